This design comes from an exercise in tuning for small area on the open sky130 flow, not from production work.
Only simulation tests tie the RTL to the original design; equivalence was not proved.
Order is by start time. A run may have started before the one above it ended, and the first run may already hold edits.
Some runs may be left out. An edit can pass the tests and still lose a function that they never use.
In runs 8 and 9 the design's own scripts or RTL, not TritonCTS, make the clock network.
The flow treats the clock pin as an ideal source. Dropping or thinning the clock tree relies on that and would not hold on a real chip.
Power figures rest on the tool's default switching activity, not on a simulated workload.

## flow/design.v

```verilog
`timescale 1ns / 1ps
module metro(
input clk,
input rst,
input sw1,
input sw2,
input sw3,
input sw4,
input sw5,
input sw6,
input swyon1,
input swyon2,
output AB1,
output AB2,
output AB3,
output AB4,
output AB5,
output AB6,
output reg CD1,
output reg CD2,
output reg CD3,
output reg CD4,
output reg CD5,
output reg CD6,
output reg CD7,
output reg CD8,
output reg CD9,
output reg CD10,
output [6:0] seg,
output reg [3:0] an 
    );
reg yonel;
wire yon;
reg [20:0]sayac1;
reg [31:0]sayac2;
reg [30:0]sayac3;
reg [31:0]sayac4;
reg clk1; 
reg clk2;
reg activate1;
reg activate2;
reg activate3;
reg activate4;
reg activate5;
reg activate6;
reg [6:0] one,two,three,four;
reg [1:0] count;
reg [2:0]scroll;
reg [10:0] D;
assign AB1 = (activate1 || sw1) & ~CD1 & ~CD2 & ~CD3 & ~CD4 & ~CD5 & ~CD6 & ~CD7 & ~CD8 & ~CD9 & ~CD10 & ~activate2 & ~activate3 & ~activate4 & ~activate5 & ~activate6;
assign AB2 = (activate2 || (sw2 & (swyon1 || swyon2))) & ~CD1 & ~CD2 & ~CD3 & ~CD4 & ~CD5 & ~CD6 & ~CD7 & ~CD8 & ~CD9 & ~CD10 & ~activate1 & ~activate3 & ~activate4 & ~activate5 & ~activate6;
assign AB3 = (activate3 || (sw3 & (swyon1 || swyon2))) & ~CD1 & ~CD2 & ~CD3 & ~CD4 & ~CD5 & ~CD6 & ~CD7 & ~CD8 & ~CD9 & ~CD10 & ~activate2 & ~activate1 & ~activate4 & ~activate5 & ~activate6;
assign AB4 = (activate4 || (sw4 & (swyon1 || swyon2))) & ~CD1 & ~CD2 & ~CD3 & ~CD4 & ~CD5 & ~CD6 & ~CD7 & ~CD8 & ~CD9 & ~CD10 & ~activate2 & ~activate3 & ~activate1 & ~activate5 & ~activate6;
assign AB5 = (activate5 || (sw5 & (swyon1 || swyon2))) & ~CD1 & ~CD2 & ~CD3 & ~CD4 & ~CD5 & ~CD6 & ~CD7 & ~CD8 & ~CD9 & ~CD10 & ~activate2 & ~activate3 & ~activate1 & ~activate4 & ~activate6;
assign AB6 = (activate6 || sw6) & ~CD1 & ~CD2 & ~CD3 & ~CD4 & ~CD5 & ~CD6 & ~CD7 & ~CD8 & ~CD9 & ~CD10 & ~activate2 & ~activate3 & ~activate4 & ~activate5 & ~activate1;
assign yon = yonel & (sw6 || (~swyon1 & ~sw1));
localparam [31:0] HALF1 = 500;
localparam [31:0] HALF2 = 5;
wire tick1 = (sayac2 == HALF1) & ~clk1;
wire tick2 = (sayac4 == HALF2) & ~clk2;
wire [1:0] count_n = count + 1;
always@(posedge clk)begin
    if (rst) begin
    sayac2 <= 0;
    clk1 <= 0;
    sayac4 <= 0;
    clk2 <= 0;
    end
    else begin
    if (sayac2 == HALF1)begin
    sayac2 <= 1;
    clk1 <= ~clk1;
    end
    else sayac2 <= sayac2 + 1;
    if (sayac4 == HALF2)begin
    sayac4 <= 1;
    clk2 <= ~clk2;
    end
    else sayac4 <= sayac4 + 1;
    end
end
segmento HH(D,seg);
always@(posedge clk)begin
    if (rst) scroll <= 0;
    else if (tick1) begin
    if (scroll == 4)begin
        scroll <= 1;
    end
    else begin
        scroll <= scroll + 1;
    end
    end
end
always@(posedge clk)begin
    if (rst) begin
    one <= 0;
    two <= 0;
    three <= 0;
    four <= 0;
    end
    else if (tick1)
    case(scroll)
        1:begin
        if (AB6)begin
        four <= 0;
        three <= 1;
        two <= 2;
        one <= 0;
        end
        if (AB5)begin
        four <= 3;
        three <= 4;
        two <= 5;
        one <= 6;
        end
        if (AB4)begin
        four <= 0;
        three <= 7;
        two <= 8;
        one <= 0;
        end
        if (AB3)begin
        four <= 0;
        three <= 9;
        two <= 10;
        one <= 11;
        end
        if (AB2)begin
        four <= 0;
        three <= 12;
        two <= 13;
        one <= 14;
        end
        if (AB1)begin
        four <= 15;
        three <= 16;
        two <= 17;
        one <= 18;
        end
        end
        2:begin
        if (AB6)begin
        four <= 1;
        three <= 2;
        two <= 0;
        one <= 0;
        end
        if (AB5)begin
        four <= 4;
        three <= 5;
        two <= 6;
        one <= 3;
        end
        if (AB4)begin
        four <= 7;
        three <= 8;
        two <= 0;
        one <= 0;
        end
        if (AB3)begin
        four <= 9;
        three <= 10;
        two <= 11;
        one <= 0;
        end
        if (AB2)begin
        four <= 12;
        three <= 13;
        two <= 14;
        one <= 0;
        end
        if (AB1)begin
        four <= 16;
        three <= 17;
        two <= 18;
        one <= 15;
        end
        end
        3:begin
        if (AB6)begin
        four <= 2;
        three <= 0;
        two <= 0;
        one <= 1;
        end
        if (AB5)begin
        four <= 5;
        three <= 6;
        two <= 3;
        one <= 4;
        end
        if (AB4)begin
        four <= 8;
        three <= 0;
        two <= 0;
        one <= 7;
        end
        if (AB3)begin
        four <= 10;
        three <= 11;
        two <= 0;
        one <= 9;
        end
        if (AB2)begin
        four <= 13;
        three <= 14;
        two <= 0;
        one <= 12;
        end
        if (AB1)begin
        four <= 17;
        three <= 18;
        two <= 15;
        one <= 16;
        end
        end
        4:begin
        if (AB6)begin
        four <= 0;
        three <= 0;
        two <= 1;
        one <= 2;
        end
        if (AB5)begin
        four <= 6;
        three <= 3;
        two <= 4;
        one <= 5;
        end
        if (AB4)begin
        four <= 0;
        three <= 0;
        two <= 7;
        one <= 8;
        end
        if (AB3)begin
        four <= 11;
        three <= 0;
        two <= 9;
        one <= 10;
        end
        if (AB2)begin
        four <= 14;
        three <= 0;
        two <= 12;
        one <= 13;
        end
        if (AB1)begin
        four <= 18;
        three <= 15;
        two <= 16;
        one <= 17;
        end
        end
    endcase
end
always@(posedge clk)begin
    if (rst) begin
    count <= 0;
    D <= 0;
    an <= 4'b1111;
    end
    else if (tick2) begin
    count <= count_n;
    case(count_n)
    2'b00: begin
    D <= one;
    if(AB1 || AB2 || AB3 || AB4 || AB5 || AB6)begin an <= 4'b1110;
    end
    else begin
    an <= 4'b1111;
    end
    end
    2'b01: begin
    D <= two;
    if(AB1 || AB2 || AB3 || AB4 || AB5 || AB6)begin an <= 4'b1101;
    end
    else begin
    an <= 4'b1111;
    end  
    end
    2'b10: begin
    D <= three;
    if(AB1 || AB2 || AB3 || AB4 || AB5 || AB6)begin an <= 4'b1011;
    end
    else begin
    an <= 4'b1111;
    end
    end
    2'b11: begin
    D <= four;
   if(AB1 || AB2 || AB3 || AB4 || AB5 || AB6)begin an <= 4'b0111;
    end
    else begin
    an <= 4'b1111;
    end
    end
    endcase
end
    end
always@(posedge clk)begin
if (rst) begin
    sayac1 <= 0;
    sayac3 <= 0;
    CD1 <= 0;
    CD2 <= 0;
    CD3 <= 0;
    CD4 <= 0;
    CD5 <= 0;
    CD6 <= 0;
    CD7 <= 0;
    CD8 <= 0;
    CD9 <= 0;
    CD10 <= 0;
    activate1 <= 0;
    activate2 <= 0;
    activate3 <= 0;
    activate4 <= 0;
    activate5 <= 0;
    activate6 <= 0;
    yonel <= 1;
end
else if (tick1) begin
if (sayac3 == 4 )begin
    sayac3 <= 0;
    if (AB1)begin
    if (sayac1 == 5)
    begin CD1 <= 1;
    activate1 <= 0;  
    yonel <= 0;
    sayac1 <= 0;
    end
    else begin 
    sayac1 <= sayac1 + 1;   
    end   
    end    
    else if (CD1 & yon)begin
    CD1 <= 0;
    activate1 <= 1;
    end
    else if (CD1 & ~yon)begin
    CD2 <= 1;
    CD1 <= 0;           
    end
    else if (CD2 & yon)begin
    CD2 <= 0;
    CD1 <= 1;       
    end
    else if (CD2 & ~yon)begin
    CD2 <= 0;
    activate2 <= 1;
    end
    else if (AB2 & yon)begin
    if (sayac1 == 5) begin
    CD2 <= 1;
    activate2 <= 0; 
    sayac1 <= 0;      
    end
    else begin 
        sayac1 <= sayac1 + 1;
    end
    end
    else if (AB2 & ~yon)begin
    if (sayac1 == 5) begin
    CD3 <= 1;
    activate2 <= 0;
    sayac1 <= 0;           
    end
    else begin 
        sayac1 <= sayac1 + 1;
    end
    end
    else if (CD3 & yon)begin
    CD3 <= 0;
    activate2 <= 1; 
    end
    else if (CD3 & ~yon)begin
    CD3 <= 0;
    CD4 <= 1;       
    end
    else if (CD4 & yon)begin
    CD4 <= 0;
    CD3 <= 1;       
    end
    else if (CD4 & ~yon)begin
    CD4 <= 0;
    activate3 <= 1; 
    end
    else if (AB3 & yon)begin
    if (sayac1 == 5)begin
    CD4 <= 1;
    activate3 <= 0;
    sayac1 <= 0;           
    end
    else begin
    sayac1 <= sayac1 + 1;
    end
    end
    else if (AB3 & ~yon)begin
    if (sayac1 == 5)begin
    CD5 <= 1;
    activate3 <= 0;
    sayac1 <= 0;           
    end
    else begin
        sayac1 <= sayac1 + 1;
    end
    end
    else if (CD5 & yon)begin
    CD5 <= 0;
    activate3 <= 1; 
    end
    else if (CD5 & ~yon)begin
    CD5 <= 0;
    CD6 <= 1;       
    end
    else if (CD6 & yon)begin
    CD6 <= 0;
    CD5 <= 1;       
    end
    else if (CD6 & ~yon)begin
    CD6 <= 0;
    activate4 <= 1;  
    end
    else if (AB4 & yon)begin
    if (sayac1 == 5)begin
    CD6 <= 1;
    activate4 <= 0;
    sayac1 <= 0;           
    end
    else begin
        sayac1 <= sayac1 + 1;
    end
    end
    else if (AB4 & ~yon)begin
    if (sayac1 == 5)begin
    CD7 <= 1;
    activate4 <= 0;
    sayac1 <= 0;           
    end
    else begin
        sayac1 <= sayac1 + 1;
    end
    end
    else if (CD7 & yon)begin
    CD7 <= 0;
    activate4 <= 1;  
    end
    else if (CD7 & ~yon)begin
    CD7 <= 0;
    CD8 <= 1;       
    end
    else if (CD8 & yon)begin
    CD8 <= 0;
    CD7 <= 1;       
    end
    else if (CD8 & ~yon)begin
    CD8 <= 0;
    activate5 <= 1;
    end
    else if (AB5 & yon)begin
    if (sayac1 == 5)begin
    CD8 <= 1;
    activate5 <= 0;
    sayac1 <= 0;      
    end
    else begin
        sayac1 <= sayac1 + 1;
    end
    end
    else if (AB5 & ~yon)begin
    if (sayac1 == 5)begin
    CD9 <= 1;
    activate5 <= 0;
    sayac1 <= 0;     
    end
    else begin
        sayac1 <= sayac1 + 1;
    end
    end
    else if (CD9 & yon)begin
    CD9 <= 0;
    activate5 <= 1; 
    end
    else if (CD9 & ~yon)begin
    CD9 <= 0;
    CD10 <= 1;       
    end
    else if (CD10 & yon)begin
    CD10 <= 0;
    CD9 <= 1;       
    end
    else if (CD10 & ~yon)begin
    CD10 <= 0;
    activate6 <= 1;  
    end
    else if (AB6)begin
    if (sayac1 == 5)begin
    CD10 <= 1;
    activate6 <= 0;
    sayac1 <= 0;     
    yonel <= 1;      
    end
    else begin 
        sayac1 <= sayac1 + 1;
    end
    end
    end
    else begin
        sayac3 <= sayac3 + 1 ;
    end
    end
end
endmodule
`timescale 1ns / 1ps
module segmento(
input [10:0] Y,
output reg [6:0] disp
    );
always@(Y)begin
case(Y)
0: disp = 7'b0111111;
1: disp = 7'b0001000;
2: disp = 7'b0000011; 
3: disp = 7'b0000011;
4: disp = 7'b0001011;
5: disp = 7'b1000110; 
6: disp = 7'b0000110;
7: disp = 7'b0010010;
8: disp = 7'b0010010;
9: disp = 7'b0010000;
10: disp = 7'b0001100;
11: disp = 7'b1100001;
12: disp = 7'b0001101;
13: disp = 7'b0100001;
14: disp = 7'b0000011;
15: disp = 7'b0111111;
16: disp = 7'b0000111;
17: disp = 7'b0101011;
18: disp = 7'b0101011;
default: disp = 7'b0000000;
endcase
end
endmodule
```

## flow/run.sh

```bash
#!/bin/bash
# synth_recipe.tcl (not shown) runs the flow's synth.tcl, then flattens the netlist and writes it again
# the make line also repeats each setting of config.mk as NAME=value (left out here)
make -C /OpenROAD-flow-scripts/flow DESIGN_CONFIG=/design/flow/config.mk WORK_HOME=/design/flow/orfs CLKGATE_MAP_FILE= SYNTH_SCRIPT=/design/flow/synth_recipe.tcl finish
```

## flow/config.mk

```make
export PLATFORM = sky130hd
export DESIGN_NAME = metro
export DESIGN_NICKNAME = metro
export VERILOG_FILES = /design/flow/design.v
export SDC_FILE = /design/flow/constraint.sdc
export NUM_CORES = 4
export LEC_CHECK = 0
export CAP_MARGIN = 20
export CORE_MARGIN = 2
export CORE_UTILIZATION = 40
export SLEW_MARGIN = 20
```

## flow/constraint.sdc

```tcl
create_clock -name core_clock -period 10.0 [get_ports {clk}]
set_input_delay 2.0000 -clock core_clock [delete_from_list [all_inputs] [get_ports {clk}]]
set_output_delay 2.0000 -clock core_clock [all_outputs]
set_load 0.01 [all_outputs]
```

==> flow_metrics.py, run 1 <==
metrics = {
    "status": {
        "status": "no timing/DRC/antenna violations",
    },
    "yosys": {
        "ys_types": 79,
        "synth_nets": 1286,
        "synth-edff-count": 0,
        "syn_inst": 1255,
        "async_reset_ff_share_pct": 0,
        "syn_area_per_cell_um2": 7.93,
        "synth_top_flop_cell": "dfxtp_1",
        "synth-seq-cells": 186,
        "synth_warnings": 2,
        "yosysSeqAreaShare_pct": 37.4,
        "syn_area_mm2": 0.00996,
    },
    "route": {
        "routed_wl_mm": 24.8,
        "viasPerCell": 5.68,
        "vias": 9024,
        "ant_nets": 0,
        "wl_per_cell_um": 15.6,
        "first_iter_violations": 819,
        "drtPass1Iterations": 6,
        "drc": 0,
    },
    "clock_tree": {
        "ctsHoldBuffers": 0,
        "ctsResizeCount": 0,
        "post_cts_buffers": 0,
        "clk_pin_slew_ns": 0.07,
        "cts.path.max_buffers": 2,
        "cts_tree": "built",
        "root_buffer": "clkbuf_16",
        "htreeDepth": 4,
        "clock_latency_ns": 0.44,
        "clock_sinks": 186,
        "numCtsBuffers": 17,
    },
    "worst_setup_path": {
        "crit_top_cell": "clkdlybuf4s50_1",
        "worst-path-buf-inv": 3,
        "critPathTopFamily": "buffers and inverters",
        "crit_type": "in2out",
        "cp-start-kind": "input port",
        "critical-path-max-stage-delay_ns": 0.61,
        "crit_chain": "clkdlybuf4s50_1 -> or2_1 -> a21oi_1 -> nand4bb_1 -> inv_2 -> clkdlybuf4s50_1",
        "cp_max_fo": 19,
        "worst_ep_arrival_time_ns": 4.48,
        "end_kind": "output pin",
        "slowest_stage": "clkdlybuf4s50_1",
        "worstPathRequired_ns": 8.00,
    },
    "run": {
        "cap_violations": 0,
    },
    "timing": {
        "hold_viol_final": 0,
        "tns_ns": 0,
        "slew_violations": 0,
        "maxClockFrequency_mhz": 154,
        "worst_clock_skew_ns": 0.0136,
        "setup_violations": 0,
        "layout_min_cycle_time_ns": 6.48,
        "fin_crit_sh_pct": 64.8,
        "slew_headroom_pct": 30.1,
        "setup_ws_ns": 3.52,
        "worst_pin_slew_ns": 1.05,
        "rsz0062_at_grt": "false",
    },
    "hold_path": {
        "hold_path_class": "reg2reg",
    },
    "global_routing": {
        "grt_pass1_vias": 8203,
        "grt_max_degree": 57,
        "overflow": 0,
        "grtUsageMet2_pct": 29.8,
        "grt_usage_pct": 19.1,
        "antenna_found_initial": 0,
        "grt_first_pass_wirelength_mm": 41.3,
        "use_met1_pct": 26.1,
        "met3_usage_pct": 3.22,
        "top_usage_layer": "met2",
    },
    "floorplanning": {
        "die-area_mm2": 0.0262,
        "core_area_mm2": 0.0244,
        "start_util_pct": 40.8,
        "io_pins": 37,
        "die_x_um": 162,
        "die_h_um": 162,
        "rows": 57,
    },
    "finish": {
        "layout.nets": 1284,
        "drive_above_1_share_pct": 5.53,
        "antenna_cells": 0,
        "area_growth_pct": 11.3,
    },
    "power": {
        "powerDensity_mw_per_mm2": 133,
        "vdd_drop_max_v": 0.0000975,
        "p_leak_nw": 3.69,
    },
    "placed_design": {
        "numPortBuffers": 36,
        "routabilityCongestion": 0.934,
        "hpwl_mm": 17.1,
        "dp_slack_ns": 3.57,
    },
}
[per-layer routing]
metal	vias up	share of wire, %
met4	0	2.7
met5	-	0
met2	314	44
li1	4484	-
met3	68	5.9
met1	4158	47
[power breakdown]
group | internal (mW) | total [mW] | switching (mW) | leakage (nW)
Combinational | 0.0256 | 0.0860 | 0.0605 | 1.93
Sequential | 0.743 | 0.746 | 0.00300 | 1.50
Clock | 0.325 | 0.641 | 0.316 | 0.257
[through the flow]
stage	power [mW]	cells	util [%]	hold slack, ns	instance area [um2]
floorplan	0.820	1255	-	0.429	9960
CTS	1.48	1589	45.3	0.466	11100
finish	1.47	1590	45.4	0.464	11100
global placement	0.846	1557	43.1	0.443	10500
detailed placement	0.846	1557	43.1	0.444	10500
global route	1.53	1590	45.4	0.480	11100
[sequential cells by signal (all words and copies together), names as in the netlist, 2 cells and up, named ones only]
name,cells
four,7
count,2
sayac4,32
an,4
one,7
sayac2,32
sayac1,21
two,7
three,7
sayac3,31
scroll,3
D,7
[synthesized netlist by cell type, drive strengths merged (28+ instances only)]
cell type	count	area (um2)
nand4	32	200
nor2	175	657
dfxtp	186	3720
a21oi	79	399
nor3	43	236
xnor2	53	464
nand2	97	364
nor4	39	289
o21ai	72	364
inv	40	150
nand3	60	300
xor2	42	368
clkbuf	50	188
or3	28	175
[worst register-to-register path, stage by stage (launching register included)]
cell and delay [ns]:
dfxtp_1 0.42, ha_1 0.17, nor4b_1 0.22, nand4_1 0.29
nor3_4 0.86, mux2i_1 0.44, nor2_1 0.13, ha_1 0.28
or2_2 0.32, and3_1 0.18, o21a_1 0.19
[cell type report]
| type | count | area [um2] |
|---|---|---|
| multi-input cells | 960 | 5790 |
| clock buffers | 19 | 433 |
| fillers | 2499 | 13300 |
| repair buffers | 45 | 443 |
| inverters | 43 | 174 |
| well taps | 324 | 405 |
| flip-flops and latches | 186 | 3720 |
| clock inverters | 13 | 114 |
[layout by cell type (no fill, tap or decap), types with 11 or more instances in the layout]
master           synthesis  layout
dfxtp_1                186     186
nor2_1                 175     175
nand2_1                 97      97
a21oi_1                 78      78
o21ai_0                 70      70
nand3_1                 60      60
xnor2_1                 53      53
xor2_1                  42      42
nor3_1                  40      40
inv_1                   38      38
nor4_1                  36      35
clkdlybuf4s50_1          0      35
nand4_1                 32      32
or3_1                   28      28
and3_1                  23      23
and2_1                  22      22
ha_1                    21      21
clkbuf_16                0      17
mux2i_1                 14      14
a31oi_1                 11      11
[kinds of logic after synthesis]
| group | share of synthesized area, % |
|---|---|
| xor gates and xnor gates | 8.36 |
| and+or+nand+nor | 29.2 |
| buffers and inverters | 4.54 |
| DFF | 37.4 |
| AOI/OAI and AO/OA | 16.2 |
| muxes | 1.63 |
| adders and majority gates | 2.64 |
[final timing paths]
path                            startpoint         to  slack, ns  depth (start not counted)
worst max register to register   sayac4[0]  flip-flop       6.41                         10
worst min register to register      one[6]     one[6]       0.46                          1
worst max-delay path                swyon1        AB4       3.52                          6
worst min-delay path                one[6]     one[6]       0.46                          1
==> run 2: changes to the inputs <==
==> flow/design.v (replaced) <==
`timescale 1ns / 1ps
module metro(
input clk,
input rst,
input sw1,
input sw2,
input sw3,
input sw4,
input sw5,
input sw6,
input swyon1,
input swyon2,
output AB1,
output AB2,
output AB3,
output AB4,
output AB5,
output AB6,
output CD1,
output CD2,
output CD3,
output CD4,
output CD5,
output CD6,
output CD7,
output CD8,
output CD9,
output CD10,
output [6:0] seg,
output [3:0] an
    );
reg [4:0] q;
reg [6:0] h;
wire tick2 = q[4] & ~q[3];                         
wire tick1 = ~q[4] & q[3] & (h == 7'd50);          
always @(posedge clk) begin
    if (rst) begin
        q <= 5'b01111;
        h <= 7'd0;
    end else begin
        q <= {q[3:0], ~q[4]};
        if (tick2) h <= (h[6] & h[5] & h[1] & h[0]) ? 7'd0 : h + 7'd1;
    end
end
wire [1:0] count = h[1:0];
reg init;           
reg [1:0] sc;       
reg [2:0] s3;       
always @(posedge clk) begin
    if (rst) begin
        init <= 1'b1;
        sc <= 2'd0;
        s3 <= 3'd0;
    end else if (tick1) begin
        init <= 1'b0;
        sc <= sc + 2'd1;
        s3 <= s3[2] ? 3'd0 : s3 + 3'd1;
    end
end
wire step = tick1 & s3[2];
reg [1:0] ph;
reg [2:0] sg;
reg [2:0] wt;       
reg yonel;
wire none = ph[1] & ph[0];
wire at = ~ph[1] & ~ph[0];
wire anysw = swyon1 | swyon2;
wire r1 = sw1;
wire r2 = sw2 & anysw;
wire r3 = sw3 & anysw;
wire r4 = sw4 & anysw;
wire r5 = sw5 & anysw;
wire r6 = sw6;
wire [5:0] sgd = {sg == 3'd5, sg == 3'd4, sg == 3'd3, sg == 3'd2, sg == 3'd1, sg == 3'd0};
wire [5:0] ab = ({6{at}} & sgd) | ({6{none}} & {r6, r5, r4, r3, r2, r1});
assign {AB6, AB5, AB4, AB3, AB2, AB1} = ab;
wire [4:0] cdo = {5{ph == 2'd1}} & sgd[4:0];
wire [4:0] cde = {5{ph == 2'd2}} & sgd[4:0];
assign {CD9, CD7, CD5, CD3, CD1} = cdo;
assign {CD10, CD8, CD6, CD4, CD2} = cde;
wire anyab = |ab;
reg [2:0] sel;
always @(*) begin
    if (ab[0]) sel = 3'd0;
    else if (ab[1]) sel = 3'd1;
    else if (ab[2]) sel = 3'd2;
    else if (ab[3]) sel = 3'd3;
    else if (ab[4]) sel = 3'd4;
    else sel = 3'd5;
end
wire yon = yonel & (sw6 | (~swyon1 & ~sw1));
wire wdone = wt[2] & wt[0];     
always @(posedge clk) begin
    if (rst) begin
        ph <= 2'd3;
        sg <= 3'd0;
        wt <= 3'd0;
        yonel <= 1'b1;
    end else if (step) begin
        if (ph[1] == ph[0]) begin
            if (anyab) begin
                if (wdone) begin
                    wt <= 3'd0;
                    if (sel == 3'd0) begin
                        ph <= 2'd1; sg <= 3'd0; yonel <= 1'b0;
                    end else if (sel == 3'd5) begin
                        ph <= 2'd2; sg <= 3'd4; yonel <= 1'b1;
                    end else if (yon) begin
                        ph <= 2'd2; sg <= sel - 3'd1;
                    end else begin
                        ph <= 2'd1; sg <= sel;
                    end
                end else
                    wt <= wt + 3'd1;
            end
        end else if (ph == 2'd1) begin
            ph <= yon ? 2'd0 : 2'd2;
        end else begin
            if (yon) ph <= 2'd1;
            else begin ph <= 2'd0; sg <= sg + 3'd1; end
        end
    end
end
reg [2:0] pend;
reg [2:0] st;
reg [1:0] rr;
always @(posedge clk) begin
    if (rst) begin
        pend <= 3'd0;
        st <= 3'd0;
        rr <= 2'd0;
    end else begin
        if (tick1) pend <= (~init & anyab) ? sel + 3'd1 : 3'd0;
        if (tick2 & (pend != 3'd0)) begin
            st <= pend;
            rr <= sc + 2'd1;
        end
    end
end
wire [1:0] j = rr - count;
reg [4:0] code;
always @(*) begin
    case ({st, j})
        {3'd1, 2'd0}: code = 5'd15;
        {3'd1, 2'd1}: code = 5'd16;
        {3'd1, 2'd2}: code = 5'd17;
        {3'd1, 2'd3}: code = 5'd18;
        {3'd2, 2'd1}: code = 5'd12;
        {3'd2, 2'd2}: code = 5'd13;
        {3'd2, 2'd3}: code = 5'd14;
        {3'd3, 2'd1}: code = 5'd9;
        {3'd3, 2'd2}: code = 5'd10;
        {3'd3, 2'd3}: code = 5'd11;
        {3'd4, 2'd1}: code = 5'd7;
        {3'd4, 2'd2}: code = 5'd8;
        {3'd5, 2'd0}: code = 5'd3;
        {3'd5, 2'd1}: code = 5'd4;
        {3'd5, 2'd2}: code = 5'd5;
        {3'd5, 2'd3}: code = 5'd6;
        {3'd6, 2'd1}: code = 5'd1;
        {3'd6, 2'd2}: code = 5'd2;
        default: code = 5'd0;
    endcase
end
segmento HH(.Y({6'd0, code}), .disp(seg));
reg anf;
always @(posedge clk) begin
    if (rst) anf <= 1'b0;
    else if (tick2) anf <= anyab;
end
assign an = anf ? ~(4'b0001 << count) : 4'b1111;
endmodule
`timescale 1ns / 1ps
module segmento(
input [10:0] Y,
output reg [6:0] disp
    );
always@(Y)begin
case(Y)
0: disp = 7'b0111111;
1: disp = 7'b0001000;
2: disp = 7'b0000011; 
3: disp = 7'b0000011;
4: disp = 7'b0001011;
5: disp = 7'b1000110; 
6: disp = 7'b0000110;
7: disp = 7'b0010010;
8: disp = 7'b0010010;
9: disp = 7'b0010000;
10: disp = 7'b0001100;
11: disp = 7'b1100001;
12: disp = 7'b0001101;
13: disp = 7'b0100001;
14: disp = 7'b0000011;
15: disp = 7'b0111111;
16: disp = 7'b0000111;
17: disp = 7'b0101011;
18: disp = 7'b0101011;
default: disp = 7'b0000000;
endcase
end
endmodule
--- a/flow/config.mk
+++ b/flow/config.mk
@@ -6,6 +6,7 @@
 export NUM_CORES = 4
 export LEC_CHECK = 0
+export ABC_AREA = 1
 export CAP_MARGIN = 20
 export CORE_MARGIN = 2
-export CORE_UTILIZATION = 40
+export CORE_UTILIZATION = 60
 export SLEW_MARGIN = 20
==> run 2 against run 1 <==
Sequential power decreased by 81%. Combinational power decreased by 66%. Still clean. Via count is 72% lower.
==> flow_metrics.py, run 2 <==
metrics = {
    "status": {
        "status": "no timing/DRC/antenna violations",
    },
    "route": {
        "viasPerCell": 5.06,
        "routed_wl_mm": 5.53,
        "first_iter_violations": 107,
        "wl_per_cell_um": 11.2,
        "vias": 2496,
        "ant_nets": 0,
        "drtPass1Iterations": 4,
        "drc": 0,
    },
    "worst_setup_path": {
        "end_kind": "output pin",
        "reg2reg_setup_slack_ns": 7.80,
        "worstPathRequired_ns": 8.00,
        "cp-start-kind": "input port",
        "crit_type": "in2out",
        "worst_ep_arrival_time_ns": 3.40,
        "cp_max_fo": 4,
    },
    "finish": {
        "final_common_cell": "nand2_1",
        "antenna_cells": 0,
        "drive_above_1_share_pct": 8.58,
        "largest_register_ffs": 7,
        "final_cell_mix": "114 x nand2_1, 62 x inv_1, 36 x dfxtp_1, 36 x clkdlybuf4s50_1, 32 x nor2_1",
        "layout.nets": 479,
        "seqCellArea_um2": 721,
        "multiInputGateArea_mm2": 0.00163,
        "area_growth_pct": 19.1,
        "reg_top3": "h (7), q (5)",
        "top_register": "h",
        "fillers": 347,
        "stdcell_count": 493,
    },
    "placed_design": {
        "hpwl_mm": 4.33,
        "dp_slack_ns": 4.61,
        "routabilityCongestion": 0.892,
        "placed_cells": 485,
        "numPortBuffers": 36,
    },
    "global_routing": {
        "grt_pass1_vias": 2356,
        "grt_usage_pct": 23.8,
        "grt_first_pass_wirelength_mm": 9.69,
        "antenna_found_initial": 0,
        "overflow": 0,
        "grt_max_degree": 21,
    },
    "yosys": {
        "ys_types": 31,
        "synthAdderAreaFrac_pct": 12.9,
        "synth_xor_area_share_pct": 1.01,
        "yosys.area_share.simple_pct": 35.9,
        "synth-edff-count": 0,
        "synth_nets": 439,
        "syn_inst": 402,
        "synth_top_area_share_pct": 27.6,
        "synth-seq-cells": 36,
        "synth.most_common_cell": "nand2_1",
        "syn_area_mm2": 0.00261,
        "synth_warnings": 2,
        "syn_area_per_cell_um2": 6.49,
        "yosysSeqAreaShare_pct": 27.6,
        "synth_top_area_cell": "dfxtp_1",
        "synthTopCellsByArea": "dfxtp_1 28%, nand2_1 16%, ha_1 13%",
        "async_reset_ff_share_pct": 0,
        "synth_top_flop_cell": "dfxtp_1",
        "synth_top_family_by_area": "simple AND/OR/NAND/NOR gates",
        "synth_common_cells": "114 x nand2_1, 62 x inv_1, 36 x dfxtp_1, 32 x nor2_1, 29 x nand3_1",
        "synth_compound_area_share_pct": 12.6,
        "synth.area.mux_share_pct": 0,
    },
    "floorplanning": {
        "core_area_mm2": 0.00409,
        "die-area_mm2": 0.00489,
        "rows": 23,
        "io_pins": 37,
        "die_x_um": 69.9,
        "die_h_um": 69.9,
        "start_util_pct": 63.8,
    },
    "run": {
        "cap_violations": 0,
    },
    "clock_tree": {
        "post_cts_buffers": 0,
        "cts.path.max_buffers": 2,
        "cts_tree": "built",
        "ctsHoldBuffers": 0,
        "root_buffer": "clkbuf_8",
        "htreeDepth": 2,
        "ctsResizeCount": 0,
        "clock_latency_ns": 0.30,
        "clock_sinks": 36,
        "numCtsBuffers": 5,
        "clk_pin_slew_ns": 0.07,
    },
    "timing": {
        "setup_ws_ns": 4.60,
        "slew_violations": 0,
        "hold_slack_ns": 0.413,
        "fin_crit_sh_pct": 54.0,
        "worst_clock_skew_ns": 0.00300,
        "worst_pin_slew_ns": 0.684,
        "maxClockFrequency_mhz": 185,
        "layout_min_cycle_time_ns": 5.40,
        "tns_ns": 0,
        "hold_viol_final": 0,
        "slew_headroom_pct": 54.3,
        "setup_violations": 0,
        "rsz0062_at_grt": "false",
    },
    "power": {
        "p_leak_nw": 1.45,
        "powerDensity_mw_per_mm2": 89.5,
        "vdd_drop_max_v": 0.0000642,
    },
    "hold_path": {
        "hold_path_class": "reg2reg",
    },
}
run 2: cell types whose count changed in the layout (fill, tap and decap cells not counted), moves of 39 or more:
cell / change
xnor2_1: -53
nor2_1: -143
xor2_1: -39
dfxtp_1: -150
o21ai_0: -50
a21oi_1: -54
run 2: power by group:
group | total, mW | switching, mW | internal (mW)
registers | 0.145 | 0.000559 | 0.144
clock network | 0.104 | 0.0559 | 0.0485
logic | 0.0291 | 0.0165 | 0.0126
total | 0.278 | 0.0730 | 0.205
run 2: worst paths after layout:
check,startpoint,end,cells past startpoint
max reg2reg,ph[1],sg[1],15
min reg2reg,q[2],q[3],1
max,swyon1,AB3,4
min,q[2],q[3],1
run 2: per-layer routing:
metal | share of wire (%) | vias up | track usage [%]
li1 | - | 1355 | -
met1 | 44 | 1074 | 27.5
met2 | 50 | 59 | 43.3
met3 | 4.7 | 8 | 4.76
met4 | 1.2 | 0 | 8.33
met5 | 0 | - | 0
run 2: kinds of logic (layout without fill, tap and decap cells):
group,count (synthesis),after routing
simple gates,208,208
buf+inv,69,110
compound gates,59,59
flops,36,36
fa+ha+maj,27,27
xor+xnor,3,3
run 2: layout make-up:
class | count | share of cell area (%)
clock inverters | 3 | 0.604
repair buffers | 36 | 11.6
inverters | 66 | 7.97
multi-input cells | 297 | 52.4
well taps | 50 | 2.01
flip-flops and latches | 36 | 23.2
clock buffers | 5 | 2.21
run 2: worst max-delay path, cell delays in order:
cell and delay [ns]:
clkdlybuf4s50_1 0.54, nor2_4 0.07, o21ai_2 0.21, clkdlybuf4s50_1 0.58
run 2: metrics by stage:
| step | utilization (%) | power [mW] | area, um2 |
|---|---|---|---|
| floorplan | - | 0.167 | 2610 |
| global placement | 73.9 | 0.177 | 3020 |
| detailed placement | 73.9 | 0.177 | 3020 |
| CTS | 76.1 | 0.280 | 3110 |
| global route | 76.1 | 0.290 | 3110 |
| finish | 76.1 | 0.278 | 3110 |
==> run 3: changes to the inputs <==
==> flow/flow/run.sh (new file) <==
#!/bin/bash
# Layout flow: the standard ORFS flow, with
#  - synthesis: ORFS's own script (same register names), but without the
#    half/full-adder extraction and with an area-oriented ABC script
#  - port buffers of the smallest buffer cell
#  - a clock tree without dummy loads
# Each tool's full output goes to a log file in the work folder.
set -euo pipefail
W=$(pwd)
F=$W/flow
# synthesis script: the reference script, with abc calls redirected to flow/area.abc
{
  echo 'proc synth {args} { yosys synth -nofsm -noshare {*}$args }'
  cat "$F/abc_wrap.tcl"
  sed -n '2,$p' "$W/synth_recipe.tcl"
} > "$W/own_synth.tcl"
export OWN_ABC_SCRIPT="$F/area.abc"
bash "$W/standard.sh" SYNTH_SCRIPT="$W/own_synth.tcl" ADDER_MAP_FILE= \
  "BUFFER_PORTS_ARGS=-buffer_cell sky130_fd_sc_hd__buf_1" \
  "CTS_ARGS=-sink_clustering_enable -repair_clock_nets -dont_use_dummy_load -buf_list {sky130_fd_sc_hd__clkbuf_4 sky130_fd_sc_hd__clkbuf_8}" \
  finish > "$W/own_flow_make.log" 2>&1
==> flow/flow/abc_wrap.tcl (new file) <==
# Route ORFS's abc call through an area-oriented script: keep the liberty and
# dont_use arguments, drop the speed constraints.
proc abc {args} {
  set keep {}
  for {set i 0} {$i < [llength $args]} {incr i} {
    set a [lindex $args $i]
    if {$a eq "-liberty" || $a eq "-dont_use"} {
      lappend keep $a [lindex $args [expr {$i + 1}]]
      incr i
    } elseif {$a eq "-script" || $a eq "-constr" || $a eq "-D"} {
      incr i
    } else {
      lappend keep $a
    }
  }
  yosys abc -script $::env(OWN_ABC_SCRIPT) {*}$keep
}
==> flow/flow/area.abc (new file) <==
strash
&get -n
&deepsyn -T 60
&put
dch -f
map -a
==> flow/standard.sh (new file) <==
#!/bin/bash
# synth_recipe.tcl (not shown) runs the flow's synth.tcl, then flattens the netlist and writes it again
# the make line also repeats each setting of config.mk as NAME=value (left out here)
make -C /OpenROAD-flow-scripts/flow DESIGN_CONFIG=/design/flow/config.mk WORK_HOME=/design/flow/orfs CLKGATE_MAP_FILE= SYNTH_SCRIPT=/design/flow/synth_recipe.tcl "${@:-finish}"
removed: flow/run.sh
==> run 3 against run 2 <==
Still clean. Via count fell by 24%. Clock skew rose by 0.013 ns. Register-to-register slack got worse by 1.4 ns. Routed wire length fell by 30%. Fmax rose by 8.4%. Largest cell class unchanged.
==> flow_metrics.py, run 3 <==
metrics = {
    "yosys": {
        "synth_common_cells": "64 x nor2_1, 61 x clkinv_1, 36 x dfxtp_1, 34 x nand2_1, 19 x a21oi_1",
        "syn_area_per_cell_um2": 6.50,
        "synth_top_area_cell": "dfxtp_1",
        "ys_types": 24,
        "synth.most_common_cell": "nor2_1",
        "yosysSeqAreaShare_pct": 39.0,
        "synth_nets": 294,
        "syn_inst": 284,
        "syn_area_mm2": 0.00185,
        "synth-edff-count": 0,
        "synth_top_area_share_pct": 39.0,
        "synthTopCellsByArea": "dfxtp_1 39%, nor2_1 13%, clkinv_1 12%",
        "synth_warnings": 2,
        "async_reset_ff_share_pct": 0,
        "synth-seq-cells": 36,
        "synth_top_flop_cell": "dfxtp_1",
    },
    "clock_tree": {
        "htreeDepth": 2,
        "cts.path.max_buffers": 2,
        "root_buffer": "clkbuf_4",
        "cts_tree": "built",
        "clk_pin_slew_ns": 0.10,
        "post_cts_buffers": 0,
        "clock_sinks": 36,
        "ctsResizeCount": 0,
        "ctsHoldBuffers": 0,
        "clock_latency_ns": 0.33,
        "numCtsBuffers": 5,
    },
    "timing": {
        "fin_crit_sh_pct": 49.8,
        "tns_ns": 0,
        "worst_pin_slew_ns": 0.604,
        "slew_headroom_pct": 59.4,
        "hold_viol_final": 0,
        "worst_clock_skew_ns": 0.0157,
        "setup_violations": 0,
        "layout_min_cycle_time_ns": 4.98,
        "rsz0062_at_grt": "false",
        "maxClockFrequency_mhz": 201,
        "slew_violations": 0,
    },
    "global_routing": {
        "antenna_found_initial": 0,
        "grt_first_pass_wirelength_mm": 6.47,
        "grt_max_degree": 16,
        "grt_usage_pct": 24.2,
        "overflow": 0,
        "grt_pass1_vias": 1606,
    },
    "worst_setup_path": {
        "worst_ep_arrival_time_ns": 5.21,
        "worstPathRequired_ns": 10.23,
        "end_kind": "flip-flop",
        "crit_type": "in2reg",
        "cp_max_fo": 4,
        "r2r_cells": 25,
        "cp-start-kind": "input port",
    },
    "finish": {
        "multiInputGateArea_um2": 897,
        "reg_top3": "h (7), q (5)",
        "final_common_cell": "nor2_1",
        "area_growth_pct": 11.6,
        "top_register": "h",
        "drive_above_1_share_pct": 2.77,
        "layout.nets": 337,
        "antenna_cells": 0,
        "fillers": 306,
        "seqCellArea_um2": 721,
        "final_cell_mix": "64 x nor2_1, 61 x clkinv_1, 36 x dfxtp_1, 36 x buf_1, 34 x nand2_1",
        "largest_register_ffs": 7,
    },
    "floorplanning": {
        "die_x_um": 59.5,
        "rows": 20,
        "die-area_mm2": 0.00354,
        "die_h_um": 59.5,
        "io_pins": 37,
        "start_util_pct": 62.0,
        "core_area_mm2": 0.00298,
    },
    "hold_path": {
        "whs_path_depth": 1,
        "hold_path_class": "reg2reg",
    },
    "route": {
        "highest_layer": "met4",
        "wl_per_cell_um": 10.8,
        "wl_met1_mm": 1.90,
        "vias": 1894,
        "ant_nets": 0,
        "viasPerCell": 5.29,
        "met2_wirelength_mm": 1.73,
        "drtPass1Iterations": 4,
        "route.met3.wl_um": 161,
        "drc": 0,
        "routed_wl_mm": 3.86,
        "first_iter_violations": 128,
    },
    "placed_design": {
        "numPortBuffers": 36,
        "hpwl_mm": 3.08,
        "routabilityCongestion": 0.872,
    },
    "power": {
        "p_leak_nw": 0.718,
        "p_total_uw": 226,
        "vdd_drop_max_v": 0.0000805,
        "powerDensity_mw_per_mm2": 110,
    },
    "run": {
        "cap_violations": 0,
    },
    "status": {
        "status": "no timing/DRC/antenna violations",
    },
}
==> run 3: cell types whose count changed after synthesis, moves of 21 or more <==
| cell | before | now |
|---|---|---|
| ha_1 | 27 | 0 |
| clkinv_1 | 0 | 61 |
| nand3_1 | 29 | 8 |
| inv_1 | 62 | 0 |
| nor2_1 | 32 | 64 |
| nand2_1 | 114 | 34 |
==> run 3: kinds of logic after synthesis <==
| family | after synthesis | synth area share [%] |
|---|---|---|
| AO/OA/AOI/OAI | 60 | 19.6 |
| XOR/XNOR | 2 | 0.949 |
| buffers and inverters | 61 | 12.4 |
| flip-flops | 36 | 39.0 |
| multiplexers | 1 | 0.542 |
| AND/OR/NAND/NOR | 124 | 27.4 |
==> run 3: stage by stage <==
stage / cell area (um2) / instances / utilization, % / setup WS (ns) / hold WS [ns]
6_report: 2060 / 358 / 69.2 / 5.02 / 0.419
5_1_grt: 2060 / 358 / 69.2 / 4.64 / 0.425
4_1_cts: 2060 / 358 / 69.2 / 5.06 / 0.418
3_5_place_dp: 2020 / 353 / 67.9 / 4.77 / 0.399
3_3_place_gp: 2020 / 353 / 67.9 / 4.96 / 0.395
2_1_floorplan: 1850 / 284 / - / 5.25 / 0.380
==> run 3: worst paths after layout <==
check / start / to / slack [ns]
max reg2reg: ph[1] / sg[1] / 6.38
min reg2reg: q[2] / q[3] / 0.42
min: q[2] / q[3] / 0.42
max: swyon1 / sg[1] / 5.02
==> run 3: layer usage <==
layer  global-route usage, %  up-vias
met5                       0        -
met4                    8.12        0
met3                    7.86        7
met2                    38.5       50
met1                    30.9      820
li1                        -     1017
==> run 3: critical path, cell delays in order <==
cell,delay (ns)
buf_1,0.08
o21ai_0,0.17
clkinv_1,0.16
a22oi_1,0.25
clkinv_1,0.13
nor2_1,0.13
nand2_1,0.11
nor2_1,0.14
clkinv_1,0.12
nor2_1,0.24
clkinv_1,0.13
nor2_1,0.25
clkinv_1,0.14
nand3_1,0.11
nor2_1,0.07
a21oi_1,0.23
a21oi_1,0.08
clkinv_1,0.07
nor2_1,0.04
nand2_1,0.13
a21oi_1,0.07
clkinv_1,0.08
a31oi_1,0.04
a221oi_1,0.24
==> run 3: power by group <==
part | internal (mW) | total, mW | switching, mW
logic | 0.00531 | 0.0164 | 0.0111
clock network | 0.0235 | 0.0639 | 0.0404
registers | 0.145 | 0.145 | 0.000928
==> run 3: layout make-up <==
class                           count  area share, %
Clock buffer                        5           1.82
Inverter                           61           11.1
Multi-Input combinational cell    187           43.5
Sequential cell                    36           35.0
Tap cell                           33           2.00
Timing Repair Buffer               36           6.56
==> run 4: changes to the inputs <==
==> flow/design.v (replaced) <==
`timescale 1ns / 1ps
module metro(
input clk,
input rst,
input sw1,
input sw2,
input sw3,
input sw4,
input sw5,
input sw6,
input swyon1,
input swyon2,
output AB1,
output AB2,
output AB3,
output AB4,
output AB5,
output AB6,
output CD1,
output CD2,
output CD3,
output CD4,
output CD5,
output CD6,
output CD7,
output CD8,
output CD9,
output CD10,
output [6:0] seg,
output [3:0] an
    );
reg [4:0] q;
reg [6:0] h;
wire tick2 = q[4] & ~q[3];
wire tick1 = ~q[4] & q[3] & (h == 7'd50);
always @(posedge clk) begin
    if (rst) begin
        q <= 5'b01111;
        h <= 7'd0;
    end else begin
        q <= {q[3:0], ~q[4]};
        if (tick2) h <= (h[6] & h[5] & h[1] & h[0]) ? 7'd0 : h + 7'd1;
    end
end
wire [1:0] count = h[1:0];
reg [1:0] sc;
reg [2:0] s3;
wire init = s3[2] & s3[0];
always @(posedge clk) begin
    if (rst) begin
        sc <= 2'd0;
        s3 <= 3'd5;
    end else if (tick1) begin
        sc <= sc + 2'd1;
        s3 <= s3[2] ? {2'b00, s3[0]} : s3 + 3'd1;
    end
end
wire step = tick1 & s3[2] & ~s3[0];
reg [1:0] ph;
reg [2:0] sg;
reg [2:0] wt;       
reg yonel;
wire none = ph[1] & ph[0];
wire at = ~ph[1] & ~ph[0];
wire anysw = swyon1 | swyon2;
wire [5:0] r = {sw6, sw5 & anysw, sw4 & anysw, sw3 & anysw, sw2 & anysw, sw1};
wire [5:0] sgd = {sg == 3'd5, sg == 3'd4, sg == 3'd3, sg == 3'd2, sg == 3'd1, sg == 3'd0};
wire [5:0] ab = ({6{at}} & sgd) | ({6{none}} & r);
assign {AB6, AB5, AB4, AB3, AB2, AB1} = ab;
assign {CD9, CD7, CD5, CD3, CD1} = {5{ph == 2'd1}} & sgd[4:0];
assign {CD10, CD8, CD6, CD4, CD2} = {5{ph == 2'd2}} & sgd[4:0];
wire anyab = at | (none & (|r));
reg [2:0] sel;
always @(*) begin
    if (at) sel = sg;
    else if (r[0]) sel = 3'd0;
    else if (r[1]) sel = 3'd1;
    else if (r[2]) sel = 3'd2;
    else if (r[3]) sel = 3'd3;
    else if (r[4]) sel = 3'd4;
    else sel = 3'd5;
end
wire yon = yonel & (sw6 | (~swyon1 & ~sw1));
wire wdone = wt[2] & wt[0];     
always @(posedge clk) begin
    if (rst) begin
        ph <= 2'd3;
        sg <= 3'd0;
        wt <= 3'd0;
        yonel <= 1'b1;
    end else if (step) begin
        if (ph[1] == ph[0]) begin
            if (anyab) begin
                if (wdone) begin
                    wt <= 3'd0;
                    if (sel == 3'd0) begin
                        ph <= 2'd1; sg <= 3'd0; yonel <= 1'b0;
                    end else if (sel == 3'd5) begin
                        ph <= 2'd2; sg <= 3'd4; yonel <= 1'b1;
                    end else if (yon) begin
                        ph <= 2'd2; sg <= sel - 3'd1;
                    end else begin
                        ph <= 2'd1; sg <= sel;
                    end
                end else
                    wt <= wt + 3'd1;
            end
        end else if (ph == 2'd1) begin
            ph <= yon ? 2'd0 : 2'd2;
        end else begin
            if (yon) ph <= 2'd1;
            else begin ph <= 2'd0; sg <= sg + 3'd1; end
        end
    end
end
reg [2:0] pend;
reg [2:0] st;
reg [1:0] rr;
always @(posedge clk) begin
    if (rst) begin
        pend <= 3'd7;
        st <= 3'd7;
        rr <= 2'd0;
    end else begin
        if (tick1) pend <= (init | ~anyab) ? 3'd7 : sel;
        if (tick2 & ~(&pend)) begin
            st <= pend;
            rr <= sc;
        end
    end
end
segmento HH(.st(st), .rr(rr), .c(count), .disp(seg));
reg anf;
always @(posedge clk) begin
    if (rst) anf <= 1'b0;
    else if (tick2) anf <= anyab;
end
assign an = anf ? ~(4'b0001 << count) : 4'b1111;
endmodule
`timescale 1ns / 1ps
module segmento(
input [2:0] st,
input [1:0] rr,
input [1:0] c,
output reg [6:0] disp
    );
always @(*) begin
case ({st, rr, c})
7'd0: disp = 7'b0000111;
7'd1: disp = 7'b0111111;
7'd2: disp = 7'b0101011;
7'd3: disp = 7'b0101011;
7'd4: disp = 7'b0101011;
7'd5: disp = 7'b0000111;
7'd6: disp = 7'b0111111;
7'd7: disp = 7'b0101011;
7'd8: disp = 7'b0101011;
7'd9: disp = 7'b0101011;
7'd10: disp = 7'b0000111;
7'd11: disp = 7'b0111111;
7'd12: disp = 7'b0111111;
7'd13: disp = 7'b0101011;
7'd14: disp = 7'b0101011;
7'd15: disp = 7'b0000111;
7'd16: disp = 7'b0001101;
7'd17: disp = 7'b0111111;
7'd18: disp = 7'b0000011;
7'd19: disp = 7'b0100001;
7'd20: disp = 7'b0100001;
7'd21: disp = 7'b0001101;
7'd22: disp = 7'b0111111;
7'd23: disp = 7'b0000011;
7'd24: disp = 7'b0000011;
7'd25: disp = 7'b0100001;
7'd26: disp = 7'b0001101;
7'd27: disp = 7'b0111111;
7'd28: disp = 7'b0111111;
7'd29: disp = 7'b0000011;
7'd30: disp = 7'b0100001;
7'd31: disp = 7'b0001101;
7'd32: disp = 7'b0010000;
7'd33: disp = 7'b0111111;
7'd34: disp = 7'b1100001;
7'd35: disp = 7'b0001100;
7'd36: disp = 7'b0001100;
7'd37: disp = 7'b0010000;
7'd38: disp = 7'b0111111;
7'd39: disp = 7'b1100001;
7'd40: disp = 7'b1100001;
7'd41: disp = 7'b0001100;
7'd42: disp = 7'b0010000;
7'd43: disp = 7'b0111111;
7'd44: disp = 7'b0111111;
7'd45: disp = 7'b1100001;
7'd46: disp = 7'b0001100;
7'd47: disp = 7'b0010000;
7'd48: disp = 7'b0010010;
7'd49: disp = 7'b0111111;
7'd50: disp = 7'b0111111;
7'd51: disp = 7'b0010010;
7'd52: disp = 7'b0010010;
7'd53: disp = 7'b0010010;
7'd54: disp = 7'b0111111;
7'd55: disp = 7'b0111111;
7'd56: disp = 7'b0111111;
7'd57: disp = 7'b0010010;
7'd58: disp = 7'b0010010;
7'd59: disp = 7'b0111111;
7'd60: disp = 7'b0111111;
7'd61: disp = 7'b0111111;
7'd62: disp = 7'b0010010;
7'd63: disp = 7'b0010010;
7'd64: disp = 7'b0001011;
7'd65: disp = 7'b0000011;
7'd66: disp = 7'b0000110;
7'd67: disp = 7'b1000110;
7'd68: disp = 7'b1000110;
7'd69: disp = 7'b0001011;
7'd70: disp = 7'b0000011;
7'd71: disp = 7'b0000110;
7'd72: disp = 7'b0000110;
7'd73: disp = 7'b1000110;
7'd74: disp = 7'b0001011;
7'd75: disp = 7'b0000011;
7'd76: disp = 7'b0000011;
7'd77: disp = 7'b0000110;
7'd78: disp = 7'b1000110;
7'd79: disp = 7'b0001011;
7'd80: disp = 7'b0001000;
7'd81: disp = 7'b0111111;
7'd82: disp = 7'b0111111;
7'd83: disp = 7'b0000011;
7'd84: disp = 7'b0000011;
7'd85: disp = 7'b0001000;
7'd86: disp = 7'b0111111;
7'd87: disp = 7'b0111111;
7'd88: disp = 7'b0111111;
7'd89: disp = 7'b0000011;
7'd90: disp = 7'b0001000;
7'd91: disp = 7'b0111111;
7'd92: disp = 7'b0111111;
7'd93: disp = 7'b0111111;
7'd94: disp = 7'b0000011;
7'd95: disp = 7'b0001000;
7'd96: disp = 7'b0111111;
7'd97: disp = 7'b0111111;
7'd98: disp = 7'b0111111;
7'd99: disp = 7'b0111111;
7'd100: disp = 7'b0111111;
7'd101: disp = 7'b0111111;
7'd102: disp = 7'b0111111;
7'd103: disp = 7'b0111111;
7'd104: disp = 7'b0111111;
7'd105: disp = 7'b0111111;
7'd106: disp = 7'b0111111;
7'd107: disp = 7'b0111111;
7'd108: disp = 7'b0111111;
7'd109: disp = 7'b0111111;
7'd110: disp = 7'b0111111;
7'd111: disp = 7'b0111111;
7'd112: disp = 7'b0111111;
7'd113: disp = 7'b0111111;
7'd114: disp = 7'b0111111;
7'd115: disp = 7'b0111111;
7'd116: disp = 7'b0111111;
7'd117: disp = 7'b0111111;
7'd118: disp = 7'b0111111;
7'd119: disp = 7'b0111111;
7'd120: disp = 7'b0111111;
7'd121: disp = 7'b0111111;
7'd122: disp = 7'b0111111;
7'd123: disp = 7'b0111111;
7'd124: disp = 7'b0111111;
7'd125: disp = 7'b0111111;
7'd126: disp = 7'b0111111;
7'd127: disp = 7'b0111111;
default: disp = 7'b0000000;
endcase
end
endmodule
==> run 4 against run 3 <==
Still clean on timing, DRC and antenna. Synthesized cell count is 1.8% higher. Sequential share of layout area is 1.2 points lower. Final area is 0.67% higher. Clock power is 3% higher. Hold slack worse by 0.0014 ns. Register-to-register slack better by 0.58 ns. Critical path depth is 20 lower. Core utilization is 0.12 points lower. Die area is 0.69% higher. Combinational power is 2% higher. Final cell count is 1.4% higher. Critical path type is now in2out. Critical endpoint is now AB5. Largest cell class unchanged. Highest routed layer unchanged.
==> flow_metrics.py, run 4 <==
metrics = {
    "status": {
        "status": "no timing/DRC/antenna violations",
    },
    "finish": {
        "drive_above_1_share_pct": 3.03,
        "fillers": 295,
        "reg_top3": "h (7), q (5)",
        "seqCellArea_um2": 701,
        "top_register": "h",
        "multiInputGateArea_um2": 942,
        "area_growth_pct": 11.5,
        "layout.nets": 342,
        "largest_register_ffs": 7,
        "final_cell_mix": "59 x nor2_1, 58 x clkinv_1, 36 x buf_1, 35 x dfxtp_1, 31 x nand2_1",
        "final_common_cell": "nor2_1",
        "antenna_cells": 0,
    },
    "clock_tree": {
        "clk_pin_slew_ns": 0.11,
        "ctsHoldBuffers": 0,
        "ctsResizeCount": 0,
        "root_buffer": "clkbuf_4",
        "clock_sinks": 35,
        "htreeDepth": 2,
        "numCtsBuffers": 5,
        "clock_latency_ns": 0.35,
        "post_cts_buffers": 0,
        "cts.path.max_buffers": 2,
        "cts_tree": "built",
    },
    "timing": {
        "worst_pin_slew_ns": 0.632,
        "slew_headroom_pct": 57.5,
        "tns_ns": 0,
        "setup_ws_ns": 5.26,
        "worst_clock_skew_ns": 0.0218,
        "rsz0062_at_grt": "false",
        "setup_violations": 0,
        "layout_min_cycle_time_ns": 4.74,
        "maxClockFrequency_mhz": 211,
        "slew_violations": 0,
        "hold_viol_final": 0,
        "fin_crit_sh_pct": 47.4,
    },
    "yosys": {
        "syn_area_per_cell_um2": 6.44,
        "ys_types": 21,
        "synth_top_area_cell": "dfxtp_1",
        "synth_top_area_share_pct": 37.7,
        "yosysSeqAreaShare_pct": 37.7,
        "synth_common_cells": "59 x nor2_1, 58 x clkinv_1, 35 x dfxtp_1, 31 x nand2_1, 25 x a21oi_1",
        "async_reset_ff_share_pct": 0,
        "synthTopCellsByArea": "dfxtp_1 38%, nor2_1 12%, clkinv_1 12%",
        "synth-seq-cells": 35,
        "synth_nets": 299,
        "synth_top_flop_cell": "dfxtp_1",
        "synth-edff-count": 0,
        "syn_area_mm2": 0.00186,
        "synth_warnings": 2,
        "synth.most_common_cell": "nor2_1",
        "syn_inst": 289,
    },
    "floorplanning": {
        "rows": 20,
        "start_util_pct": 62.0,
        "io_pins": 37,
        "die_x_um": 59.7,
        "core_area_mm2": 0.00300,
        "die_h_um": 59.7,
        "die-area_mm2": 0.00356,
    },
    "placed_design": {
        "dp_slack_ns": 5.26,
        "routabilityCongestion": 0.861,
        "numPortBuffers": 36,
        "hpwl_mm": 3.09,
    },
    "route": {
        "wl_per_cell_um": 10.9,
        "viasPerCell": 5.39,
        "routed_wl_mm": 3.97,
        "vias": 1958,
        "first_iter_violations": 103,
        "drc": 0,
        "drtPass1Iterations": 4,
        "ant_nets": 0,
    },
    "worst_setup_path": {
        "worst_ep_arrival_time_ns": 2.74,
        "worstReg2RegStart": "h[4]",
        "end_kind": "output pin",
        "crit_start": "swyon1",
        "cp_max_fo": 4,
        "crit_type": "in2out",
        "worstPathRequired_ns": 8.00,
        "crit_chain": "buf_1 -> o21ai_0 -> o22ai_1 -> buf_1",
        "cp-start-kind": "input port",
        "slowest_stage": "o21ai_0",
        "crit_top_cell": "buf_1",
        "critical-path-max-stage-delay_ns": 0.37,
    },
    "hold_path": {
        "hold_path_class": "reg2reg",
        "holdCritStartpoint": "q[2]",
    },
    "global_routing": {
        "grt_first_pass_wirelength_mm": 6.70,
        "antenna_found_initial": 0,
        "grt_max_degree": 16,
        "grt_usage_pct": 24.9,
        "overflow": 0,
        "grt_pass1_vias": 1602,
    },
    "power": {
        "vdd_drop_max_v": 0.000112,
        "powerDensity_mw_per_mm2": 108,
        "switching_share_pct": 24.1,
        "clock_power_share_pct": 29.5,
        "p_leak_nw": 0.719,
        "power_frac_comb_pct": 7.5,
        "pwr-share-seq_pct": 63.0,
        "power.internal_uw": 169,
        "p_sw_uw": 53.7,
    },
    "run": {
        "cap_violations": 0,
    },
}
-- run 4: changes by cell type after synthesis, sizes merged, moves of 3 or more --
cell and change:
nor3 -3, clkinv -3, nand3 +5, a21oi +6
nand2 -3, o21ai +8, nor2 -5
-- run 4: path summary, 6_finish.rpt --
path | to | slack (ns) | cells past startpoint
max | AB5 | 5.26 | 4
min | q[3] | 0.42 | 1
max reg2reg | sg[0] | 6.96 | 14
min reg2reg | q[3] | 0.42 | 1
-- run 4: cell type report --
type | count | area share, %
tap | 33 | 1.99
sequential | 35 | 33.8
timing repair buffer | 36 | 6.51
clock buffer | 5 | 1.81
multi-input combinational | 196 | 45.4
inverter | 58 | 10.5
-- run 4: critical path, delay by kind of cell --
family | cells | cell delay, ns
buffers and inverters | 2 | 0.24
AOI/OAI and AO/OA | 2 | 0.50
-- run 4: cells by family after synthesis --
logic type / after synthesis / share of synthesized area [%]
DFF: 35 / 37.7
and+or+nand+nor: 120 / 26.8
AOI/OAI and AO/OA: 74 / 22.9
xor gates and xnor gates: 2 / 0.942
buffers and inverters: 58 / 11.7
-- run 4: metrics by stage --
step / hold slack (ns) / area [um2] / cells / power, mW / util (%)
CTS: 0.423 / 2070 / 363 / 0.226 / 69.1
finish: 0.418 / 2070 / 363 / 0.223 / 69.1
detailed placement: 0.396 / 2040 / 358 / 0.160 / 67.8
global placement: 0.393 / 2040 / 358 / 0.160 / 67.8
global route: 0.447 / 2070 / 363 / 0.233 / 69.1
floorplan: 0.380 / 1860 / 289 / 0.155 / -
-- run 4: power groups by stage --
stage               clock (mW)  combinational, mW  sequential (mW)
finish                  0.0657             0.0168            0.141
global route            0.0735             0.0190            0.141
CTS                     0.0686             0.0167            0.141
detailed placement           0             0.0166            0.144
global placement             0             0.0164            0.144
floorplan                    0             0.0112            0.144
-- run 4: metal layers --
metal  GRT usage [%]  up-vias  share of wire, %
met5               0        -                 0
met4            8.57        0               1.6
met2            38.8       44                44
met3            7.14        8               4.3
met1            32.8      859                50
li1                -     1047                 -
==> run 5: changes to the inputs <==
--- a/flow/flow/run.sh
+++ b/flow/flow/run.sh
@@ -18,4 +18,4 @@
 bash "$W/standard.sh" SYNTH_SCRIPT="$W/own_synth.tcl" ADDER_MAP_FILE= \
   "BUFFER_PORTS_ARGS=-buffer_cell sky130_fd_sc_hd__buf_1" \
-  "CTS_ARGS=-sink_clustering_enable -repair_clock_nets -dont_use_dummy_load -buf_list {sky130_fd_sc_hd__clkbuf_4 sky130_fd_sc_hd__clkbuf_8}" \
+  "CTS_ARGS=-sink_clustering_enable -sink_clustering_size 50 -sink_clustering_max_diameter 300 -repair_clock_nets -dont_use_dummy_load -buf_list {sky130_fd_sc_hd__clkbuf_8 sky130_fd_sc_hd__clkbuf_16} -root_buf sky130_fd_sc_hd__clkbuf_8" \
   finish > "$W/own_flow_make.log" 2>&1
==> flow/flow/area.abc (replaced) <==
strash
&get -n
&deepsyn -T 60
&put
dch -f
amap
==> run 5 against run 4 <==
Largest cell class unchanged. Highest routed layer unchanged. Synthesized cell count fell by 9.0%. Sequential cell count did not move. Via count fell by 0.31%. Fmax fell by 2.7%. Synthesized area fell by 3.0%. Worst setup slack got worse by 0.13 ns. Clock-buffer cell count did not move. Global-route usage fell by 0.19 points. Combinational power fell by 9.5%. Routed wire length fell by 1.4%.
==> flow_metrics.py, run 5 <==
metrics = {
    "status": {
        "status": "no timing/DRC/antenna violations",
    },
    "clock_tree": {
        "clock_latency_ns": 0.28,
        "post_cts_buffers": 0,
        "htreeDepth": 2,
        "numCtsBuffers": 5,
        "cts_tree": "built",
        "cts.path.max_buffers": 2,
        "clock_sinks": 35,
        "clk_pin_slew_ns": 0.07,
        "ctsHoldBuffers": 0,
        "ctsResizeCount": 0,
        "root_buffer": "clkbuf_8",
    },
    "yosys": {
        "synth_top_area_cell": "dfxtp_1",
        "synthTopCellsByArea": "dfxtp_1 39%, nor2_1 11%, clkinv_1 7.9%",
        "synthAdderAreaFrac_pct": 0,
        "synth_warnings": 2,
        "synth.area.mux_share_pct": 0,
        "synth-seq-cells": 35,
        "synth-edff-count": 0,
        "synth_nets": 273,
        "yosys.area_share.simple_pct": 27.5,
        "synth_top_area_share_pct": 38.8,
        "synth_xor_area_share_pct": 0,
        "ys_types": 28,
        "async_reset_ff_share_pct": 0,
        "synth_common_cells": "54 x nor2_1, 38 x clkinv_1, 35 x dfxtp_1, 26 x nand2_1, 26 x o21ai_0",
        "syn_inst": 263,
        "synth_top_family_by_area": "simple AND/OR/NAND/NOR gates",
        "syn_area_per_cell_um2": 6.86,
        "synth.most_common_cell": "nor2_1",
        "synth_compound_area_share_pct": 25.8,
        "syn_area_mm2": 0.00181,
        "synth_top_flop_cell": "dfxtp_1",
        "yosysSeqAreaShare_pct": 38.8,
    },
    "route": {
        "ant_nets": 0,
        "route.met3.wl_um": 257,
        "vias": 1952,
        "wl_per_cell_um": 11.7,
        "wl_met1_mm": 1.82,
        "drc": 0,
        "routed_wl_mm": 3.91,
        "highest_layer": "met4",
        "viasPerCell": 5.83,
        "first_iter_violations": 156,
        "drtPass1Iterations": 16,
        "met2_wirelength_mm": 1.80,
    },
    "timing": {
        "fin_crit_sh_pct": 48.7,
        "hold_viol_final": 0,
        "setup_violations": 0,
        "layout_min_cycle_time_ns": 4.87,
        "maxClockFrequency_mhz": 205,
        "slew_headroom_pct": 53.8,
        "rsz0062_at_grt": "false",
        "tns_ns": 0,
        "hold_slack_ns": 0.387,
        "worst_clock_skew_ns": 0.00764,
        "worst_pin_slew_ns": 0.693,
        "slew_violations": 0,
    },
    "power": {
        "p_sw_uw": 54.2,
        "vdd_drop_max_v": 0.000103,
        "power.internal_uw": 190,
        "p_leak_nw": 0.679,
        "powerDensity_mw_per_mm2": 119,
        "p_total_uw": 244,
        "switching_share_pct": 22.2,
        "pwr-share-seq_pct": 57.6,
        "clock_power_share_pct": 36.2,
        "power_frac_comb_pct": 6.2,
    },
    "floorplanning": {
        "die_x_um": 58.9,
        "io_pins": 37,
        "start_util_pct": 64.4,
        "die-area_mm2": 0.00346,
        "die_h_um": 58.9,
        "rows": 19,
        "core_area_mm2": 0.00281,
    },
    "finish": {
        "area_growth_pct": 13.4,
        "antenna_cells": 0,
        "drive_above_1_share_pct": 1.64,
        "top_register": "h",
        "layout.nets": 316,
        "reg_top3": "h (7), q (5)",
        "final_common_cell": "nor2_1",
        "largest_register_ffs": 7,
        "stdcell_count": 335,
        "fin_util_pct": 73.0,
        "fillers": 243,
        "final_cell_mix": "54 x nor2_1, 38 x clkinv_1, 36 x buf_1, 35 x dfxtp_1",
    },
    "worst_setup_path": {
        "worst_ep_arrival_time_ns": 2.87,
        "cp-start-kind": "input port",
        "end_kind": "output pin",
        "slowest_stage": "or3_1",
        "crit_chain": "buf_1 -> nor2_1 -> or3_1 -> o22ai_1 -> buf_1",
        "crit_type": "in2out",
        "critical-path-max-stage-delay_ns": 0.37,
        "worstPathRequired_ns": 8.00,
        "crit_top_cell": "buf_1",
        "cp_max_fo": 4,
    },
    "placed_design": {
        "hpwl_mm": 3.07,
        "placed_cells": 330,
        "numPortBuffers": 36,
        "routabilityCongestion": 0.902,
    },
    "global_routing": {
        "grt_max_degree": 17,
        "overflow": 0,
        "grt_pass1_vias": 1599,
        "antenna_found_initial": 0,
        "grt_first_pass_wirelength_mm": 6.68,
        "grt_usage_pct": 24.7,
    },
    "run": {
        "cap_violations": 0,
    },
    "hold_path": {
        "hold_path_class": "reg2reg",
    },
}
[run 5: cell types whose count changed after synthesis, sizes merged, moves of 3 or more]
cell / delta
a211oi: +7
a21oi: -13
a22oi: -4
a31oi: -4
clkinv: -20
nand2: -5
nor2: -5
o21ai: +4
o22a: +6
o22ai: +3
or3: +3
[run 5: through the flow]
step	worst slack, ns	area [um2]
2_1_floorplan	5.40	1810
3_3_place_gp	5.19	1980
3_5_place_dp	5.14	1980
4_1_cts	5.14	2050
5_1_grt	5.06	2050
6_report	5.13	2050
[run 5: logic make-up after synthesis]
group | after synthesis
simple gates | 115
compound gates | 75
buf+inv | 38
flops | 35
[run 5: per-layer routing]
layer	global-route usage [%]	vias up
met2	39.5	69
li1	-	1001
met4	7.14	0
met3	5.27	6
met5	0	-
met1	33.5	876
[run 5: path summary, 6_finish.rpt]
check	from	to	slack, ns	cells past startpoint
max reg2reg	h[4]	sg[0]	6.42	11
min	q[4]	q[0]	0.39	1
min reg2reg	q[4]	q[0]	0.39	1
max	swyon1	AB5	5.13	5
[run 5: critical path, delay by kind of cell]
family | cells | cell delay (ns)
compound gates | 1 | 0.16
simple gates | 2 | 0.43
buf+inv | 2 | 0.28
[run 5: area by class of cell]
class	instances	area, um2	area share [%]
clock buffers	5	68.8	3.36
inverters	38	143	6.96
multi-input cells	190	962	47.0
flip-flops and latches	35	701	34.2
well taps	31	38.8	1.89
repair buffers	36	135	6.60
[run 5: power groups by stage]
stage          logic, mW  clock network, mW  registers [mW]
5_1_grt           0.0172             0.0952           0.141
3_3_place_gp      0.0148                  0           0.144
3_5_place_dp      0.0151                  0           0.144
2_1_floorplan    0.00962                  0           0.144
6_report          0.0152             0.0885           0.141
4_1_cts           0.0152             0.0907           0.141
==> run 6: changes to the inputs <==
==> flow/design.v (replaced) <==
`timescale 1ns / 1ps
module metro(
input clk,
input rst,
input sw1,
input sw2,
input sw3,
input sw4,
input sw5,
input sw6,
input swyon1,
input swyon2,
output AB1,
output AB2,
output AB3,
output AB4,
output AB5,
output AB6,
output CD1,
output CD2,
output CD3,
output CD4,
output CD5,
output CD6,
output CD7,
output CD8,
output CD9,
output CD10,
output [6:0] seg,
output [3:0] an
    );
reg [4:0] q;
reg [6:0] h;
wire tick2 = q[4] & ~q[3];
wire tick1 = ~q[4] & q[3] & (h == 7'd50);
always @(posedge clk) begin
    if (rst) begin
        q <= 5'b01111;
        h <= 7'd0;
    end else begin
        q <= {q[3:0], ~q[4]};
        if (tick2) h <= (h[6] & h[5] & h[1] & h[0]) ? 7'd0 : h + 7'd1;
    end
end
wire [1:0] count = h[1:0];
reg [1:0] sc;
reg [2:0] s3;
wire init = s3[2] & s3[0];
always @(posedge clk) begin
    if (rst) begin
        sc <= 2'd0;
        s3 <= 3'd5;
    end else if (tick1) begin
        sc <= sc + 2'd1;
        s3 <= s3[2] ? {2'b00, s3[0]} : s3 + 3'd1;
    end
end
wire step = tick1 & s3[2] & ~s3[0];
reg [1:0] ph;
reg [2:0] sg;
reg [2:0] wt;       
reg yonel;
wire none = ~ph[1] & ph[0];
wire at = ~ph[1] & ~ph[0];
wire anysw = swyon1 | swyon2;
wire [5:0] r = {sw6, sw5 & anysw, sw4 & anysw, sw3 & anysw, sw2 & anysw, sw1};
wire [5:0] sgd = {sg[2] & ~sg[1], sg[1] & ~sg[0], sg[2] & sg[0],
                  ~sg[2] & sg[1], ~sg[1] & sg[0], ~sg[2] & ~sg[0]};
wire [5:0] ab = ({6{at}} & sgd) | ({6{none}} & r);
assign {AB6, AB5, AB4, AB3, AB2, AB1} = ab;
assign {CD9, CD7, CD5, CD3, CD1} = {5{ph[1] & ~ph[0]}} & sgd[4:0];
assign {CD10, CD8, CD6, CD4, CD2} = {5{ph[1] & ph[0]}} & sgd[4:0];
wire anyab = at | (none & (|r));
reg [2:0] sel;
always @(*) begin
    if (at) sel = sg;
    else if (r[0]) sel = 3'b000;
    else if (r[1]) sel = 3'b001;
    else if (r[2]) sel = 3'b011;
    else if (r[3]) sel = 3'b111;
    else if (r[4]) sel = 3'b110;
    else sel = 3'b100;
end
wire sel1 = ~sel[2] & ~sel[0];    
wire sel6 = sel[2] & ~sel[1];     
wire yon = yonel & (sw6 | (~swyon1 & ~sw1));
wire wdone = wt[2] & ~wt[1];
always @(posedge clk) begin
    if (rst) begin
        ph <= 2'b01;
        sg <= 3'b000;
        wt <= 3'b000;
        yonel <= 1'b1;
    end else if (step) begin
        if (~ph[1]) begin
            if (anyab) begin
                if (wdone) begin
                    wt <= 3'b000;
                    if (sel1) yonel <= 1'b0;
                    if (sel6) yonel <= 1'b1;
                    if (sel1 | (~yon & ~sel6)) begin
                        ph <= 2'b10; sg <= sel;                         
                    end else begin
                        ph <= 2'b11; sg <= {~sel[0], sel[2], sel[1]};   
                    end
                end else
                    wt <= {wt[1], wt[0], ~wt[2]};
            end
        end else if (~ph[0]) begin
            ph <= yon ? 2'b00 : 2'b11;
        end else begin
            if (yon) ph <= 2'b10;
            else begin ph <= 2'b00; sg <= {sg[1], sg[0], ~sg[2]}; end
        end
    end
end
reg [2:0] pend;
reg [2:0] st;
reg [1:0] rr;
always @(posedge clk) begin
    if (rst) begin
        pend <= 3'b010;
        st <= 3'b010;
        rr <= 2'd0;
    end else begin
        if (tick1) pend <= (init | ~anyab) ? 3'b010 : sel;
        if (tick2 & (pend != 3'b010)) begin
            st <= pend;
            rr <= sc;
        end
    end
end
segmento HH(.st(st), .rr(rr), .c(count), .disp(seg));
reg anf;
always @(posedge clk) begin
    if (rst) anf <= 1'b0;
    else if (tick2) anf <= anyab;
end
assign an = anf ? ~(4'b0001 << count) : 4'b1111;
endmodule
`timescale 1ns / 1ps
module segmento(
input [2:0] st,
input [1:0] rr,
input [1:0] c,
output reg [6:0] disp
    );
always @(*) begin
case ({st, rr, c})
7'd0: disp = 7'b0000111;
7'd1: disp = 7'b0111111;
7'd2: disp = 7'b0101011;
7'd3: disp = 7'b0101011;
7'd4: disp = 7'b0101011;
7'd5: disp = 7'b0000111;
7'd6: disp = 7'b0111111;
7'd7: disp = 7'b0101011;
7'd8: disp = 7'b0101011;
7'd9: disp = 7'b0101011;
7'd10: disp = 7'b0000111;
7'd11: disp = 7'b0111111;
7'd12: disp = 7'b0111111;
7'd13: disp = 7'b0101011;
7'd14: disp = 7'b0101011;
7'd15: disp = 7'b0000111;
7'd16: disp = 7'b0001101;
7'd17: disp = 7'b0111111;
7'd18: disp = 7'b0000011;
7'd19: disp = 7'b0100001;
7'd20: disp = 7'b0100001;
7'd21: disp = 7'b0001101;
7'd22: disp = 7'b0111111;
7'd23: disp = 7'b0000011;
7'd24: disp = 7'b0000011;
7'd25: disp = 7'b0100001;
7'd26: disp = 7'b0001101;
7'd27: disp = 7'b0111111;
7'd28: disp = 7'b0111111;
7'd29: disp = 7'b0000011;
7'd30: disp = 7'b0100001;
7'd31: disp = 7'b0001101;
7'd32: disp = 7'b0111111;
7'd33: disp = 7'b0111111;
7'd34: disp = 7'b0111111;
7'd35: disp = 7'b0111111;
7'd36: disp = 7'b0111111;
7'd37: disp = 7'b0111111;
7'd38: disp = 7'b0111111;
7'd39: disp = 7'b0111111;
7'd40: disp = 7'b0111111;
7'd41: disp = 7'b0111111;
7'd42: disp = 7'b0111111;
7'd43: disp = 7'b0111111;
7'd44: disp = 7'b0111111;
7'd45: disp = 7'b0111111;
7'd46: disp = 7'b0111111;
7'd47: disp = 7'b0111111;
7'd48: disp = 7'b0010000;
7'd49: disp = 7'b0111111;
7'd50: disp = 7'b1100001;
7'd51: disp = 7'b0001100;
7'd52: disp = 7'b0001100;
7'd53: disp = 7'b0010000;
7'd54: disp = 7'b0111111;
7'd55: disp = 7'b1100001;
7'd56: disp = 7'b1100001;
7'd57: disp = 7'b0001100;
7'd58: disp = 7'b0010000;
7'd59: disp = 7'b0111111;
7'd60: disp = 7'b0111111;
7'd61: disp = 7'b1100001;
7'd62: disp = 7'b0001100;
7'd63: disp = 7'b0010000;
7'd64: disp = 7'b0001000;
7'd65: disp = 7'b0111111;
7'd66: disp = 7'b0111111;
7'd67: disp = 7'b0000011;
7'd68: disp = 7'b0000011;
7'd69: disp = 7'b0001000;
7'd70: disp = 7'b0111111;
7'd71: disp = 7'b0111111;
7'd72: disp = 7'b0111111;
7'd73: disp = 7'b0000011;
7'd74: disp = 7'b0001000;
7'd75: disp = 7'b0111111;
7'd76: disp = 7'b0111111;
7'd77: disp = 7'b0111111;
7'd78: disp = 7'b0000011;
7'd79: disp = 7'b0001000;
7'd80: disp = 7'b0111111;
7'd81: disp = 7'b0111111;
7'd82: disp = 7'b0111111;
7'd83: disp = 7'b0111111;
7'd84: disp = 7'b0111111;
7'd85: disp = 7'b0111111;
7'd86: disp = 7'b0111111;
7'd87: disp = 7'b0111111;
7'd88: disp = 7'b0111111;
7'd89: disp = 7'b0111111;
7'd90: disp = 7'b0111111;
7'd91: disp = 7'b0111111;
7'd92: disp = 7'b0111111;
7'd93: disp = 7'b0111111;
7'd94: disp = 7'b0111111;
7'd95: disp = 7'b0111111;
7'd96: disp = 7'b0001011;
7'd97: disp = 7'b0000011;
7'd98: disp = 7'b0000110;
7'd99: disp = 7'b1000110;
7'd100: disp = 7'b1000110;
7'd101: disp = 7'b0001011;
7'd102: disp = 7'b0000011;
7'd103: disp = 7'b0000110;
7'd104: disp = 7'b0000110;
7'd105: disp = 7'b1000110;
7'd106: disp = 7'b0001011;
7'd107: disp = 7'b0000011;
7'd108: disp = 7'b0000011;
7'd109: disp = 7'b0000110;
7'd110: disp = 7'b1000110;
7'd111: disp = 7'b0001011;
7'd112: disp = 7'b0010010;
7'd113: disp = 7'b0111111;
7'd114: disp = 7'b0111111;
7'd115: disp = 7'b0010010;
7'd116: disp = 7'b0010010;
7'd117: disp = 7'b0010010;
7'd118: disp = 7'b0111111;
7'd119: disp = 7'b0111111;
7'd120: disp = 7'b0111111;
7'd121: disp = 7'b0010010;
7'd122: disp = 7'b0010010;
7'd123: disp = 7'b0111111;
7'd124: disp = 7'b0111111;
7'd125: disp = 7'b0111111;
7'd126: disp = 7'b0010010;
7'd127: disp = 7'b0010010;
default: disp = 7'b0000000;
endcase
end
endmodule
--- a/flow/flow/run.sh
+++ b/flow/flow/run.sh
@@ -18,4 +18,4 @@
 bash "$W/standard.sh" SYNTH_SCRIPT="$W/own_synth.tcl" ADDER_MAP_FILE= \
   "BUFFER_PORTS_ARGS=-buffer_cell sky130_fd_sc_hd__buf_1" \
-  "CTS_ARGS=-sink_clustering_enable -sink_clustering_size 50 -sink_clustering_max_diameter 300 -repair_clock_nets -dont_use_dummy_load -buf_list {sky130_fd_sc_hd__clkbuf_8 sky130_fd_sc_hd__clkbuf_16} -root_buf sky130_fd_sc_hd__clkbuf_8" \
+  "CTS_ARGS=-sink_clustering_enable -repair_clock_nets -dont_use_dummy_load -buf_list {sky130_fd_sc_hd__clkbuf_4} -root_buf sky130_fd_sc_hd__clkbuf_4" \
   finish > "$W/own_flow_make.log" 2>&1
==> flow/flow/area.abc (replaced) <==
strash
&get -n
&deepsyn -T 60
&put
dch -f
amap
strash
&get -n
&deepsyn -T 60
&put
dch -f
amap
--- a/flow/config.mk
+++ b/flow/config.mk
@@ -9,4 +9,4 @@
 export CAP_MARGIN = 20
 export CORE_MARGIN = 2
-export CORE_UTILIZATION = 60
+export CORE_UTILIZATION = 45
 export SLEW_MARGIN = 20
==> run 6 against run 5 <==
Critical path depth unchanged. Via count fell by 8.7%. Hold slack better by 0.022 ns. Die area increased by 27%. Register-to-register slack gained 0.49 ns. Fmax decreased by 0.91%. Sequential cell count stayed put. Clock-buffer cell count did not move. Final area is 3.4% lower. Critical path type unchanged. Largest cell class unchanged. Largest power group unchanged.
==> flow_metrics.py, run 6 <==
metrics = {
    "worst_setup_path": {
        "r2r_cells": 15,
        "worstPathRequired_ns": 8.00,
        "cp-start-kind": "input port",
        "cp_max_fo": 4,
        "crit_top_cell": "buf_1",
        "crit_start": "swyon1",
        "crit_end": "AB2",
        "crit_type": "in2out",
        "slowest_stage": "or3_1",
        "worstReg2RegStart": "ph[0]",
        "critical-path-max-stage-delay_ns": 0.41,
        "crit_chain": "buf_1 -> nor2_1 -> or3_1 -> o22ai_1 -> buf_1",
        "r2r-end": "sg[2]",
        "end_kind": "output pin",
        "reg2reg_setup_slack_ns": 6.91,
        "worst_ep_arrival_time_ns": 2.92,
    },
    "timing": {
        "fin_crit_sh_pct": 49.2,
        "maxClockFrequency_mhz": 203,
        "slew_headroom_pct": 65.7,
        "setup_violations": 0,
        "layout_min_cycle_time_ns": 4.92,
        "rsz0062_at_grt": "false",
        "slew_violations": 0,
        "hold_viol_final": 0,
        "setup_ws_ns": 5.08,
        "tns_ns": 0,
        "worst_pin_slew_ns": 0.515,
        "worst_clock_skew_ns": 0.0242,
    },
    "run": {
        "cap_violations": 0,
    },
    "route": {
        "ant_nets": 0,
        "wl_per_cell_um": 11.5,
        "drc": 0,
        "vias": 1783,
        "drtPass1Iterations": 4,
        "first_iter_violations": 100,
        "routed_wl_mm": 3.90,
        "viasPerCell": 5.26,
    },
    "yosys": {
        "syn_inst": 250,
        "yosysSeqAreaShare_pct": 40.1,
        "synth_top_area_cell": "dfxtp_1",
        "syn_area_mm2": 0.00175,
        "syn_area_per_cell_um2": 6.98,
        "synth.most_common_cell": "nor2_1",
        "synth-seq-cells": 35,
        "ys_types": 32,
        "synth_nets": 260,
        "async_reset_ff_share_pct": 0,
        "synth_warnings": 2,
        "synth_top_area_share_pct": 40.1,
        "synthTopCellsByArea": "dfxtp_1 40%, nor2_1 13%, clkinv_1 8.6%",
        "synth-edff-count": 0,
        "synth_top_flop_cell": "dfxtp_1",
        "synth_common_cells": "62 x nor2_1, 40 x clkinv_1, 35 x dfxtp_1, 20 x nand2_1, 13 x o22ai_1",
    },
    "finish": {
        "largest_register_ffs": 7,
        "layout.nets": 303,
        "final_cell_mix": "62 x nor2_1, 40 x clkinv_1, 36 x buf_1, 35 x dfxtp_1, 20 x nand2_1",
        "area_growth_pct": 13.3,
        "fillers": 402,
        "top_register": "h",
        "antenna_cells": 0,
        "drive_above_1_share_pct": 1.72,
        "final_common_cell": "nor2_1",
        "reg_top3": "h (7), q (5)",
        "fin_area_mm2": 0.00198,
    },
    "floorplanning": {
        "die_x_um": 66.3,
        "core_area_mm2": 0.00369,
        "rows": 22,
        "die_h_um": 66.3,
        "start_util_pct": 47.3,
        "die-area_mm2": 0.00439,
        "io_pins": 37,
    },
    "power": {
        "p_leak_nw": 0.639,
        "powerDensity_mw_per_mm2": 112,
        "vdd_drop_max_v": 0.0000967,
        "p_total_uw": 222,
    },
    "global_routing": {
        "grt_usage_pct": 19.7,
        "antenna_found_initial": 0,
        "grt_pass1_vias": 1563,
        "overflow": 0,
        "grt_max_degree": 15,
        "grt_first_pass_wirelength_mm": 6.69,
    },
    "clock_tree": {
        "ctsResizeCount": 0,
        "clock_latency_ns": 0.34,
        "root_buffer": "clkbuf_4",
        "cts_tree": "built",
        "numCtsBuffers": 5,
        "clock_sinks": 35,
        "ctsHoldBuffers": 0,
        "htreeDepth": 2,
        "cts.path.max_buffers": 2,
        "clk_pin_slew_ns": 0.09,
        "post_cts_buffers": 0,
    },
    "placed_design": {
        "hpwl_mm": 3.05,
        "numPortBuffers": 36,
        "placed_area_mm2": 0.00194,
        "routabilityCongestion": 0.785,
        "dp_slack_ns": 5.09,
    },
    "hold_path": {
        "hold_path_class": "reg2reg",
    },
    "status": {
        "status": "no timing/DRC/antenna violations",
    },
}
run 6: cell count changes after synthesis, sizes merged, moves of 3 or more:
cell,previous run,this run
nor2,54,62
o22a,6,2
nand2,26,20
nor3,8,11
o21ai,26,12
a21oi,12,9
nand3,12,6
a31oi,1,4
run 6: cell families (layout without fill, tap and decap cells):
kind of cell / count (synthesis) / after routing / synth area share, %
DFF: 35 / 35 / 40.1
and+or+nand+nor: 113 / 113 / 27.7
buffers and inverters: 40 / 81 / 8.60
AOI/OAI and AO/OA: 62 / 62 / 23.6
run 6: worst max-delay path, delay by kind of cell:
kind                   cells  cell delay (ns)
AO/OA/AOI/OAI              1             0.15
buffers and inverters      2             0.29
AND/OR/NAND/NOR            2             0.48
run 6: power breakdown:
group | internal (mW) | switching, mW | total [mW]
Combinational | 0.00541 | 0.0105 | 0.0159
Clock | 0.0235 | 0.0423 | 0.0658
Sequential | 0.140 | 0.000440 | 0.141
Total | 0.169 | 0.0533 | 0.222
run 6: layout make-up:
class	instances	area, um2	area share, %
multi-input cells	175	895	45.2
flip-flops and latches	35	701	35.4
inverters	40	150	7.59
repair buffers	36	135	6.83
well taps	48	60.1	3.04
clock buffers	5	37.5	1.90
run 6: per-stage QoR:
stage / utilization [%] / instances / hold slack [ns]
finish: 53.6 / 339 / 0.409
global route: 53.6 / 339 / 0.433
CTS: 53.6 / 339 / 0.412
detailed placement: 52.6 / 334 / 0.384
global placement: 52.6 / 334 / 0.388
floorplan: - / 250 / 0.367
run 6: metal layers:
metal	up-vias	part of all wire, %	global-route usage (%)
met2	53	44	32.6
li1	956	-	-
met3	6	6.7	6.47
met4	0	1.3	5.36
met5	-	0	0
met1	768	48	24.5
run 6: worst min path at each step:
| stage | start | endpoint | slack [ns] | cells past startpoint |
|---|---|---|---|---|
| 6_report | q[4] | q[0] | 0.41 | 1 |
| 5_1_grt | q[4] | q[0] | 0.43 | 1 |
| 3_5_place_dp | q[4] | q[0] | 0.38 | 1 |
| 4_1_cts | q[4] | q[0] | 0.41 | 1 |
| 2_1_floorplan | q[4] | q[0] | 0.37 | 1 |
| 3_3_place_gp | q[4] | q[0] | 0.39 | 1 |
==> run 7: changes to the inputs <==
==> flow/design.v (replaced) <==
`timescale 1ns / 1ps
module metro(
input clk,
input rst,
input sw1,
input sw2,
input sw3,
input sw4,
input sw5,
input sw6,
input swyon1,
input swyon2,
output AB1,
output AB2,
output AB3,
output AB4,
output AB5,
output AB6,
output CD1,
output CD2,
output CD3,
output CD4,
output CD5,
output CD6,
output CD7,
output CD8,
output CD9,
output CD10,
output [6:0] seg,
output [3:0] an
    );
reg [4:0] q;
reg [6:0] h;
wire tick2 = q[4] & ~q[3];
wire tick1 = ~q[4] & q[3] & (h == 7'd50);
always @(posedge clk) begin
    if (rst) begin
        q <= 5'b01111;
        h <= 7'd0;
    end else begin
        q <= {q[3:0], ~q[4]};
        if (tick2) h <= (h[6] & h[5] & h[1] & h[0]) ? 7'd0 : h + 7'd1;
    end
end
wire [1:0] count = h[1:0];
reg [1:0] sc;
reg [2:0] s3;
wire init = s3[2] & s3[0];
always @(posedge clk) begin
    if (rst) begin
        sc <= 2'd0;
        s3 <= 3'd5;
    end else if (tick1) begin
        sc <= sc + 2'd1;
        s3 <= s3[2] ? {2'b00, s3[0]} : s3 + 3'd1;
    end
end
wire step = tick1 & s3[2] & ~s3[0];
reg [1:0] ph;
reg [2:0] sg;
reg [2:0] wt;       
reg yonel;
wire none = ~ph[1] & ph[0];
wire at = ~ph[1] & ~ph[0];
wire anysw = swyon1 | swyon2;
wire [5:0] r = {sw6, sw5 & anysw, sw4 & anysw, sw3 & anysw, sw2 & anysw, sw1};
wire [5:0] sgd = {sg[2] & ~sg[1], sg[1] & ~sg[0], sg[2] & sg[0],
                  ~sg[2] & sg[1], ~sg[1] & sg[0], ~sg[2] & ~sg[0]};
wire [5:0] ab = ({6{at}} & sgd) | ({6{none}} & r);
assign {AB6, AB5, AB4, AB3, AB2, AB1} = ab;
assign {CD9, CD7, CD5, CD3, CD1} = {5{ph[1] & ~ph[0]}} & sgd[4:0];
assign {CD10, CD8, CD6, CD4, CD2} = {5{ph[1] & ph[0]}} & sgd[4:0];
wire anyab = at | (none & (|r));
reg [2:0] sel;
always @(*) begin
    if (at) sel = sg;
    else if (r[0]) sel = 3'b000;
    else if (r[1]) sel = 3'b001;
    else if (r[2]) sel = 3'b011;
    else if (r[3]) sel = 3'b111;
    else if (r[4]) sel = 3'b110;
    else sel = 3'b100;
end
wire sel1 = ~sel[2] & ~sel[0];    
wire sel6 = sel[2] & ~sel[1];     
wire yon = yonel & (sw6 | (~swyon1 & ~sw1));
wire wdone = wt[2] & ~wt[1];
always @(posedge clk) begin
    if (rst) begin
        ph <= 2'b01;
        sg <= 3'b000;
        wt <= 3'b000;
        yonel <= 1'b1;
    end else if (step) begin
        if (~ph[1]) begin
            if (anyab) begin
                if (wdone) begin
                    wt <= 3'b000;
                    if (sel1) yonel <= 1'b0;
                    if (sel6) yonel <= 1'b1;
                    if (sel1 | (~yon & ~sel6)) begin
                        ph <= 2'b10; sg <= sel;                         
                    end else begin
                        ph <= 2'b11; sg <= {~sel[0], sel[2], sel[1]};   
                    end
                end else
                    wt <= {wt[1], wt[0], ~wt[2]};
            end
        end else if (~ph[0]) begin
            ph <= yon ? 2'b00 : 2'b11;
        end else begin
            if (yon) ph <= 2'b10;
            else begin ph <= 2'b00; sg <= {sg[1], sg[0], ~sg[2]}; end
        end
    end
end
reg [2:0] pend;
reg [2:0] st;
reg [1:0] jj;       
always @(posedge clk) begin
    if (rst) begin
        pend <= 3'b010;
        st <= 3'b010;
        jj <= 2'd0;
    end else begin
        if (tick1) pend <= (init | ~anyab) ? 3'b010 : sel;
        if (tick2) begin
            if (pend != 3'b010) begin
                st <= pend;
                jj <= sc - count;
            end else
                jj <= jj - 2'd1;
        end
    end
end
segmento HH(.st(st), .j(jj), .disp(seg));
reg anf;
always @(posedge clk) begin
    if (rst) anf <= 1'b0;
    else if (tick2) anf <= anyab;
end
assign an = anf ? ~(4'b0001 << count) : 4'b1111;
endmodule
`timescale 1ns / 1ps
module segmento(
input [2:0] st,
input [1:0] j,
output reg [6:0] disp
    );
always @(*) begin
case ({st, j})
5'd0: disp = 7'b0111111;
5'd1: disp = 7'b0000111;
5'd2: disp = 7'b0101011;
5'd3: disp = 7'b0101011;
5'd4: disp = 7'b0111111;
5'd5: disp = 7'b0001101;
5'd6: disp = 7'b0100001;
5'd7: disp = 7'b0000011;
5'd8: disp = 7'b0111111;
5'd9: disp = 7'b0111111;
5'd10: disp = 7'b0111111;
5'd11: disp = 7'b0111111;
5'd12: disp = 7'b0111111;
5'd13: disp = 7'b0010000;
5'd14: disp = 7'b0001100;
5'd15: disp = 7'b1100001;
5'd16: disp = 7'b0111111;
5'd17: disp = 7'b0001000;
5'd18: disp = 7'b0000011;
5'd19: disp = 7'b0111111;
5'd20: disp = 7'b0111111;
5'd21: disp = 7'b0111111;
5'd22: disp = 7'b0111111;
5'd23: disp = 7'b0111111;
5'd24: disp = 7'b0000011;
5'd25: disp = 7'b0001011;
5'd26: disp = 7'b1000110;
5'd27: disp = 7'b0000110;
5'd28: disp = 7'b0111111;
5'd29: disp = 7'b0010010;
5'd30: disp = 7'b0010010;
5'd31: disp = 7'b0111111;
default: disp = 7'b0111111;
endcase
end
endmodule
==> run 7 against run 6 <==
Routed wire length grew 2.3%. Largest cell class unchanged. Via count shrank 0.50%. Final area grew 0.25%. Hold slack lost 0.0032 ns. Power grew 0.18%. Final cell count is the same. Sequential power is essentially flat.
==> flow_metrics.py, run 7 <==
metrics = {
    "power": {
        "vdd_drop_max_v": 0.0000688,
        "powerDensity_mw_per_mm2": 112,
        "p_total_uw": 223,
        "p_leak_nw": 0.633,
    },
    "yosys": {
        "yosys.area_share.simple_pct": 30.5,
        "async_reset_ff_share_pct": 0,
        "synth_common_cells": "50 x nor2_1, 36 x clkinv_1, 35 x dfxtp_1, 24 x nand2_1, 21 x nor3_1",
        "synth-edff-count": 0,
        "syn_area_mm2": 0.00175,
        "synthAdderAreaFrac_pct": 0,
        "syn_area_per_cell_um2": 7.00,
        "synth_top_area_cell": "dfxtp_1",
        "synth_nets": 260,
        "synth-seq-cells": 35,
        "synthTopCellsByArea": "dfxtp_1 40%, nor2_1 11%, clkinv_1 7.7%",
        "synth_compound_area_share_pct": 21.8,
        "synth.most_common_cell": "nor2_1",
        "yosysSeqAreaShare_pct": 40.0,
        "synth_xor_area_share_pct": 0,
        "synth_top_area_share_pct": 40.0,
        "synth_top_family_by_area": "simple AND/OR/NAND/NOR gates",
        "synth.area.mux_share_pct": 0,
        "syn_inst": 250,
        "synth_top_flop_cell": "dfxtp_1",
        "ys_types": 28,
        "synth_warnings": 2,
    },
    "timing": {
        "slew_headroom_pct": 60.9,
        "worst_pin_slew_ns": 0.587,
        "maxClockFrequency_mhz": 196,
        "fin_crit_sh_pct": 51.0,
        "layout_min_cycle_time_ns": 5.10,
        "worst_clock_skew_ns": 0.0130,
        "setup_violations": 0,
        "slew_violations": 0,
        "hold_viol_final": 0,
        "rsz0062_at_grt": "false",
        "tns_ns": 0,
    },
    "clock_tree": {
        "numCtsBuffers": 5,
        "cts.path.max_buffers": 2,
        "clock_latency_ns": 0.32,
        "htreeDepth": 2,
        "cts_tree": "built",
        "post_cts_buffers": 0,
        "ctsResizeCount": 0,
        "clk_pin_slew_ns": 0.10,
        "clock_sinks": 35,
        "ctsHoldBuffers": 0,
        "root_buffer": "clkbuf_4",
    },
    "worst_setup_path": {
        "end_kind": "output pin",
        "worst-path-buf-inv": 3,
        "crit_chain": "buf_1 -> nor2_1 -> nor2_1 -> nor3_1 -> a21oi_1 -> clkinv_1 -> nor3_1 -> buf_1",
        "cp-start-kind": "input port",
        "r2r_cells": 12,
        "worstPathRequired_ns": 8.00,
        "crit_type": "in2out",
        "critPathTopFamily": "buffers and inverters",
        "worst_ep_arrival_time_ns": 3.10,
        "path_depth": 8,
        "cp_max_fo": 5,
        "slowest_stage": "a21oi_1",
        "critical-path-max-stage-delay_ns": 0.23,
    },
    "route": {
        "viasPerCell": 5.23,
        "routed_wl_mm": 3.99,
        "drc": 0,
        "vias": 1774,
        "drtPass1Iterations": 4,
        "first_iter_violations": 93,
        "ant_nets": 0,
        "wl_per_cell_um": 11.8,
    },
    "global_routing": {
        "grt_pass1_vias": 1534,
        "grt_first_pass_wirelength_mm": 6.80,
        "grt_usage_pct": 20.0,
        "overflow": 0,
        "antenna_found_initial": 0,
        "grt_max_degree": 15,
    },
    "floorplanning": {
        "die_x_um": 66.4,
        "die-area_mm2": 0.00440,
        "core_area_mm2": 0.00369,
        "die_h_um": 66.4,
        "io_pins": 37,
        "start_util_pct": 47.5,
        "rows": 22,
    },
    "finish": {
        "largest_register_ffs": 7,
        "top_register": "h",
        "fillers": 403,
        "drive_above_1_share_pct": 1.72,
        "reg_top3": "h (7), q (5)",
        "antenna_cells": 0,
        "final_common_cell": "nor2_1",
        "final_cell_mix": "50 x nor2_1, 36 x clkinv_1, 36 x buf_1, 35 x dfxtp_1, 24 x nand2_1",
        "area_growth_pct": 13.3,
        "layout.nets": 303,
    },
    "run": {
        "cap_violations": 0,
    },
    "hold_path": {
        "whs_path_depth": 1,
        "hold_path_class": "reg2reg",
    },
    "placed_design": {
        "numPortBuffers": 36,
        "routabilityCongestion": 0.802,
        "hpwl_mm": 3.07,
    },
    "status": {
        "status": "no timing/DRC/antenna violations",
    },
}
==> run 7: changes by cell type in the layout (fill, tap and decap cells not counted), moves of 2 or more <==
cell,delta
clkinv_1,-4
nand2_1,+4
nor2_1,-12
o21ai_0,+3
a31oi_1,-2
a31o_1,-2
o32ai_1,-2
nor3_1,+10
and3_1,+4
a21oi_1,-2
o22ai_1,+2
==> run 7: where the power goes <==
| group | switching (mW) | leakage (nW) | internal, mW |
|---|---|---|---|
| sequential | 0.000507 | 0.283 | 0.140 |
| combinational | 0.0112 | 0.327 | 0.00550 |
| clock | 0.0417 | 0.0230 | 0.0235 |
| total | 0.0535 | 0.633 | 0.169 |
==> run 7: final cells by class <==
type | count | area (um2) | area share [%]
multi-input combinational | 179 | 915 | 46.1
sequential | 35 | 701 | 35.3
timing repair buffer | 36 | 135 | 6.81
inverter | 36 | 135 | 6.81
tap | 48 | 60.1 | 3.03
clock buffer | 5 | 37.5 | 1.89
==> run 7: logic make-up after synthesis <==
family | after synthesis
AND/OR/NAND/NOR | 120
AO/OA/AOI/OAI | 59
buffers and inverters | 36
flip-flops | 35
==> run 7: worst reg2reg max path: stages (launching register included) <==
cell and delay (ns):
dfxtp_1 0.42, clkinv_1 0.19, nor3_1 0.29, o211ai_1 0.16
a31oi_1 0.36, clkinv_1 0.19, or3_1 0.40, nor2_1 0.16
nand2_1 0.10, o21ai_0 0.14, o211ai_1 0.17, or2_0 0.28
o22ai_1 0.16
==> run 7: final timing paths <==
| path | slack, ns | startpoint | end |
|---|---|---|---|
| setup / recovery | 4.90 | swyon1 | AB1 |
| hold / removal | 0.41 | q[4] | q[0] |
| setup reg to reg | 6.93 | ph[0] | sg[2] |
| hold reg to reg | 0.41 | q[4] | q[0] |
==> run 7: through the flow <==
step           hold WS [ns]  area (um2)  util, %  std cells  worst slack (ns)
6_report              0.406        1980     53.8        339              4.90
5_1_grt               0.426        1980     53.8        339              4.74
4_1_cts               0.408        1980     53.8        339              4.89
3_5_place_dp          0.377        1950     52.7        334              4.89
3_3_place_gp          0.380        1950     52.7        334              4.93
2_1_floorplan         0.362        1750        -        250              5.14
==> run 7: metal layers <==
layer	share of wire [%]	track usage, %	vias up	routed length, um
met5	0	0	-	0
met4	0.63	6.12	0	25
met3	4.4	5.11	2	174
met2	45	32.3	36	1790
met1	50	26.1	776	2000
li1	-	-	960	-
==> run 8: changes to the inputs <==
==> flow/design.v: back to that of run 6 <==
--- a/flow/flow/run.sh
+++ b/flow/flow/run.sh
@@ -4,5 +4,5 @@
 #    half/full-adder extraction and with an area-oriented ABC script
 #  - port buffers of the smallest buffer cell
-#  - a clock tree without dummy loads
+#  - one clock buffer driving all registers instead of a buffer tree
 # Each tool's full output goes to a log file in the work folder.
 set -euo pipefail
@@ -19,3 +19,4 @@
   "BUFFER_PORTS_ARGS=-buffer_cell sky130_fd_sc_hd__buf_1" \
   "CTS_ARGS=-sink_clustering_enable -repair_clock_nets -dont_use_dummy_load -buf_list {sky130_fd_sc_hd__clkbuf_4} -root_buf sky130_fd_sc_hd__clkbuf_4" \
+  "POST_CTS_TCL=$F/one_clock_buffer.tcl" \
   finish > "$W/own_flow_make.log" 2>&1
==> flow/flow/one_clock_buffer.tcl (new file) <==
# POST_CTS hook: drive every register clock pin from one clock buffer
# (sky130_fd_sc_hd__clkbuf_16) fed by the clock port, in place of the
# buffer tree that clock_tree_synthesis built for this small design.
set block [ord::get_db_block]
set master [[ord::get_db] findMaster sky130_fd_sc_hd__clkbuf_16]
set clk_net [[$block findBTerm clk] getNet]
set old_insts {}
set old_nets {}
foreach inst [$block getInsts] {
  if {[string match "clkbuf_*" [$inst getName]] &&
      [string match "sky130_fd_sc_hd__clkbuf_*" [[$inst getMaster] getName]]} {
    lappend old_insts $inst
    set on [[$inst findITerm X] getNet]
    if {$on ne "NULL"} { lappend old_nets $on }
  }
}
set sinks {}
foreach net [concat [list $clk_net] $old_nets] {
  foreach it [$net getITerms] {
    if {[lsearch -exact $old_insts [$it getInst]] < 0} { lappend sinks $it }
  }
}
puts "one_clock_buffer: [llength $old_insts] tree buffers, [llength $sinks] clock sinks"
set new_net [odb::dbNet_create $block clknet_one]
$new_net setSigType CLOCK
set buf [odb::dbInst_create $block $master clkbuf_one]
set sx 0
set sy 0
foreach it $sinks {
  set inst [$it getInst]
  set loc [$inst getLocation]
  set sx [expr {$sx + [lindex $loc 0]}]
  set sy [expr {$sy + [lindex $loc 1]}]
  $it disconnect
  $it connect $new_net
}
foreach inst $old_insts { odb::dbInst_destroy $inst }
foreach net $old_nets { odb::dbNet_destroy $net }
[$buf findITerm A] connect $clk_net
[$buf findITerm X] connect $new_net
set n [llength $sinks]
$buf setLocation [expr {$sx / $n}] [expr {$sy / $n}]
$buf setPlacementStatus PLACED
detailed_placement
check_placement -verbose
estimate_parasitics -placement
report_check_types -max_slew -max_capacitance -violators
==> run 8 against run 7 <==
Routed wire length is 5.0% lower. Clock skew shrank 0.0096 ns. Synthesized area shrank 0.29%. Global-route usage down 1.8 points. Critical path depth fell by 3. Final cell count fell by 1.2%. First-iteration DRC count fell by 12%. Hold slack better by 0.012 ns. Sequential share of layout area rose by 0.31 points. Still clean on timing, DRC and antenna. Sequential cell count unchanged. Synthesized cell count unchanged. Worst setup slack better by 0.18 ns.
==> flow_metrics.py, run 8 <==
metrics = {
    "status": {
        "status": "no timing/DRC/antenna violations",
    },
    "route": {
        "vias": 1756,
        "wl_per_cell_um": 11.3,
        "ant_nets": 0,
        "routed_wl_mm": 3.79,
        "drtPass1Iterations": 4,
        "drc": 0,
        "viasPerCell": 5.24,
        "first_iter_violations": 82,
    },
    "yosys": {
        "synth.most_common_cell": "nor2_1",
        "syn_area_mm2": 0.00175,
        "synth_warnings": 2,
        "ys_types": 32,
        "synth-edff-count": 0,
        "synth_nets": 260,
        "synthTopCellsByArea": "dfxtp_1 40%, nor2_1 13%, clkinv_1 8.6%",
        "synth_top_area_cell": "dfxtp_1",
        "syn_area_per_cell_um2": 6.98,
        "yosysSeqAreaShare_pct": 40.1,
        "synth_top_area_share_pct": 40.1,
        "async_reset_ff_share_pct": 0,
        "synth_common_cells": "62 x nor2_1, 40 x clkinv_1, 35 x dfxtp_1, 20 x nand2_1, 13 x o22ai_1",
        "synth_top_flop_cell": "dfxtp_1",
        "syn_inst": 250,
        "synth-seq-cells": 35,
    },
    "finish": {
        "fin_util_pct": 53.3,
        "top_register": "h",
        "antenna_cells": 0,
        "fin_area_mm2": 0.00197,
        "layout.nets": 299,
        "fillers": 398,
        "stdcell_count": 335,
        "final_cell_mix": "62 x nor2_1, 40 x clkinv_1, 36 x buf_1, 35 x dfxtp_1, 20 x nand2_1",
        "final_common_cell": "nor2_1",
        "largest_register_ffs": 7,
        "reg_top3": "h (7), q (5)",
        "area_growth_pct": 12.6,
        "drive_above_1_share_pct": 0.348,
    },
    "run": {
        "cap_violations": 0,
    },
    "floorplanning": {
        "core_area_mm2": 0.00369,
        "die-area_mm2": 0.00439,
        "die_h_um": 66.3,
        "io_pins": 37,
        "start_util_pct": 47.3,
        "die_x_um": 66.3,
        "rows": 22,
    },
    "clock_tree": {
        "clock_sinks": 35,
        "clk_pin_slew_ns": 0.12,
        "clock_latency_ns": 0.17,
    },
    "worst_setup_path": {
        "worstPathRequired_ns": 8.00,
        "reg2reg_setup_slack_ns": 6.92,
        "worst_ep_arrival_time_ns": 2.92,
        "cp-start-kind": "input port",
        "cp_max_fo": 4,
        "end_kind": "output pin",
        "crit_type": "in2out",
    },
    "timing": {
        "maxClockFrequency_mhz": 203,
        "setup_ws_ns": 5.08,
        "rsz0062_at_grt": "false",
        "layout_min_cycle_time_ns": 4.92,
        "worst_pin_slew_ns": 0.506,
        "tns_ns": 0,
        "hold_viol_final": 0,
        "fin_crit_sh_pct": 49.2,
        "slew_violations": 0,
        "setup_violations": 0,
        "worst_clock_skew_ns": 0.00339,
        "slew_headroom_pct": 66.3,
        "hold_slack_ns": 0.418,
    },
    "power": {
        "pwr-share-seq_pct": 67.7,
        "powerDensity_mw_per_mm2": 106,
        "vdd_drop_max_v": 0.000122,
        "power.internal_uw": 164,
        "power_frac_comb_pct": 7.7,
        "p_leak_nw": 0.629,
        "p_sw_uw": 43.3,
        "switching_share_pct": 20.9,
        "clock_power_share_pct": 24.6,
        "p_total_uw": 208,
    },
    "placed_design": {
        "dp_slack_ns": 5.09,
        "numPortBuffers": 36,
        "routabilityCongestion": 0.785,
        "hpwl_mm": 3.05,
        "placed_area_mm2": 0.00194,
        "placed_cells": 334,
    },
    "global_routing": {
        "antenna_found_initial": 0,
        "overflow": 0,
        "grt_pass1_vias": 1513,
        "grt_usage_pct": 18.2,
        "grt_max_degree": 36,
        "grt_first_pass_wirelength_mm": 6.51,
    },
    "hold_path": {
        "hold_path_class": "reg2reg",
    },
}
## run 8: cell count changes after synthesis, moves of 3 or more
cell / delta
nor3_1: -10
nor2_1: +12
clkinv_1: +4
o21ai_0: -3
and3_1: -4
nand2_1: -4
## run 8: cells by family after synthesis
logic type / count (synthesis) / synth area share, %
simple gates: 113 / 27.7
flops: 35 / 40.1
compound gates: 62 / 23.6
buf+inv: 40 / 8.60
## run 8: power by group through the flow
stage | logic, mW | clock network [mW] | registers (mW)
floorplan | 0.0103 | 0 | 0.144
global placement | 0.0160 | 0 | 0.144
detailed placement | 0.0159 | 0 | 0.144
global route | 0.0182 | 0.0572 | 0.141
finish | 0.0159 | 0.0511 | 0.141
## run 8: per-layer routing
metal	track usage (%)	up-vias	wire (um)
li1	-	945	-
met1	24.4	766	1880
met2	32.3	43	1690
met3	1.36	2	198
met4	3.06	0	25
met5	0	-	0
## run 8: worst max-delay path, stage by stage
cell and delay [ns]:
buf_1 0.12, nor2_1 0.07, or3_1 0.41, o22ai_1 0.15
buf_1 0.17
## run 8: layout make-up
type	count	area (um2)	area share, %
repair buffers	36	135	6.87
inverters	40	150	7.64
plain buffers	1	25.0	1.27
well taps	48	60.1	3.06
flip-flops and latches	35	701	35.6
multi-input cells	175	895	45.5
## run 8: final timing paths
path,start,to,cells past startpoint
worst max-delay path,swyon1,AB2,5
worst min register to register,q[4],q[0],1
worst min-delay path,q[4],q[0],1
worst max register to register,ph[0],sg[2],15
==> run 9: changes to the inputs <==
--- a/flow/design.v
+++ b/flow/design.v
@@ -30,35 +30,51 @@
 output [3:0] an
     );
-reg [4:0] q;
-reg [6:0] h;
+localparam [4:0] P_Q = 5'b10100;
+reg [4:0] q_s;
+wire [4:0] q = q_s ^ P_Q;
+localparam [6:0] P_H = 7'b0000000;
+reg [6:0] h_s;
+wire [6:0] h = h_s ^ P_H;
 wire tick2 = q[4] & ~q[3];
 wire tick1 = ~q[4] & q[3] & (h == 7'd50);
 always @(posedge clk) begin
     if (rst) begin
-        q <= 5'b01111;
-        h <= 7'd0;
+        q_s <= (5'b01111) ^ P_Q;
+        h_s <= (7'd0) ^ P_H;
     end else begin
-        q <= {q[3:0], ~q[4]};
-        if (tick2) h <= (h[6] & h[5] & h[1] & h[0]) ? 7'd0 : h + 7'd1;
+        q_s <= ({q[3:0], ~q[4]}) ^ P_Q;
+        if (tick2) h_s <= ((h[6] & h[5] & h[1] & h[0]) ? 7'd0 : h + 7'd1) ^ P_H;
     end
 end
 wire [1:0] count = h[1:0];
-reg [1:0] sc;
-reg [2:0] s3;
+localparam [1:0] P_SC = 2'b00;
+reg [1:0] sc_s;
+wire [1:0] sc = sc_s ^ P_SC;
+localparam [2:0] P_S3 = 3'b000;
+reg [2:0] s3_s;
+wire [2:0] s3 = s3_s ^ P_S3;
 wire init = s3[2] & s3[0];
 always @(posedge clk) begin
     if (rst) begin
-        sc <= 2'd0;
-        s3 <= 3'd5;
+        sc_s <= (2'd0) ^ P_SC;
+        s3_s <= (3'd5) ^ P_S3;
     end else if (tick1) begin
-        sc <= sc + 2'd1;
-        s3 <= s3[2] ? {2'b00, s3[0]} : s3 + 3'd1;
+        sc_s <= (sc + 2'd1) ^ P_SC;
+        s3_s <= (s3[2] ? {2'b00, s3[0]} : s3 + 3'd1) ^ P_S3;
     end
 end
 wire step = tick1 & s3[2] & ~s3[0];
-reg [1:0] ph;
-reg [2:0] sg;
-reg [2:0] wt;       
-reg yonel;
+localparam [1:0] P_PH = 2'b00;
+reg [1:0] ph_s;
+wire [1:0] ph = ph_s ^ P_PH;
+localparam [2:0] P_SG = 3'b010;
+reg [2:0] sg_s;
+wire [2:0] sg = sg_s ^ P_SG;
+localparam [2:0] P_WT = 3'b000;
+reg [2:0] wt_s;
+wire [2:0] wt = wt_s ^ P_WT;       
+localparam P_YONEL = 1'b0;
+reg yonel_s;
+wire yonel = yonel_s ^ P_YONEL;
 wire none = ~ph[1] & ph[0];
 wire at = ~ph[1] & ~ph[0];
@@ -88,52 +104,60 @@
 always @(posedge clk) begin
     if (rst) begin
-        ph <= 2'b01;
-        sg <= 3'b000;
-        wt <= 3'b000;
-        yonel <= 1'b1;
+        ph_s <= (2'b01) ^ P_PH;
+        sg_s <= (3'b000) ^ P_SG;
+        wt_s <= (3'b000) ^ P_WT;
+        yonel_s <= (1'b1) ^ P_YONEL;
     end else if (step) begin
         if (~ph[1]) begin
             if (anyab) begin
                 if (wdone) begin
-                    wt <= 3'b000;
-                    if (sel1) yonel <= 1'b0;
-                    if (sel6) yonel <= 1'b1;
+                    wt_s <= (3'b000) ^ P_WT;
+                    if (sel1) yonel_s <= (1'b0) ^ P_YONEL;
+                    if (sel6) yonel_s <= (1'b1) ^ P_YONEL;
                     if (sel1 | (~yon & ~sel6)) begin
-                        ph <= 2'b10; sg <= sel;                         
+                        ph_s <= (2'b10) ^ P_PH; sg_s <= (sel) ^ P_SG;                         
                     end else begin
-                        ph <= 2'b11; sg <= {~sel[0], sel[2], sel[1]};   
+                        ph_s <= (2'b11) ^ P_PH; sg_s <= ({~sel[0], sel[2], sel[1]}) ^ P_SG;   
                     end
                 end else
-                    wt <= {wt[1], wt[0], ~wt[2]};
+                    wt_s <= ({wt[1], wt[0], ~wt[2]}) ^ P_WT;
             end
         end else if (~ph[0]) begin
-            ph <= yon ? 2'b00 : 2'b11;
+            ph_s <= (yon ? 2'b00 : 2'b11) ^ P_PH;
         end else begin
-            if (yon) ph <= 2'b10;
-            else begin ph <= 2'b00; sg <= {sg[1], sg[0], ~sg[2]}; end
+            if (yon) ph_s <= (2'b10) ^ P_PH;
+            else begin ph_s <= (2'b00) ^ P_PH; sg_s <= ({sg[1], sg[0], ~sg[2]}) ^ P_SG; end
         end
     end
 end
-reg [2:0] pend;
-reg [2:0] st;
-reg [1:0] rr;
+localparam [2:0] P_PEND = 3'b000;
+reg [2:0] pend_s;
+wire [2:0] pend = pend_s ^ P_PEND;
+localparam [2:0] P_ST = 3'b000;
+reg [2:0] st_s;
+wire [2:0] st = st_s ^ P_ST;
+localparam [1:0] P_RR = 2'b00;
+reg [1:0] rr_s;
+wire [1:0] rr = rr_s ^ P_RR;
 always @(posedge clk) begin
     if (rst) begin
-        pend <= 3'b010;
-        st <= 3'b010;
-        rr <= 2'd0;
+        pend_s <= (3'b010) ^ P_PEND;
+        st_s <= (3'b010) ^ P_ST;
+        rr_s <= (2'd0) ^ P_RR;
     end else begin
-        if (tick1) pend <= (init | ~anyab) ? 3'b010 : sel;
+        if (tick1) pend_s <= ((init | ~anyab) ? 3'b010 : sel) ^ P_PEND;
         if (tick2 & (pend != 3'b010)) begin
-            st <= pend;
-            rr <= sc;
+            st_s <= (pend) ^ P_ST;
+            rr_s <= (sc) ^ P_RR;
         end
     end
 end
 segmento HH(.st(st), .rr(rr), .c(count), .disp(seg));
-reg anf;
-always @(posedge clk) begin
-    if (rst) anf <= 1'b0;
-    else if (tick2) anf <= anyab;
+localparam P_ANF = 1'b0;
+reg anf_s;
+wire anf = anf_s ^ P_ANF;
+always @(posedge clk) begin
+    if (rst) anf_s <= (1'b0) ^ P_ANF;
+    else if (tick2) anf_s <= (anyab) ^ P_ANF;
 end
 assign an = anf ? ~(4'b0001 << count) : 4'b1111;
==> run 9 against run 8 <==
Still clean. Via count grew 0.11%. Worst setup slack got worse by 0.24 ns. Clock skew increased by 0.0059 ns. Synthesized cell count unchanged. Sequential cell count stayed put. Power rose by 0.30%. Fmax decreased by 4.6%. First-iteration DRC count is the same. Clock power barely moved. Critical path type is now reg2out. Highest routed layer unchanged.
==> flow_metrics.py, run 9 <==
metrics = {
    "yosys": {
        "yosysSeqAreaShare_pct": 40.2,
        "synth_top_flop_cell": "dfxtp_1",
        "synth_nets": 260,
        "async_reset_ff_share_pct": 0,
        "synth-seq-cells": 35,
        "synthTopCellsByArea": "dfxtp_1 40%, nor2_1 12%, clkinv_1 7.3%",
        "synth_top_area_cell": "dfxtp_1",
        "synth_common_cells": "56 x nor2_1, 35 x dfxtp_1, 34 x clkinv_1, 27 x nand2_1, 14 x a21oi_1",
        "synth.most_common_cell": "nor2_1",
        "syn_area_per_cell_um2": 6.97,
        "synth_top_area_share_pct": 40.2,
        "synth-edff-count": 0,
        "syn_inst": 250,
        "synth_warnings": 2,
        "syn_area_mm2": 0.00174,
        "ys_types": 29,
    },
    "timing": {
        "worst_pin_slew_ns": 0.619,
        "tns_ns": 0,
        "layout_min_cycle_time_ns": 5.16,
        "hold_viol_final": 0,
        "slew_headroom_pct": 58.7,
        "hold_slack_ns": 0.376,
        "rsz0062_at_grt": "false",
        "fin_crit_sh_pct": 51.6,
        "slew_violations": 0,
        "worst_clock_skew_ns": 0.00928,
        "setup_violations": 0,
        "maxClockFrequency_mhz": 194,
    },
    "finish": {
        "multiInputGateArea_um2": 915,
        "area_growth_pct": 12.6,
        "antenna_cells": 0,
        "layout.nets": 299,
        "fin_area_mm2": 0.00196,
        "stdcell_count": 335,
        "fillers": 381,
        "top_register": "h_s",
        "final_cell_mix": "56 x nor2_1, 36 x buf_1, 35 x dfxtp_1, 34 x clkinv_1, 27 x nand2_1",
        "drive_above_1_share_pct": 0.348,
        "reg_top3": "h_s (7), q_s (5)",
        "largest_register_ffs": 7,
        "seqCellArea_um2": 701,
        "final_common_cell": "nor2_1",
    },
    "worst_setup_path": {
        "worst_ep_arrival_time_ns": 3.16,
        "worst-path-buf-inv": 2,
        "end_kind": "output pin",
        "critical-path-max-stage-delay_ns": 0.40,
        "crit_chain": "clkinv_1 -> o21ai_0 -> nand2_1 -> o21ai_0 -> nor2_1 -> or3_1 -> or2_0 -> o21ai_0 -> nor4_1 -> o21a_1 -> nand2_1 -> nand2_1 -> a21oi_1 -> o22a_1 -> o21a_1 -> buf_1",
        "critPathTopFamily": "compound AO/OA/AOI/OAI gates",
        "crit_type": "reg2out",
        "cp-start-kind": "flip-flop",
        "cp_max_fo": 6,
        "slowest_stage": "dfxtp_1",
        "worstPathRequired_ns": 8.00,
    },
    "global_routing": {
        "grt_max_degree": 36,
        "antenna_found_initial": 0,
        "overflow": 0,
        "grt_pass1_vias": 1531,
        "grt_usage_pct": 18.5,
        "grt_first_pass_wirelength_mm": 6.59,
    },
    "status": {
        "status": "no timing/DRC/antenna violations",
    },
    "placed_design": {
        "routabilityCongestion": 0.805,
        "placed_cells": 334,
        "hpwl_mm": 2.94,
        "numPortBuffers": 36,
        "placed_area_mm2": 0.00194,
    },
    "floorplanning": {
        "start_util_pct": 47.3,
        "die_x_um": 66.2,
        "core_area_mm2": 0.00369,
        "die-area_mm2": 0.00439,
        "io_pins": 37,
        "rows": 22,
        "die_h_um": 66.2,
    },
    "clock_tree": {
        "clock_sinks": 35,
        "clock_latency_ns": 0.18,
        "clk_pin_slew_ns": 0.12,
    },
    "route": {
        "viasPerCell": 5.25,
        "drc": 0,
        "ant_nets": 0,
        "wl_per_cell_um": 11.2,
        "drtPass1Iterations": 4,
        "first_iter_violations": 82,
        "vias": 1758,
        "routed_wl_mm": 3.77,
    },
    "power": {
        "p_leak_nw": 0.654,
        "powerDensity_mw_per_mm2": 106,
        "p_total_uw": 208,
        "vdd_drop_max_v": 0.000116,
    },
    "run": {
        "cap_violations": 0,
    },
    "hold_path": {
        "hold_path_class": "reg2reg",
    },
}
-- run 9: changes by cell type after synthesis, moves of 2 or more --
| cell | before | now |
|---|---|---|
| a21oi_1 | 9 | 14 |
| clkinv_1 | 40 | 34 |
| nand2_1 | 20 | 27 |
| nor2_1 | 62 | 56 |
| nor2b_1 | 2 | 0 |
| nor4_1 | 1 | 3 |
| o21a_1 | 2 | 5 |
| o221ai_1 | 0 | 2 |
| o32ai_1 | 3 | 1 |
-- run 9: power breakdown --
group | internal [mW] | switching (mW)
Clock | 0.0187 | 0.0324
Sequential | 0.140 | 0.000474
Combinational | 0.00568 | 0.0108
-- run 9: cells by family after synthesis --
family	count (synthesis)	synth area share [%]
and+or+nand+nor	115	28.1
buffers and inverters	34	7.32
DFF	35	40.2
AOI/OAI and AO/OA	66	24.4
-- run 9: layer usage --
| metal | global-route usage [%] | vias to the layer above | routed length (um) |
|---|---|---|---|
| li1 | - | 934 | - |
| met1 | 25.7 | 785 | 1890 |
| met2 | 31.3 | 37 | 1700 |
| met3 | 1.53 | 2 | 154 |
| met4 | 3.83 | 0 | 24 |
| met5 | 0 | - | 0 |
-- run 9: area by class of cell --
type / instances / share of cell area [%]
multi-input combinational: 181 / 46.6
sequential: 35 / 35.7
timing repair buffer: 36 / 6.88
inverter: 34 / 6.50
tap: 48 / 3.06
buffer: 1 / 1.27
-- run 9: path summary, 6_finish.rpt --
kind            from  endpoint  slack (ns)  cells past startpoint
min           q_s[2]    q_s[3]        0.38                      1
min reg2reg   q_s[2]    q_s[3]        0.38                      1
max           h_s[1]    seg[6]        4.84                     16
max reg2reg  ph_s[0]   sg_s[1]        6.84                     15
-- run 9: per-stage QoR --
step | util [%] | setup WS (ns)
after detailed placement | 52.5 | 5.09
after global placement | 52.5 | 5.15
after floorplan | - | 5.16
after global routing | 53.2 | 4.45
final | 53.2 | 4.84

-- what the ideal ports hide --
In the flow no input, the clock included, has a driving cell. The finished layouts below were timed again as built, in two steps.
Step 1, drivers: a clkbuf_16 drives clk and a buf_2 each remaining input, both assumed.
Step 2 also shifts input and output timing later by t, the mid clock arrival at the registers, as if the neighbouring blocks saw the same clock.
Three values: ideal, step 1, step 2; two values: the first two.
run	t (ns)	slack for setup (ns)	worst hold slack (ns)	worst data-port slew with drivers (ns)	cell pins on the clock port's net
run 1	0.479	3.518 / 3.493 / 3.493	0.464 / 0.464 / 0.464	0.03	1
run 2	0.327	4.602 / 4.579 / 4.579	0.413 / 0.413 / 0.413	0.03	1
run 3	0.344	5.019 / 5.021 / 4.677	0.419 / 0.419 / 0.419	0.03	1
run 4	0.361	5.261 / 5.242 / 5.242	0.418 / 0.418 / 0.418	0.03	1
run 5	0.301	5.129 / 5.106 / 5.106	0.387 / 0.387 / 0.387	0.03	1
run 6	0.354	5.084 / 5.051 / 5.051	0.409 / 0.409 / 0.409	0.03	1
run 7	0.342	4.898 / 4.875 / 4.875	0.406 / 0.406 / 0.406	0.03	1
run 8	0.201	5.081 / 5.049 / 5.049	0.418 / 0.418 / 0.418	0.03	1
run 9	0.203	4.842 / 4.812 / 5.014	0.376 / 0.376 / 0.376	0.03	1
After both steps setup and hold are still met in every run listed. For run 3, which loses most, drivers alone change the setup slack by +0.002 ns; drivers and shift together by -0.342 ns.
